Context: an optimization exercise on an open-source flow, tuned for small area. The choices shown serve that exercise and are no tape-out recipe.
RTL that was checked went through simulation tests only; none was proved equivalent to the original.
The runs stand in the order in which they began. Some may have run side by side, so a run need not build on the results above it, and the first need not be the original design.
Some runs may be left out. An edit can pass the tests and still lose a function that they never use.
Function not checked in runs 1, 6 and 7: the RTL went through the layout flow alone.
The flow treats the clock pin as an ideal source, which a real chip does not have.
No activity file was given, so power comes from the tool's default toggle rates.

==> flow/design.v <==
`timescale 1ns / 1ps
module DECODER(
	input[2:0] ADDR,
	output[0:7] SELECT
    );
reg[0:7] DEC;
assign SELECT = ~DEC;
always@* begin
 case(ADDR)
	3'd0: DEC=8'b10000000;
   3'd1: DEC=8'b01000000;
   3'd2: DEC=8'b00100000;
   3'd3: DEC=8'b00010000;
   3'd4: DEC=8'b00001000;
   3'd5: DEC=8'b00000100;
   3'd6: DEC=8'b00000010;
   default: DEC=8'b00000001;
 endcase
end
endmodule
`timescale 1ns / 1ps
module COL_COUNTER(
	input CLK, CE, RST,
	output CEO, output[2:0] Q
    );
parameter [3:0] CNTR_WIDTH = 4;
parameter [3:0] MAX = 8;
reg [CNTR_WIDTH - 1:0] CNT;
reg DONE;
assign Q = CNT;
assign CEO = DONE;
always @ (posedge CLK, posedge RST) begin
	if(RST) CNT <= {CNTR_WIDTH{1'b0}};
	else if(CE) CNT <= CNT + 1; 
	else if(CNT == MAX)begin
		DONE <= 1;
		CNT <= 0;
	end
end
endmodule
`timescale 1ns / 1ps
module LR5_MATRIX_DISP(
	input CLK, CE, RST,
	input [63:0] SEQ,
	output ROW_0, ROW_1, ROW_2, ROW_3, ROW_4, ROW_5, ROW_6, ROW_7, 
	COL_0, COL_1, COL_2, COL_3, COL_4, COL_5, COL_6, COL_7
    );
wire[2:0]COL;
wire[7:0] CURR_COL;
assign ROW_0 = SEQ[(63-COL)];
assign ROW_1 = SEQ[(55-COL)];
assign ROW_2 = SEQ[(47-COL)];
assign ROW_3 = SEQ[(39-COL)];
assign ROW_4 = SEQ[(31-COL)];
assign ROW_5 = SEQ[(23-COL)];
assign ROW_6 = SEQ[(15-COL)];
assign ROW_7 = SEQ[(7-COL)];
COL_COUNTER COL_CNT(.CLK(CLK), .CE(CE), .Q(COL), .RST(RST));
DECODER COL_DEC(.ADDR(COL), .SELECT(CURR_COL));
assign {COL_0, COL_1, COL_2, COL_3, COL_4, COL_5, COL_6, COL_7} = 
 CURR_COL;
endmodule
`timescale 1ns / 1ps
module PWM_FSM #(
	parameter UDW = 4)
(
	input CLK,
	input RST,
	input RE,
	input CE,
	input [UDW-1:0] PWM_IN,
	output reg PWM_P,  
	output reg PWM_N,  
	output reg [UDW-1:0] PWM_REG, FSM_STATE
 );
 always@* PWM_N <= ~PWM_P;
 always@(posedge CLK, posedge RST)begin
	if(RST)PWM_REG <= 0;
	else if((FSM_STATE == 2**UDW-2) && CE) PWM_REG <= PWM_IN;
 end
 always @ (posedge CLK, posedge RST)begin
	if(RST)begin
		PWM_P <= 0;
		FSM_STATE <= 0;
	end	
	else if(RE)begin
		FSM_STATE <= 0;
		PWM_P <= 0;
	end
	else if(CE)begin
		case(FSM_STATE)
			0 : begin
				PWM_P <= 0;
				FSM_STATE <= 2**UDW-2;
			end
			{UDW{1'b1}} :begin
				if(PWM_REG != 0) PWM_P <= 1;
				else PWM_P <= 0;
				FSM_STATE <= 1;
			end 
			default : begin
				if(PWM_REG > FSM_STATE) PWM_P <= 1;
				else PWM_P <= 0;
				FSM_STATE <= FSM_STATE + 1;
			end
		endcase
	end
end
 endmodule
`timescale 1ns / 1ps
module SHIFT_REG(
	input clk, shift_l, shift_r, rst,
	output reg[63:0] shift
    );
always@(posedge clk, posedge rst)begin
	if(rst) shift<={{4'hD},{4'h4},{4'h7},{4'hA},{4'h8},{4'hB},{4'h8},{4'hD},{4'h3},{4'h5},{4'h2},
		{4'hF},{4'hB},{4'hC},{4'h7},{4'h0}};
	else if(shift_l) shift<=shift<<<4;
	else if(shift_r) shift<=shift>>>4;
end
endmodule
`timescale 1ns / 1ps
module LR5_TOP(
	input CLK_100,
	input BTN_0,BTN_1,BTN_2,BTN_3,
	output[0:7] ROW, 
	output[0:7] COL_B,
	output[0:15] LED
    );
wire CLK;
wire LEFT, RIGHT, RST, RE;
wire[63:0] SHIFT;
parameter PWM_WIDTH = 4;
assign RST = BTN_0;
assign RE = BTN_1;
assign LEFT = BTN_2;
assign RIGHT = BTN_3;
SHIFT_REG SH_REG(.clk(CLK_100), .shift_l(LEFT), .shift_r(RIGHT), .rst(RST), .shift(SHIFT));
genvar i;
generate
	for(i=0; i<64; i=i+4)begin : pwm_gen
		PWM_FSM#(.UDW(PWM_WIDTH)) PWM(.CLK(CLK_100), .RST(RST), .RE(RE), .CE(1'b1), 
			.PWM_IN(SHIFT[i+:4]), .PWM_P(LED[(i/4)]));
	end
endgenerate
LR5_MATRIX_DISP MATRIX(.CLK(CLK_100), .CE(1'b1), .SEQ(SHIFT), .RST(RST),
.ROW_0(ROW[0]),
.ROW_1(ROW[1]),
.ROW_2(ROW[2]),
.ROW_3(ROW[3]),
.ROW_4(ROW[4]),
.ROW_5(ROW[5]),
.ROW_6(ROW[6]),
.ROW_7(ROW[7]),
.COL_0(COL_B[0]),
.COL_1(COL_B[1]),
.COL_2(COL_B[2]),
.COL_3(COL_B[3]),
.COL_4(COL_B[4]),
.COL_5(COL_B[5]),
.COL_6(COL_B[6]),
.COL_7(COL_B[7]));
endmodule
==> flow/run.sh <==
#!/bin/bash
# synth_recipe.tcl (not shown) runs the flow's synth.tcl, then flattens the netlist and writes it again
# the make line also repeats each setting of config.mk as NAME=value (left out here)
make -C /OpenROAD-flow-scripts/flow DESIGN_CONFIG=/design/flow/config.mk WORK_HOME=/design/flow/orfs CLKGATE_MAP_FILE= SYNTH_SCRIPT=/design/flow/synth_recipe.tcl finish
==> flow/config.mk <==
export PLATFORM = sky130hd
export DESIGN_NAME = LR5_TOP
export DESIGN_NICKNAME = LR5_TOP
export VERILOG_FILES = /design/flow/design.v
export SDC_FILE = /design/flow/constraint.sdc
export NUM_CORES = 4
export LEC_CHECK = 0
export CAP_MARGIN = 20
export CORE_MARGIN = 2
export CORE_UTILIZATION = 40
export SLEW_MARGIN = 20
==> flow/constraint.sdc <==
create_clock -name core_clock -period 10.0 [get_ports {CLK_100}]
set_input_delay 2.0000 -clock core_clock [delete_from_list [all_inputs] [get_ports {CLK_100}]]
set_output_delay 2.0000 -clock core_clock [all_outputs]
set_load 0.01 [all_outputs]
==> impl_metrics.ini, run 1 <==
[outcome]
outcome = no timing/DRC/antenna violations

[sta]
fin_crit_sh_pct = 51.0
max_freq_mhz = 196
final-max-slew-violation-count = 0
rsz0062_at_grt = no
maxSlewHeadroom_pct = 28.2
max_slew.worst_pin.slew_ns = 1.08
finalSetupViolations = 0
final_hold_viol_count = 0
whs_ns = 0.512
fin_crit_ns = 5.10
finalSetupTns_ns = 0
finalClockSkew_ns = 0.00844

[final_layout]
final_common_cell = dfrtp_1
antenna_cells = 0
instances_no_fill = 1633
fin_area_sq_mm = 0.0136
fillCellCount = 2894
layout-drive-gt1-share_pct = 12.7
layout.nets = 1342
mostFrequentLayoutCells = dfrtp_1, nand2_1, ha_1, o21ai_0, inv_1
area_growth_pct = 10.8

[grt]
grt_max_degree = 125
antenna_found_initial = 0
grt_pass1_vias = 8688
grt_overflow = 0
grt_pass1_wl_microns = 43100
grt_usage_pct = 16.1

[synthesis]
syn_area_sq_mm = 0.0123
yosys_warnings = 4
yosysSeqAreaShare_pct = 43.3
ys_seq_elements = 211
synthDistinctLibCells = 36
syn_area_per_cell_sq_um = 10.1
syn_nets = 1343
synth_cells = 1221

[critical_path]
slowest_delay_ns = 0.97
worstSetupPathType = flip-flop to output port
worst_setup_path_start_kind = flip-flop
reg2reg_depth = 3
crit_slowest_cell = dfrtp_1
cp.required_ns = 8.00
crit_path_end_kind = output port
crit_arrival_ns = 3.10
path_cells = inv_1, ha_1, a2111o_1, nand2_1, clkdlybuf4s50_1
worst-path-max-fanout = 19

[drt]
wl_per_cell_microns = 15.3
wirelength_microns = 25000
drt-pass1-iter-count = 7
drt_iter0_drc = 354
ant_nets = 0
routed-via-count = 8683
drc_errors = 0
vias_per_cell = 5.32

[die]
die_area_sq_mm = 0.0322
die_y_microns = 179
boundaryPins = 37
initial_utilization_pct = 40.4
core_area_sq_mm = 0.0304
rows = 64
die_w_microns = 179

[clocking]
clk_pin_slew_ns = 0.06
post_cts_resized = 0
cts_tree = done
htree_levels = 1
root_buffer = clkbuf_16
cts_buffers = 25
cts.sinks = 211
holdBufCountCts = 0
insertion_delay_ns = 0.52
cts_setup_buffers = 0
cts_max_path_buffers = 3

[worst_hold_path]
min_path_cells = 2
hold_path.class = flip-flop to flip-flop

[place]
dp.cells = 1588
gp_congestion = 0.768
placed_area_sq_mm = 0.0128
dpl.hpwl_microns = 16800
io_buffers = 36

[run]
max-cap-violations = 0

[power]
ir_drop_uv = 117
power_density_mw_per_mm2 = 234
leakagePower_nw = 6.37
finalPower_w = 0.00319
==> registers in the layout, summed over array words and instances, names as in the netlist <==
signal                 count
pwm_gen.PWM.FSM_STATE     64
pwm_gen.PWM.PWM_P         16
pwm_gen.PWM.PWM_REG       64
MATRIX.COL_CNT.CNT         3
SH_REG.shift              64
==> cell usage after synthesis <==
master       n  area share [%]
a21oi_1     81             3.3
clkbuf_1    15            0.46
buf_2       16            0.65
o21ai_0    111             4.5
a41o_1      14             1.1
mux2_2      64             5.9
nand3_1     29             1.2
nand2_1    172             5.2
buf_12       1            0.16
nor3b_1     13            0.79
inv_1      102             3.1
dfstp_2     34             7.3
a32o_1       1           0.081
a2bb2oi_1    2            0.14
a41oi_1     23             1.6
a31oi_1      2            0.10
xnor2_1      1           0.071
nand4_1      5            0.25
buf_6        1           0.092
ha_1       117              12
mux4_2       8             1.5
or4_1        1           0.061
buf_4       33             2.0
mux2i_1     60             4.9
nor2_1      38             1.2
a2111o_1     1           0.092
mux4_1       8             1.7
a31o_2       1           0.071
nor3_1      20            0.81
nor4_1      18            0.92
nand2b_1     4            0.20
buf_1        4            0.12
and2_1       1           0.051
nor2b_1     17            0.86
dfrtp_1    177              36
a211oi_1    26             1.6
==> metrics by stage <==
step | setup WS [ns] | util (%)
2_1_floorplan | 2.29 | -
6_report | 4.90 | 44.8
3_5_place_dp | 5.36 | 41.9
5_1_grt | 4.66 | 44.8
4_1_cts | 4.79 | 44.7
3_3_place_gp | 5.43 | 41.9
==> kinds of logic (layout without fill, tap and decap cells) <==
kind of cell	count (synthesis)	in the layout	share of synthesized area, %
AND/OR/NAND/NOR	318	318	11.5
AO/OA/AOI/OAI	262	262	12.7
flip-flops	211	211	43.3
buffers and inverters	172	188	6.61
multiplexers	140	140	13.9
adder cells (fa/ha/maj)	117	117	11.9
XOR/XNOR	1	1	0.0712
==> critical path, delay by kind of cell, from the launching register on <==
family,cells,cell delay [ns]
simple gates,1,0.09
fa+ha+maj,1,0.32
flops,1,0.97
buf+inv,2,0.73
compound gates,1,0.47
==> final timing paths <==
check	from	end	slack [ns]
worst min register to register	SH_REG.shift[49]	SH_REG.shift[53]	0.51
max in group asynchronous	BTN_0	MATRIX.COL_CNT.CNT[2]	6.68
worst max register to register	MATRIX.COL_CNT.CNT[0]	MATRIX.COL_CNT.CNT[2]	8.36
worst min-delay path	SH_REG.shift[49]	SH_REG.shift[53]	0.51
min in group asynchronous	BTN_0	pwm_gen[44].PWM.FSM_STATE[0]	2.01
worst max-delay path	MATRIX.COL_CNT.CNT[0]	COL_B[3]	4.90
==> per-layer routing <==
layer | global-route usage [%] | part of all wire (%)
met2 | 27.3 | 47
met5 | 0 | 0
met4 | 4.03 | 2.2
met3 | 2.13 | 3.0
met1 | 21.8 | 48
==> power breakdown <==
group	switching, W	internal [W]	total (W)
logic	0.000574	0.000452	0.00103
clock network	0.000358	0.000585	0.000943
registers	0.000215	0.00100	0.00122
total	0.00115	0.00204	0.00319
==> layout make-up <==
type	count	area (sq um)	area share [%]
Tap cell	396	495	3.63
Timing Repair Buffer	42	405	2.97
Clock buffer	36	737	5.41
Clock inverter	8	119	0.872
Sequential cell	211	5320	39.0
Inverter	102	390	2.86
Multi-Input combinational cell	838	6160	45.2
==> run 2, diff against run 1 <==
==> flow/design.v (replaced) <==
`timescale 1ns / 1ps
module DECODER(
	input[2:0] ADDR,
	output[0:7] SELECT
    );
reg[0:7] DEC;
assign SELECT = ~DEC;
always@* begin
 case(ADDR)
	3'd0: DEC=8'b10000000;
   3'd1: DEC=8'b01000000;
   3'd2: DEC=8'b00100000;
   3'd3: DEC=8'b00010000;
   3'd4: DEC=8'b00001000;
   3'd5: DEC=8'b00000100;
   3'd6: DEC=8'b00000010;
   default: DEC=8'b00000001;
 endcase
end
endmodule
`timescale 1ns / 1ps
module COL_COUNTER(
	input CLK, RST,
	output reg [2:0] Q
    );
always @ (posedge CLK, posedge RST) begin
	if(RST) Q <= 3'd0;
	else Q <= Q + 3'd1;
end
endmodule
`timescale 1ns / 1ps
module LR5_MATRIX_DISP(
	input CLK, RST,
	input [63:0] SEQ,
	output [0:7] ROW,
	output [0:7] COL
    );
wire [2:0] C;
COL_COUNTER COL_CNT(.CLK(CLK), .RST(RST), .Q(C));
DECODER COL_DEC(.ADDR(C), .SELECT(COL));
genvar r;
generate
	for (r = 0; r < 8; r = r + 1) begin : row_gen
		wire [7:0] BYTE = SEQ[63-8*r -: 8];
		assign ROW[r] = BYTE[3'd7 - C];
	end
endgenerate
endmodule
`timescale 1ns / 1ps
module PWM_FSM (
	input CLK,
	input RST,
	input LD,
	input [3:0] NK,
	input [3:0] PWM_IN,
	output reg PWM_P
 );
 reg [3:0] PWM_REG;
 always @(posedge CLK) if (LD) PWM_REG <= PWM_IN;
 wire g0 = PWM_REG[0] & NK[0];
 wire g1 = (PWM_REG[1] & NK[1]) | (g0 & (PWM_REG[1] | NK[1]));
 wire g2 = (PWM_REG[2] & NK[2]) | (g1 & (PWM_REG[2] | NK[2]));
 wire g3 = (PWM_REG[3] & NK[3]) | (g2 & (PWM_REG[3] | NK[3]));
 always @(posedge CLK, posedge RST)
	if (RST) PWM_P <= 1'b0;
	else PWM_P <= g3;
endmodule
`timescale 1ns / 1ps
module SHIFT_REG(
	input clk, shift_l, shift_r, rst,
	output reg[63:0] shift
    );
always@(posedge clk, posedge rst)begin
	if(rst) shift<={{4'hD},{4'h4},{4'h7},{4'hA},{4'h8},{4'hB},{4'h8},{4'hD},{4'h3},{4'h5},{4'h2},
		{4'hF},{4'hB},{4'hC},{4'h7},{4'h0}};
	else if(shift_l) shift<=shift<<<4;
	else if(shift_r) shift<=shift>>>4;
end
endmodule
`timescale 1ns / 1ps
module LR5_TOP(
	input CLK_100,
	input BTN_0,BTN_1,BTN_2,BTN_3,
	output[0:7] ROW, 
	output[0:7] COL_B,
	output[0:15] LED
    );
wire RST = BTN_0;
wire RE = BTN_1;
wire LEFT = BTN_2;
wire RIGHT = BTN_3;
wire [63:0] SHIFT;
SHIFT_REG SH_REG(.clk(CLK_100), .shift_l(LEFT), .shift_r(RIGHT), .rst(RST), .shift(SHIFT));
reg [3:0] ST;
reg FRESH;
always @(posedge CLK_100, posedge RST) begin
	if (RST) begin
		ST <= 4'd0;
		FRESH <= 1'b1;
	end else begin
		if (ST == 4'd14) FRESH <= 1'b0;
		if (RE) ST <= 4'd0;
		else if (ST == 4'd0) ST <= 4'd14;
		else if (ST == 4'd15) ST <= 4'd1;
		else ST <= ST + 4'd1;
	end
end
wire LD = (ST == 4'd14);
wire BLOCK = RE | (ST == 4'd0) | (LD & FRESH);
wire [3:0] NK = BLOCK ? 4'd0 : (ST == 4'd15) ? 4'hF : ~ST;
genvar i;
generate
	for(i=0; i<16; i=i+1)begin : pwm_gen
		PWM_FSM PWM(.CLK(CLK_100), .RST(RST), .LD(LD), .NK(NK),
			.PWM_IN(SHIFT[4*i+:4]), .PWM_P(LED[i]));
	end
endgenerate
LR5_MATRIX_DISP MATRIX(.CLK(CLK_100), .RST(RST), .SEQ(SHIFT), .ROW(ROW), .COL(COL_B));
endmodule
==> run 2 against run 1 <==
  * Still clean
  * Synthesized cell count shrank 49%
  * First-iteration DRC count increased by 8.5%
  * Area after synthesis down 39%
  * Via count down 42%
  * Utilization grew 1.1 points
  * Cell count down 46%
==> impl_metrics.ini, run 2 <==
[outcome]
outcome = no timing/DRC/antenna violations

[sta]
final_hold_viol_count = 0
fin_crit_sh_pct = 48.9
max_slew.worst_pin.slew_ns = 1.11
maxSlewHeadroom_pct = 26.2
rsz0062_at_grt = no
finalSetupViolations = 0
max_freq_mhz = 204
final-max-slew-violation-count = 0
fin_crit_ns = 4.89
finalSetupTns_ns = 0
whs_ns = 0.498
setup_ws_ns = 5.11
finalClockSkew_ns = 0.00653

[synthesis]
synth_area_leaders = edfxtp_1, dfrtp_1, dfstp_2, mux2i_1, o21ai_0
ys_seq_elements = 152
yosys.area.top_type_share_pct = 25.6
synth.most_common_cell = nand2_1
syn_nets = 636
yosysSeqAreaShare_pct = 55.6
async_reset_ff_share_pct = 57.9
synth_edf_count = 64
synth_commonest_cells = nand2_1, o21ai_0, edfxtp_1
syn_area_per_cell_sq_um = 12.0
yosysTopAreaCell = edfxtp_1
syn_area_sq_mm = 0.00749
synthDistinctLibCells = 48
yosys_warnings = 5
synth_top_flop_cell = edfxtp_1
synth_cells = 623

[die]
rows = 50
die_y_microns = 141
die_area_sq_mm = 0.0198
die_w_microns = 141
initial_utilization_pct = 40.5
core_area_sq_mm = 0.0185
boundaryPins = 37

[power]
seqPwrFrac_pct = 41.8
power_density_mw_per_mm2 = 201
p_clk_share_pct = 41.1
switchingPower_w = 0.000489
p_int_w = 0.00121
swShare_pct = 28.7
leakagePower_nw = 3.37
ir_drop_uv = 126
combPwrFrac_pct = 17.2

[place]
dpl.hpwl_microns = 10500
gp_congestion = 0.779
placed_area_sq_mm = 0.00785
io_buffers = 36
place_worst_setup_slack_ns = 5.32

[grt]
grt_pass1_vias = 5187
antenna_found_initial = 0
grt_max_degree = 125
grt_pass1_wl_microns = 28100
grt_usage_pct = 18.3
grt_overflow = 0

[final_layout]
layout-drive-gt1-share_pct = 19.3
final_util_pct = 45.9
reg_top3 = SH_REG.shift: 64 flops, pwm_gen.PWM.PWM_REG: 64 flops, pwm_gen.PWM.PWM_P: 16 flops
antenna_cells = 0
fin_area_sq_mm = 0.00849
area_growth_pct = 13.3
mostFrequentLayoutCells = nand2_1, o21ai_0, edfxtp_1, mux2i_1, dfrtp_1
layout.nets = 641
final_common_cell = nand2_1

[worst_hold_path]
min_path_cells = 1
hold_path.class = flip-flop to flip-flop

[drt]
wl_per_cell_microns = 19.7
drc_errors = 0
routed-via-count = 5014
ant_nets = 0
vias_per_cell = 5.73
wirelength_microns = 17300
drt_iter0_drc = 384
drt-pass1-iter-count = 7

[clocking]
htree_levels = 4
cts_setup_buffers = 0
insertion_delay_ns = 0.43
holdBufCountCts = 0
cts_tree = done
cts_max_path_buffers = 2
root_buffer = clkbuf_16
cts_buffers = 17
post_cts_resized = 0
clk_pin_slew_ns = 0.06
cts.sinks = 152

[critical_path]
cp.required_ns = 8.00
crit_path_end_kind = output port
crit_arrival_ns = 2.89
worstSetupPathType = flip-flop to output port
worst-path-max-fanout = 19
slowest_delay_ns = 0.98
path_cells = inv_1, ha_1, a2111o_1, nand2_1, clkdlybuf4s50_1
crit_slowest_cell = dfrtp_1
worst_setup_path_start_kind = flip-flop
reg2reg_depth = 8
r2r_slack_ns = 6.42

[run]
max-cap-violations = 0
run 2: changes by cell type in the layout (fill, tap and decap cells not counted), sizes merged, moves of 25 or more:
cell,before,now
a211oi,26,1
a21oi,81,7
a32oi,0,32
dfrtp,177,53
edfxtp,0,64
ha,117,8
inv,103,25
mux2,64,0
nand2,172,91
nor2,38,12
o21ai,111,79
run 2: per-layer routing:
layer,vias up,wire length [microns],global-route usage (%)
met5,-,0,0
met4,0,400,8.63
met3,29,731,3.29
met2,140,8500,29.1
met1,2562,7630,24.6
li1,2283,-,-
run 2: cell type report:
type	count	area, sq um
multi-input combinational	391	2900
clock inverter	8	140
clock buffer	24	503
inverter	26	98.8
fill	1662	10000
timing repair buffer	40	385
tap	234	293
sequential	152	4170
run 2: power by group through the flow:
stage | clock network, W | registers [W] | logic, W
after floorplan | 0 | 0.000696 | 0.000250
after global routing | 0.000736 | 0.000716 | 0.000313
after global placement | 0 | 0.000723 | 0.000278
after detailed placement | 0 | 0.000724 | 0.000287
after CTS | 0.000707 | 0.000712 | 0.000289
final | 0.000699 | 0.000712 | 0.000292
run 2: through the flow:
stage / std cells / total power [W]
after floorplan: 623 / 0.000946
after global placement: 843 / 0.00100
after detailed placement: 843 / 0.00101
after CTS: 875 / 0.00171
after global routing: 875 / 0.00177
final: 875 / 0.00170
run 2: final timing paths:
| kind | from | endpoint |
|---|---|---|
| min in group asynchronous | BTN_0 | MATRIX.COL_CNT.Q[0] |
| max reg2reg | ST[1] | pwm_gen[13].PWM.PWM_P |
| min reg2reg | FRESH | FRESH |
| min | FRESH | FRESH |
| max in group asynchronous | BTN_0 | pwm_gen[12].PWM.PWM_P |
| max | MATRIX.COL_CNT.Q[1] | COL_B[3] |
run 2: logic make-up after synthesis:
logic type / synth area share, %
flip-flops: 55.6
AO/OA/AOI/OAI: 13.0
AND/OR/NAND/NOR: 9.10
multiplexers: 12.8
buffers and inverters: 5.81
adder cells (fa/ha/maj): 3.64
run 2: critical path, delay by kind of cell, from the launching register on:
kind,cells,cell delay (ns)
AOI/OAI and AO/OA,1,0.42
adders and majority gates,1,0.28
buffers and inverters,2,0.71
DFF,1,0.98
and+or+nand+nor,1,0.08
==> run 3, diff against run 2 <==
==> flow/flow/run.sh (new file) <==
#!/bin/bash
# Standard ORFS layout (standard.sh), with two changes:
#  - port buffers are the smallest buffer cell instead of the one buffer_ports picks;
#  - clock tree synthesis inserts no dummy loads and uses small clock buffers.
set -euo pipefail
bash standard.sh \
  "BUFFER_PORTS_ARGS=-buffer_cell sky130_fd_sc_hd__buf_1" \
  "CTS_ARGS=-sink_clustering_enable -repair_clock_nets -dont_use_dummy_load -buf_list {sky130_fd_sc_hd__clkbuf_1 sky130_fd_sc_hd__clkbuf_2 sky130_fd_sc_hd__clkbuf_4 sky130_fd_sc_hd__clkbuf_8}" \
  finish > standard_flow.log 2>&1
==> flow/standard.sh (new file) <==
#!/bin/bash
# synth_recipe.tcl (not shown) runs the flow's synth.tcl, then flattens the netlist and writes it again
# the make line also repeats each setting of config.mk as NAME=value (left out here)
make -C /OpenROAD-flow-scripts/flow DESIGN_CONFIG=/design/flow/config.mk WORK_HOME=/design/flow/orfs CLKGATE_MAP_FILE= SYNTH_SCRIPT=/design/flow/synth_recipe.tcl "${@:-finish}"
--- a/flow/config.mk
+++ b/flow/config.mk
@@ -5,6 +5,7 @@
 export SDC_FILE = /design/flow/constraint.sdc
 export NUM_CORES = 4
 export LEC_CHECK = 0
+export ABC_AREA = 1
 export CAP_MARGIN = 20
 export CORE_MARGIN = 2
 export CORE_UTILIZATION = 40
removed: flow/run.sh
==> run 3 against run 2 <==
  * Still clean on timing, DRC and antenna
  * Cell count rose by 11%
  * Worst setup slack improved by 0.014 ns
  * Design area fell by 11%
  * Sequential cell count did not move
  * Die area fell by 3.9%
  * Non-clock buffer count rose by 5
  * Hold slack got worse by 0.047 ns
  * Critical path type unchanged
  * Critical endpoint unchanged
==> impl_metrics.ini, run 3 <==
[synthesis]
synth_area_leaders = edfxtp_1, dfrtp_1, dfstp_2, inv_1, nand2_1
yosysSeqAreaShare_pct = 58.0
synth_cells = 749
syn_nets = 762
syn_area_per_cell_sq_um = 9.60
synth.most_common_cell = inv_1
syn_area_sq_mm = 0.00719
yosys_warnings = 5
synth_edf_count = 64
synthDistinctLibCells = 29
ys_seq_elements = 152
synth_commonest_cells = inv_1, nand2_1, o21ai_0
synth_top_flop_cell = edfxtp_1
yosysTopAreaCell = edfxtp_1
yosys.area.top_type_share_pct = 26.7
async_reset_ff_share_pct = 57.9

[grt]
grt_overflow = 0
grt_pass1_vias = 5251
grt_max_degree = 65
grt_pass1_wl_microns = 28700
antenna_found_initial = 0
grt_usage_pct = 18.9

[sta]
maxSlewHeadroom_pct = 47.0
final-max-slew-violation-count = 0
fin_crit_sh_pct = 48.8
finalSetupViolations = 0
max_slew.worst_pin.slew_ns = 0.796
final_hold_viol_count = 0
rsz0062_at_grt = no
finalSetupTns_ns = 0
max_freq_mhz = 205
finalClockSkew_ns = 0.0163
fin_crit_ns = 4.88

[clocking]
holdBufCountCts = 0
cts.sinks = 152
cts_setup_buffers = 0
cts_tree = done
insertion_delay_ns = 0.46
post_cts_resized = 0
clk_pin_slew_ns = 0.07
cts_buffers = 17
cts_max_path_buffers = 2
root_buffer = clkbuf_8
htree_levels = 4

[critical_path]
worstReg2RegEnd = pwm_gen[14].PWM.PWM_P
crit_slowest_cell = dfrtp_1
worstSetupPathType = flip-flop to output port
path_buf_inv = 2
worst-path-max-fanout = 19
worst_setup_path_start_kind = flip-flop
r2r_slack_ns = 7.30
crit_path_end_kind = output port
crit_family = buffers and inverters
path_cells = clkinv_1, ha_1, a2111o_1, nand2_1, buf_1
cp.required_ns = 8.00
reg2reg_depth = 8
slowest_delay_ns = 0.73
crit_arrival_ns = 2.88
worstReg2RegStart = ST[1]

[final_layout]
layout-drive-gt1-share_pct = 9.38
area_growth_pct = 5.59
instances_no_fill = 975
antenna_cells = 0
fin_area_sq_mm = 0.00759
mostFrequentLayoutCells = inv_1, nand2_1, o21ai_0, edfxtp_1
layout.nets = 761
final_common_cell = inv_1
reg_top3 = SH_REG.shift: 64 flops, pwm_gen.PWM.PWM_REG: 64 flops, pwm_gen.PWM.PWM_P: 16 flops

[power]
ir_drop_uv = 95.3
combPwrFrac_pct = 25.2
switchingPower_w = 0.000542
leakagePower_nw = 3.06
power_density_mw_per_mm2 = 207
swShare_pct = 34.6
p_clk_share_pct = 22.0
seqPwrFrac_pct = 52.8
p_int_w = 0.00103
finalPower_w = 0.00157

[die]
boundaryPins = 37
die_area_sq_mm = 0.0191
die_w_microns = 138
initial_utilization_pct = 40.4
die_y_microns = 138
core_area_sq_mm = 0.0178
rows = 49

[place]
io_buffers = 36
gp_congestion = 0.916
dp.cells = 958
dpl.hpwl_microns = 11800
placed_area_sq_mm = 0.00735

[drt]
wirelength_microns = 17700
drt_iter0_drc = 555
ant_nets = 0
vias_per_cell = 5.60
drc_errors = 0
drt-pass1-iter-count = 5
wl_per_cell_microns = 18.1
routed-via-count = 5458

[outcome]
outcome = no timing/DRC/antenna violations

[worst_hold_path]
hp-start = FRESH
min_path_cells = 2
hold_path.class = flip-flop to flip-flop
worstHoldEndpoint = FRESH

[run]
max-cap-violations = 0
-- run 3: cell types whose count changed after synthesis, sizes merged, moves of 15 or more --
cell,change
nand2,+20
a21oi,+47
nand4,+49
o221ai,+38
o211ai,-16
mux2i,-60
maj3,-16
a32oi,-32
inv,+88
nor2,+15
mux4,-16
and3,-16
-- run 3: worst register-to-register path: stages (launching register included) --
cell,delay (ns)
dfrtp_1,0.44
inv_1,0.10
ha_1,0.25
a21oi_4,0.16
buf_4,0.45
nand3_2,0.59
o21ai_0,0.39
inv_1,0.07
a21oi_1,0.17
-- run 3: power groups by stage --
stage | Sequential, W | Combinational [W] | Clock, W
2_1_floorplan | 0.000808 | 0.000338 | 0
3_3_place_gp | 0.000839 | 0.000382 | 0
3_5_place_dp | 0.000839 | 0.000396 | 0
4_1_cts | 0.000828 | 0.000398 | 0.000355
5_1_grt | 0.000841 | 0.000450 | 0.000379
6_report | 0.000829 | 0.000396 | 0.000345
-- run 3: area by class of cell --
cell class | count | area (sq um)
sequential | 152 | 4170
clock buffer | 17 | 234
multi-input combinational | 415 | 2260
tap | 229 | 287
timing repair buffer | 45 | 203
inverter | 117 | 440
fill | 1746 | 10200
-- run 3: how the worst max path moves through the flow --
| stage | from | endpoint | slack [ns] | depth (start not counted) |
|---|---|---|---|---|
| CTS | MATRIX.COL_CNT.Q[1] | COL_B[3] | 5.09 | 5 |
| global placement | BTN_1 | pwm_gen[0].PWM.PWM_P | 5.60 | 7 |
| floorplan | BTN_0 | MATRIX.COL_CNT.Q[0] | 5.78 | 1 |
| detailed placement | BTN_1 | pwm_gen[14].PWM.PWM_P | 5.53 | 7 |
| finish | MATRIX.COL_CNT.Q[1] | COL_B[3] | 5.12 | 5 |
| global route | MATRIX.COL_CNT.Q[1] | COL_B[3] | 4.87 | 5 |
-- run 3: cells by family after synthesis --
family	share of synthesized area, %
adder cells (fa/ha/maj)	1.39
AO/OA/AOI/OAI	16.5
flip-flops	58.0
buffers and inverters	10.7
AND/OR/NAND/NOR	13.4
-- run 3: metal layers --
layer | vias to the layer above | global-route usage, % | part of all wire, %
li1 | 2576 | - | -
met1 | 2638 | 27.9 | 48
met2 | 215 | 27.7 | 44
met3 | 29 | 3.74 | 5.8
met4 | 0 | 6.98 | 1.9
met5 | - | 0 | 0
-- run 3: metrics by stage --
| stage | worst slack (ns) | utilization, % | hold slack (ns) |
|---|---|---|---|
| floorplan | 5.78 | - | 0.425 |
| global placement | 5.60 | 41.4 | 0.443 |
| detailed placement | 5.53 | 41.4 | 0.442 |
| CTS | 5.09 | 42.7 | 0.452 |
| global route | 4.87 | 42.7 | 0.468 |
| finish | 5.12 | 42.7 | 0.451 |
==> run 4, diff against run 3 <==
==> flow/run.sh (new file) <==
#!/bin/bash
# synth_recipe.tcl (not shown) runs the flow's synth.tcl, then flattens the netlist and writes it again
# the make line also repeats each setting of config.mk as NAME=value (left out here)
make -C /OpenROAD-flow-scripts/flow DESIGN_CONFIG=/design/flow/config.mk WORK_HOME=/design/flow/orfs CLKGATE_MAP_FILE= SYNTH_SCRIPT=/design/flow/synth_recipe.tcl finish
--- a/flow/config.mk
+++ b/flow/config.mk
@@ -9,4 +9,5 @@
 export CAP_MARGIN = 20
 export CORE_MARGIN = 2
 export CORE_UTILIZATION = 40
+export CTS_BUF_LIST = sky130_fd_sc_hd__clkbuf_1 sky130_fd_sc_hd__clkbuf_2 sky130_fd_sc_hd__clkbuf_4 sky130_fd_sc_hd__clkbuf_8
 export SLEW_MARGIN = 20
removed: flow/flow/run.sh
removed: flow/standard.sh
==> run 4 against run 3 <==
  * Sequential share of layout area decreased by 2.7 points
  * Hold slack better by 0.0034 ns
  * Total power up 12%
  * Worst setup slack worse by 0.45 ns
  * First-iteration DRC count grew 12%
  * Non-clock buffer count stayed put
==> impl_metrics.ini, run 4 <==
[critical_path]
r2r_slack_ns = 7.22
crit_slowest_cell = dfrtp_1
cp.required_ns = 8.00
cp.depth = 5
worstReg2RegEnd = pwm_gen[0].PWM.PWM_P
crit_path_start = MATRIX.COL_CNT.Q[1]
crit_family = buffers and inverters
worst-path-max-fanout = 19
path_buf_inv = 2
crit_path_end_kind = output port
slowest_delay_ns = 0.75
worstSetupPathType = flip-flop to output port
crit_end = COL_B[3]
path_cells = clkinv_1, ha_1, a2111o_1, nand2_1, clkdlybuf4s50_1
worstReg2RegStart = ST[1]
worst_setup_path_start_kind = flip-flop
crit_arrival_ns = 3.33
reg2reg_depth = 8

[synthesis]
synth_top_flop_cell = edfxtp_1
synth_compound_area_share_pct = 16.5
synthDistinctLibCells = 29
synth_mux_area_share_pct = 0
synth_commonest_cells = inv_1, nand2_1, o21ai_0
syn_area_per_cell_sq_um = 9.60
syn_area_sq_mm = 0.00719
synth_cells = 749
synthSimpleGateAreaFrac_pct = 13.4
synth_edf_count = 64
yosys.area.top_type_share_pct = 26.7
yosysSeqAreaShare_pct = 58.0
yosysTopAreaCell = edfxtp_1
synth_area_leaders = edfxtp_1, dfrtp_1, dfstp_2, inv_1, nand2_1
synth_top_family_by_area = compound AO/OA/AOI/OAI gates
synth.most_common_cell = inv_1
yosys_warnings = 5
syn_nets = 762
synth-xor-area-share_pct = 0
async_reset_ff_share_pct = 57.9
ys_seq_elements = 152
synthAdderAreaFrac_pct = 1.39

[die]
die_y_microns = 138
die_area_sq_mm = 0.0191
core_area_sq_mm = 0.0178
boundaryPins = 37
initial_utilization_pct = 40.4
rows = 49
die_w_microns = 138

[place]
gp_congestion = 0.918
placed_area_sq_mm = 0.00758
dp.cells = 958
dpl.hpwl_microns = 12100
io_buffers = 36

[final_layout]
mostFrequentLayoutCells = inv_1, nand2_1, o21ai_0, edfxtp_1
final_common_cell = inv_1
reg_top3 = SH_REG.shift: 64 flops, pwm_gen.PWM.PWM_REG: 64 flops, pwm_gen.PWM.PWM_P: 16 flops
instances_no_fill = 990
fillCellCount = 1682
layout-drive-gt1-share_pct = 10.9
antenna_cells = 0
area_growth_pct = 11.1
layout.nets = 761
fin_area_sq_mm = 0.00799

[clocking]
cts.sinks = 152
holdBufCountCts = 0
htree_levels = 4
cts_setup_buffers = 0
clk_pin_slew_ns = 0.08
post_cts_resized = 0
root_buffer = clkbuf_8
cts_tree = done
insertion_delay_ns = 0.46
cts_buffers = 17
cts_max_path_buffers = 2

[sta]
rsz0062_at_grt = no
whs_ns = 0.455
max_freq_mhz = 188
fin_crit_sh_pct = 53.3
finalClockSkew_ns = 0.00898
maxSlewHeadroom_pct = 47.7
finalSetupTns_ns = 0
final-max-slew-violation-count = 0
fin_crit_ns = 5.33
final_hold_viol_count = 0
max_slew.worst_pin.slew_ns = 0.784
finalSetupViolations = 0

[drt]
drc_errors = 0
drt_iter0_drc = 619
drt-pass1-iter-count = 7
vias_per_cell = 5.62
wirelength_microns = 18300
routed-via-count = 5565
ant_nets = 0
wl_per_cell_microns = 18.5

[power]
p_int_w = 0.00117
switchingPower_w = 0.000587
p_clk_share_pct = 27.4
seqPwrFrac_pct = 47.2
power_density_mw_per_mm2 = 220
ir_drop_uv = 95.7
finalPower_w = 0.00176
leakagePower_nw = 3.23
combPwrFrac_pct = 25.3
swShare_pct = 33.4

[worst_hold_path]
hold_path.class = flip-flop to flip-flop

[grt]
grt_pass1_vias = 5170
grt_usage_pct = 19.4
grt_pass1_wl_microns = 29300
grt_overflow = 0
antenna_found_initial = 0
grt_max_degree = 65

[run]
max-cap-violations = 0

[outcome]
outcome = no timing/DRC/antenna violations
==> run 4: cell counts after synthesis <==
No cell type changed its count.
==> run 4: per-layer routing <==
layer	vias up	share of wire (%)	track usage, %
met4	0	1.6	7.41
li1	2589	-	-
met5	-	0	0
met1	2738	47	28.7
met3	29	5.9	3.64
met2	209	46	28.6
==> run 4: layout make-up <==
type	instances	area (sq um)	area share, %
inverter	117	440	5.51
clock buffer	19	251	3.15
multi-input combinational	415	2260	28.3
sequential	152	4170	52.2
tap	229	287	3.59
timing repair buffer	45	428	5.36
clock inverter	13	154	1.93
==> run 4: tightest hold or removal path, stage by stage (launching register included) <==
cell	delay (ns)
dfstp_2	0.38
nand2_1	0.05
inv_1	0.03
==> run 4: worst min path at each step <==
stage,start,to,slack (ns),depth (start not counted)
2_1_floorplan,SH_REG.shift[2],pwm_gen[0].PWM.PWM_REG[2],0.42,0
5_1_grt,FRESH,FRESH,0.47,2
3_3_place_gp,FRESH,FRESH,0.44,2
6_report,FRESH,FRESH,0.45,2
3_5_place_dp,SH_REG.shift[45],pwm_gen[11].PWM.PWM_REG[1],0.44,0
4_1_cts,FRESH,FRESH,0.46,2
==> run 4: cells by family after synthesis <==
kind of cell | count (synthesis)
compound gates | 194
fa+ha+maj | 8
flops | 152
simple gates | 213
buf+inv | 182
==> run 4: per-stage QoR <==
step           util (%)  setup slack (ns)
3_5_place_dp       42.6              5.07
3_3_place_gp       42.6              5.22
6_report           44.9              4.67
5_1_grt            44.9              4.49
2_1_floorplan         -              5.78
4_1_cts            44.9              4.66
==> run 4: power groups by stage <==
stage               Sequential [W]  Clock (W)  Combinational [W]
floorplan                 0.000808          0           0.000338
global placement          0.000838          0           0.000425
detailed placement        0.000843          0           0.000444
CTS                       0.000830   0.000491           0.000445
global route              0.000844   0.000513           0.000493
finish                    0.000830   0.000482           0.000445
==> run 5, diff against run 4 <==
==> flow/design.v (replaced) <==
`timescale 1ns / 1ps
module NAND3(input A, B, C, output Y);
	assign Y = ~(A & B & C);
endmodule
module INV(input A, output Y);
	assign Y = ~A;
endmodule
module DECODER(
	input[2:0] ADDR,
	output[0:7] SEL,
	output[0:7] SELECT
    );
wire [2:0] N;
INV I0(.A(ADDR[0]), .Y(N[0]));
INV I1(.A(ADDR[1]), .Y(N[1]));
INV I2(.A(ADDR[2]), .Y(N[2]));
genvar k;
generate
	for (k = 0; k < 8; k = k + 1) begin : dec_gen
		NAND3 D(.A(k[0] ? ADDR[0] : N[0]), .B(k[1] ? ADDR[1] : N[1]),
			.C(k[2] ? ADDR[2] : N[2]), .Y(SELECT[k]));
		INV I(.A(SELECT[k]), .Y(SEL[k]));
	end
endgenerate
endmodule
`timescale 1ns / 1ps
module COL_COUNTER(
	input CLK, RST,
	output reg [2:0] Q
    );
always @ (posedge CLK, posedge RST) begin
	if(RST) Q <= 3'd0;
	else Q <= Q + 3'd1;
end
endmodule
`timescale 1ns / 1ps
module SEL8(input [7:0] D, input [7:0] S, output Y);
	assign Y = |(D & S);
endmodule
module LR5_MATRIX_DISP(
	input CLK, RST,
	input [63:0] SEQ,
	output [0:7] ROW,
	output [0:7] COL
    );
wire [2:0] C;
wire [0:7] OH;
COL_COUNTER COL_CNT(.CLK(CLK), .RST(RST), .Q(C));
DECODER COL_DEC(.ADDR(C), .SEL(OH), .SELECT(COL));
genvar r, k;
generate
	for (r = 0; r < 8; r = r + 1) begin : row_gen
		wire [7:0] D;
		for (k = 0; k < 8; k = k + 1) begin : k_gen
			assign D[k] = SEQ[63 - 8*r - k];
		end
		SEL8 RSEL(.D(D), .S({OH[7], OH[6], OH[5], OH[4], OH[3], OH[2], OH[1], OH[0]}), .Y(ROW[r]));
	end
endgenerate
endmodule
`timescale 1ns / 1ps
module MAJ3(input A, B, C, output Y);
	assign Y = (A & B) | (C & (A | B));
endmodule
module PWM_CMP(input [3:0] R, input [3:0] NK, output Y);
	wire g0 = R[0] & NK[0];
	wire g1, g2;
	MAJ3 M1(.A(R[1]), .B(g0), .C(NK[1]), .Y(g1));
	MAJ3 M2(.A(R[2]), .B(g1), .C(NK[2]), .Y(g2));
	MAJ3 M3(.A(R[3]), .B(g2), .C(NK[3]), .Y(Y));
endmodule
module PWM_FSM (
	input CLK,
	input RST,
	input LD,
	input [3:0] NK,
	input [63:0] PWM_IN,
	output reg [0:15] PWM_P
 );
 reg [63:0] PWM_REG;
 always @(posedge CLK) if (LD) PWM_REG <= PWM_IN;
 wire [0:15] NEXT;
 genvar i;
 generate
	for (i = 0; i < 16; i = i + 1) begin : ch_gen
		PWM_CMP CMP(.R(PWM_REG[4*i+:4]), .NK(NK), .Y(NEXT[i]));
	end
 endgenerate
 always @(posedge CLK, posedge RST)
	if (RST) PWM_P <= 16'd0;
	else PWM_P <= NEXT;
endmodule
`timescale 1ns / 1ps
module SEL2(input A, SA, B, SB, output Y);
	assign Y = (A & SA) | (B & SB);
endmodule
module SEL3(input A, SA, B, SB, C, SC, output Y);
	assign Y = (A & SA) | (B & SB) | (C & SC);
endmodule
module SHIFT_REG(
	input clk, shift_l, shift_r, rst,
	output reg[63:0] shift
    );
wire SL = shift_l;
wire SR = ~shift_l & shift_r;
wire SH = ~shift_l & ~shift_r;
wire [63:0] NEXT;
genvar i;
generate
	for (i = 0; i < 64; i = i + 1) begin : bit_gen
		if (i < 4) begin : lo
			SEL2 SEL(.A(shift[i+4]), .SA(SR), .B(shift[i]), .SB(SH), .Y(NEXT[i]));
		end else if (i >= 60) begin : hi
			SEL2 SEL(.A(shift[i-4]), .SA(SL), .B(shift[i]), .SB(SH), .Y(NEXT[i]));
		end else begin : mid
			SEL3 SEL(.A(shift[i-4]), .SA(SL), .B(shift[i+4]), .SB(SR), .C(shift[i]), .SC(SH), .Y(NEXT[i]));
		end
	end
endgenerate
always@(posedge clk, posedge rst)begin
	if(rst) shift<={{4'hD},{4'h4},{4'h7},{4'hA},{4'h8},{4'hB},{4'h8},{4'hD},{4'h3},{4'h5},{4'h2},
		{4'hF},{4'hB},{4'hC},{4'h7},{4'h0}};
	else shift<=NEXT;
end
endmodule
`timescale 1ns / 1ps
module LR5_TOP(
	input CLK_100,
	input BTN_0,BTN_1,BTN_2,BTN_3,
	output[0:7] ROW, 
	output[0:7] COL_B,
	output[0:15] LED
    );
wire RST = BTN_0;
wire RE = BTN_1;
wire LEFT = BTN_2;
wire RIGHT = BTN_3;
wire [63:0] SHIFT;
SHIFT_REG SH_REG(.clk(CLK_100), .shift_l(LEFT), .shift_r(RIGHT), .rst(RST), .shift(SHIFT));
reg [3:0] K;
reg FRESH;
wire LD = (K == 4'd14);
always @(posedge CLK_100, posedge RST) begin
	if (RST) begin
		K <= 4'd15;
		FRESH <= 1'b1;
	end else begin
		if (LD) FRESH <= 1'b0;
		if (RE) K <= 4'd15;
		else if (K == 4'd15) K <= 4'd14;
		else if (LD) K <= 4'd0;
		else K <= K + 4'd1;
	end
end
wire BLOCK = RE | (LD & FRESH);
wire [3:0] NK = BLOCK ? 4'd0 : ~K;
PWM_FSM PWM(.CLK(CLK_100), .RST(RST), .LD(LD), .NK(NK), .PWM_IN(SHIFT), .PWM_P(LED));
LR5_MATRIX_DISP MATRIX(.CLK(CLK_100), .RST(RST), .SEQ(SHIFT), .ROW(ROW), .COL(COL_B));
endmodule
==> flow/flow/run.sh (new file) <==
#!/bin/bash
# Standard ORFS layout (standard.sh), with two changes:
#  - port buffers are the smallest buffer cell instead of the one buffer_ports picks;
#  - clock tree synthesis inserts no dummy loads and uses small clock buffers.
set -euo pipefail
bash standard.sh \
  "BUFFER_PORTS_ARGS=-buffer_cell sky130_fd_sc_hd__buf_1" \
  "CTS_ARGS=-sink_clustering_enable -repair_clock_nets -dont_use_dummy_load -buf_list {sky130_fd_sc_hd__clkbuf_1 sky130_fd_sc_hd__clkbuf_2 sky130_fd_sc_hd__clkbuf_4 sky130_fd_sc_hd__clkbuf_8}" \
  finish > standard_flow.log 2>&1
==> flow/standard.sh (new file) <==
#!/bin/bash
# synth_recipe.tcl (not shown) runs the flow's synth.tcl, then flattens the netlist and writes it again
# the make line also repeats each setting of config.mk as NAME=value (left out here)
make -C /OpenROAD-flow-scripts/flow DESIGN_CONFIG=/design/flow/config.mk WORK_HOME=/design/flow/orfs CLKGATE_MAP_FILE= SYNTH_SCRIPT=/design/flow/synth_recipe.tcl "${@:-finish}"
==> flow/config.mk (replaced) <==
export PLATFORM = sky130hd
export DESIGN_NAME = LR5_TOP
export DESIGN_NICKNAME = LR5_TOP
export VERILOG_FILES = /design/flow/design.v
export SDC_FILE = /design/flow/constraint.sdc
export NUM_CORES = 4
export LEC_CHECK = 0
export CAP_MARGIN = 20
export CORE_MARGIN = 2
export CORE_UTILIZATION = 40
export SLEW_MARGIN = 20
export SYNTH_HIERARCHICAL = 1
removed: flow/run.sh
==> run 5 against run 4 <==
  * Sequential power down 8.9%
  * Sequential share of layout area increased by 8.4 points
  * Still clean
  * Non-clock buffer count is 1 lower
  * Synthesized cell count fell by 43%
  * Total power decreased by 30%
  * Die area down 13%
  * Clock skew rose by 0.015 ns
  * Hold slack improved by 0.040 ns
  * Combinational power shrank 67%
  * Fmax grew 33%
  * Utilization rose by 0.38 points
  * Clock power is about 30% lower
==> impl_metrics.ini, run 5 <==
[synthesis]
ys_seq_elements = 152
syn_nets = 430
synth.most_common_cell = inv_1
yosys.area.top_type_share_pct = 31.0
synthDistinctLibCells = 26
syn_area_per_cell_sq_um = 14.6
yosys_warnings = 10
syn_area_sq_mm = 0.00621
synth_commonest_cells = inv_1, edfxtp_1, a222oi_1
yosysTopAreaCell = edfxtp_1
synth_area_leaders = edfxtp_1, dfrtp_1, dfstp_2, a222oi_1, maj3_2
synth_edf_count = 64
yosysSeqAreaShare_pct = 67.2
synth_cells = 424
synth_top_flop_cell = edfxtp_1
async_reset_ff_share_pct = 57.9

[drt]
drt_iter0_drc = 607
wl_per_cell_microns = 18.5
ant_nets = 0
routed-via-count = 3851
drt-pass1-iter-count = 7
drc_errors = 0
vias_per_cell = 5.72
wirelength_microns = 12400

[sta]
finalSetupTns_ns = 0
fin_crit_ns = 4.00
maxSlewHeadroom_pct = 40.2
final_hold_viol_count = 0
finalClockSkew_ns = 0.0244
fin_crit_sh_pct = 40.0
max_slew.worst_pin.slew_ns = 0.896
final-max-slew-violation-count = 0
rsz0062_at_grt = no
max_freq_mhz = 250
finalSetupViolations = 0

[clocking]
insertion_delay_ns = 0.44
cts_max_path_buffers = 2
clk_pin_slew_ns = 0.06
htree_levels = 4
cts.sinks = 152
cts_tree = done
cts_setup_buffers = 0
cts_buffers = 17
holdBufCountCts = 0
post_cts_resized = 0
root_buffer = clkbuf_8

[critical_path]
worstReg2RegEnd = PWM.PWM_P[6]
worst-path-max-fanout = 8
cp.required_ns = 8.00
reg2reg_depth = 6
worstReg2RegStart = K[2]
crit_path_end_kind = output port
slowest_delay_ns = 0.45
worst_setup_path_start_kind = flip-flop
path_buf_inv = 3
path_cells = inv_1, nand3_1, inv_1, a22oi_1, nand4_1, buf_1
crit_family = buffers and inverters
crit_arrival_ns = 2.00
worstSetupPathType = flip-flop to output port
r2r_slack_ns = 7.72
crit_slowest_cell = dfrtp_1
cp_common_cell = inv_1

[grt]
grt_pass1_vias = 3754
grt_pass1_wl_microns = 20100
grt_usage_pct = 15.8
antenna_found_initial = 0
grt_overflow = 0
grt_max_degree = 66

[final_layout]
fillCellCount = 1330
final_common_cell = inv_1
mostFrequentLayoutCells = inv_1, edfxtp_1, a222oi_1, dfrtp_1, maj3_2
area_growth_pct = 11.0
multi_input_area_sq_mm = 0.00178
fin_area_sq_mm = 0.00689
layout-drive-gt1-share_pct = 24.5
reg_top3 = PWM.PWM_REG: 64 flops, SH_REG.shift: 64 flops, PWM.PWM_P: 16 flops
instances_no_fill = 673
layout.nets = 493
seqCellArea_sq_mm = 0.00417
antenna_cells = 0

[power]
power_density_mw_per_mm2 = 179
ir_drop_uv = 82.2
finalPower_w = 0.00124
leakagePower_nw = 3.08

[die]
die_w_microns = 129
die_y_microns = 129
boundaryPins = 37
rows = 45
initial_utilization_pct = 40.8
core_area_sq_mm = 0.0152
die_area_sq_mm = 0.0165

[worst_hold_path]
hp-start = FRESH
hold_path.class = flip-flop to flip-flop
worstHoldEndpoint = FRESH
min_path_cells = 1

[outcome]
outcome = no timing/DRC/antenna violations

[run]
max-cap-violations = 0

[place]
gp_congestion = 0.780
dp.cells = 656
dpl.hpwl_microns = 7880
placed_area_sq_mm = 0.00665
io_buffers = 36
[run 5: per-layer routing]
layer / share of wire, % / GRT usage, %
met5: 0 / 0
met4: 1.8 / 5.69
met3: 4.7 / 4.12
met2: 48 / 24.8
met1: 46 / 21.4
[run 5: cell type report]
| class | count | share of cell area [%] |
|---|---|---|
| Multi-Input combinational cell | 200 | 25.8 |
| Timing Repair Buffer | 44 | 2.85 |
| Sequential cell | 152 | 60.6 |
| Clock buffer | 17 | 3.40 |
| Inverter | 72 | 3.92 |
| Tap cell | 188 | 3.42 |
[run 5: power breakdown]
part           switching, W  leakage, nW  internal [W]
Sequential        0.0000239         1.70      0.000732
Combinational     0.0000957         1.26     0.0000497
Clock              0.000185        0.122      0.000150
[run 5: cells by family after synthesis]
group / Yosys count / share of synthesized area (%)
buffers and inverters: 72 / 4.35
XOR/XNOR: 1 / 0.141
AO/OA/AOI/OAI: 104 / 15.0
adder cells (fa/ha/maj): 49 / 8.91
flip-flops: 152 / 67.2
AND/OR/NAND/NOR: 46 / 4.35
[run 5: metrics by stage]
step	setup WS, ns	hold slack, ns	util (%)
floorplan	5.68	0.470	-
global placement	6.12	0.486	43.8
detailed placement	6.10	0.487	43.8
CTS	5.98	0.500	45.3
global route	5.85	0.512	45.3
finish	6.00	0.495	45.3
[run 5: how the worst max path moves through the flow]
stage               cells after the start                 from                to
floorplan                               3                BTN_2  SH_REG.shift[10]
global placement                        6                BTN_1     PWM.PWM_P[14]
detailed placement                      6                BTN_1     PWM.PWM_P[14]
CTS                                     6  MATRIX.COL_CNT.Q[2]            ROW[4]
global route                            6  MATRIX.COL_CNT.Q[0]            ROW[4]
finish                                  6  MATRIX.COL_CNT.Q[0]            ROW[3]
[run 5: worst register-to-register path, stage by stage (launching register included)]
cell and delay [ns]:
dfstp_2 0.58, and3_2 0.21, a211oi_2 0.21, and2_1 0.22
maj3_2 0.32, maj3_2 0.33, maj3_2 0.30
[run 5: per-module statistics from Yosys, one instance, submodules excluded, a selection]
module | cell area, sq um | times used
SEL3 | 13.8 | 56
PWM_FSM | 2330 | 1
SEL8 | 36.3 | 8
SHIFT_REG | 1670 | 1
MAJ3 | 11.3 | 48
NAND3 | 5.00 | 8
PWM_CMP | 6.26 | 16
COL_COUNTER | 104 | 1
INV | 3.75 | 11
LR5_TOP | 259 | 1
SEL2 | 8.76 | 8
==> run 6, diff against run 5 <==
--- a/flow/design.v
+++ b/flow/design.v
@@ -34,8 +34,18 @@
 end
 endmodule
 `timescale 1ns / 1ps
+module AOI222(input A1, A2, B1, B2, C1, C2, output Y);
+	assign Y = ~((A1 & A2) | (B1 & B2) | (C1 & C2));
+endmodule
+module AOI22(input A1, A2, B1, B2, output Y);
+	assign Y = ~((A1 & A2) | (B1 & B2));
+endmodule
 module SEL8(input [7:0] D, input [7:0] S, output Y);
-	assign Y = |(D & S);
+	wire y0, y1, y2;
+	AOI222 G0(.A1(D[0]), .A2(S[0]), .B1(D[1]), .B2(S[1]), .C1(D[2]), .C2(S[2]), .Y(y0));
+	AOI222 G1(.A1(D[3]), .A2(S[3]), .B1(D[4]), .B2(S[4]), .C1(D[5]), .C2(S[5]), .Y(y1));
+	AOI22 G2(.A1(D[6]), .A2(S[6]), .B1(D[7]), .B2(S[7]), .Y(y2));
+	NAND3 G3(.A(y0), .B(y1), .C(y2), .Y(Y));
 endmodule
 module LR5_MATRIX_DISP(
 	input CLK, RST,
==> flow/flow/run.sh (replaced) <==
#!/bin/bash
# Standard ORFS layout (standard.sh), with these changes:
#  - port buffers are the smallest buffer cell instead of the one buffer_ports picks;
#  - clock tree synthesis inserts no dummy loads and uses small clock buffers;
#  - after floorplan, combinational cells get their smallest drive strength
#    (repair_design later upsizes or buffers where slew or load needs it);
#  - power recovery after global routing downsizes non-critical cells.
set -euo pipefail
bash standard.sh \
  "BUFFER_PORTS_ARGS=-buffer_cell sky130_fd_sc_hd__buf_1" \
  "CTS_ARGS=-sink_clustering_enable -repair_clock_nets -dont_use_dummy_load -buf_list {sky130_fd_sc_hd__clkbuf_1 sky130_fd_sc_hd__clkbuf_2 sky130_fd_sc_hd__clkbuf_4 sky130_fd_sc_hd__clkbuf_8}" \
  "POST_FLOORPLAN_TCL=$PWD/flow/downsize.tcl" \
  "RECOVER_POWER=100" \
  finish > standard_flow.log 2>&1
==> flow/flow/downsize.tcl (new file) <==
# Replace every combinational cell by the smallest-area cell of the same
# function family (same base name, other drive strength).
set n 0
set saved 0.0
foreach inst [get_cells *] {
  set master [get_property $inst ref_name]
  if {![regexp {^(sky130_fd_sc_hd__[a-z0-9]+)_([0-9]+)$} $master -> base drive]} { continue }
  if {[regexp {^sky130_fd_sc_hd__(df|edf|sdf|dl|sdl|clk|tap|fill|decap|conb|dly|lpflow|buf|inv|bufinv|probe|diode)} $base]} { continue }
  set best $master
  set best_area [get_property [get_lib_cells */$master] area]
  foreach d {0 1 2} {
    set cand ${base}_$d
    set lcs [get_lib_cells -quiet */$cand]
    if {[llength $lcs] == 0} { continue }
    if {[lsearch $::env(DONT_USE_CELLS) $cand] >= 0} { continue }
    set a [get_property $lcs area]
    if {$a < $best_area} { set best $cand; set best_area $a }
  }
  if {$best ne $master} {
    set saved [expr {$saved + [get_property [get_lib_cells */$master] area] - $best_area}]
    replace_cell $inst [get_lib_cells */$best]
    incr n
  }
}
puts "downsize: replaced $n cells, saved $saved um2"
==> run 6 against run 5 <==
  * Now fails the layout checks on capacitance limit, slew limit
  * Wire length is 4.2% higher
  * Cell count is 1.2% lower
  * Worst setup slack worse by 1.8 ns
  * Hold slack worse by 0.0038 ns
  * Total power is 0.63% lower
  * Die area is 0.16% higher
  * Via count is 1.1% higher
  * Global-route usage is 0.70 points higher
  * Fmax is 31% lower
  * Synthesized cell count is 1.9% lower
  * Count of clock-buffer cells in the layout stayed put
==> impl_metrics.ini, run 6 <==
[drt]
ant_nets = 0
routed-via-count = 3894
drt-pass1-iter-count = 11
dr_wl_met3_microns = 863
routedLengthMet1_microns = 5550
drc_errors = 0
wl_per_cell_microns = 19.5
route.top_layer_used = met4
wirelength_microns = 12900
drt_iter0_drc = 561
met2_length_microns = 6320
vias_per_cell = 5.86

[power]
power_density_mw_per_mm2 = 181
ir_drop_uv = 88.2
leakagePower_nw = 3.00

[final_layout]
instances_no_fill = 665
final_common_cell = a222oi_1
final_util_pct = 44.6
area_growth_pct = 9.00
layout-drive-gt1-share_pct = 6.08
layout.nets = 485
mostFrequentLayoutCells = a222oi_1, inv_1, edfxtp_1, dfrtp_1, maj3_1
reg_top3 = PWM.PWM_REG: 64 flops, SH_REG.shift: 64 flops, PWM.PWM_P: 16 flops
antenna_cells = 0

[synthesis]
synth-xor-area-share_pct = 0.141
yosysTopAreaCell = edfxtp_1
yosysSeqAreaShare_pct = 67.1
synthAdderAreaFrac_pct = 8.90
async_reset_ff_share_pct = 57.9
synth_commonest_cells = a222oi_1, inv_1, edfxtp_1
synthDistinctLibCells = 25
yosys.area.top_type_share_pct = 30.9
syn_area_sq_mm = 0.00622
synthSimpleGateAreaFrac_pct = 4.19
synth_edf_count = 64
yosys_warnings = 10
syn_nets = 422
syn_area_per_cell_sq_um = 14.9
ys_seq_elements = 152
synth_cells = 416
synth_top_family_by_area = compound AO/OA/AOI/OAI gates
synth_compound_area_share_pct = 15.3
synth_area_leaders = edfxtp_1, dfrtp_1, dfstp_2, a222oi_1, maj3_2
synth_mux_area_share_pct = 0
synth_top_flop_cell = edfxtp_1

[critical_path]
crit_path_end_kind = flip-flop
worstReg2RegStart = K[2]
worst_setup_path_start_kind = primary input
reg2reg_depth = 3
crit_path_start = BTN_2
cp.required_ns = 10.36
crit_arrival_ns = 6.16
worstReg2RegEnd = PWM.PWM_REG[15]
r2r_slack_ns = 6.14
worstSetupPathType = primary input to flip-flop
worst-path-max-fanout = 64

[place]
dp.cells = 648
gp_congestion = 0.894
io_buffers = 36
dpl.hpwl_microns = 8210

[clocking]
cts_tree = done
clk_pin_slew_ns = 0.07
cts_buffers = 17
holdBufCountCts = 0
post_cts_resized = 0
cts_max_path_buffers = 2
htree_levels = 4
root_buffer = clkbuf_8
insertion_delay_ns = 0.44
cts.sinks = 152
cts_setup_buffers = 0

[die]
core_area_sq_mm = 0.0152
die_y_microns = 129
rows = 45
die_area_sq_mm = 0.0166
initial_utilization_pct = 40.9
die_w_microns = 129
boundaryPins = 37

[sta]
max_slew.worst_pin.slew_ns = 3.53
fin_crit_sh_pct = 58.0
finalSetupTns_ns = 0
final_hold_viol_count = 0
finalClockSkew_ns = 0.0271
rsz0062_at_grt = no
fin_crit_ns = 5.80
final-max-slew-violation-count = 276
max_freq_mhz = 172
finalSetupViolations = 0
maxSlewHeadroom_pct = -135
whs_ns = 0.491

[outcome]
so_faults = capacitance limit, slew limit
outcome = finished with violations

[worst_hold_path]
min_path_cells = 1
hold_path.class = flip-flop to flip-flop
hp-start = PWM.PWM_REG[47]
worstHoldEndpoint = PWM.PWM_P[11]

[grt]
antenna_found_initial = 0
grt_usage_pct = 16.5
grt_max_degree = 66
grt_pass1_wl_microns = 20700
grt_overflow = 0
grt_pass1_vias = 3834

[run]
max-cap-violations = 5
## run 6: changes by cell type after synthesis
cell,previous run,this run
a222oi_1,56,72
nand3_1,8,16
a22oi_1,32,0
nand4_1,8,0
a22oi_2,0,8
## run 6: metal layers
metal | vias up | GRT usage, %
met4 | 0 | 6.39
li1 | 1781 | -
met5 | - | 0
met3 | 14 | 3.87
met2 | 148 | 26.1
met1 | 1951 | 22.3
## run 6: how the worst max path moves through the flow
stage	cells past startpoint	end
after global placement	6	PWM.PWM_P[12]
after detailed placement	6	PWM.PWM_P[12]
after floorplan	3	SH_REG.shift[10]
final	6	SH_REG.shift[39]
after global routing	6	SH_REG.shift[51]
after CTS	6	ROW[3]
## run 6: area by class of cell
class / instances / area (sq um)
fillers: 1366 / 8430
flip-flops and latches: 152 / 4170
multi-input cells: 192 / 1680
inverters: 72 / 270
well taps: 188 / 235
clock buffers: 17 / 234
repair buffers: 44 / 181
## run 6: kinds of logic after synthesis
logic type | Yosys count
adders and majority gates | 49
DFF | 152
buffers and inverters | 72
xor gates and xnor gates | 1
AOI/OAI and AO/OA | 96
and+or+nand+nor | 46
## run 6: worst max-delay path: stages
cell and delay, ns:
clkbuf_2 0.08, clkbuf_1 1.09, nor2_4 0.34, clkbuf_1 2.09, a222oi_1 0.32, inv_1 0.16
## run 6: modules after synthesis (local to each module, per instance), a selection
module / cell area (sq um) / cells
SEL2: 8.76 / 1
COL_COUNTER: 104 / 7
AOI222: 10.0 / 1
SEL3: 13.8 / 2
AOI22: 12.5 / 1
MAJ3: 11.3 / 1
SHIFT_REG: 1670 / 67
INV: 3.75 / 1
PWM_CMP: 6.26 / 1
NAND3: 5.00 / 1
## run 6: per-stage QoR
stage | power, W | instance area [sq um] | setup WS [ns]
global placement | 0.000900 | 6560 | 6.08
floorplan | 0.000864 | 6220 | 5.68
CTS | 0.00124 | 6800 | 5.94
detailed placement | 0.000905 | 6560 | 6.06
finish | 0.00123 | 6780 | 4.20
global route | 0.00129 | 6780 | 3.95
## run 6: power by group
part	internal [W]	leakage [nW]	total, W	switching [W]
registers	0.000737	1.70	0.000762	0.0000246
clock network	0.000150	0.122	0.000335	0.000186
logic	0.0000402	1.17	0.000131	0.0000911
total	0.000927	3.00	0.00123	0.000301
==> run 7, diff against run 6 <==
==> flow/flow/run.sh (replaced) <==
#!/bin/bash
# Standard ORFS layout (standard.sh), with these changes:
#  - port buffers are the smallest buffer cell instead of the one buffer_ports picks;
#  - clock tree synthesis inserts no dummy loads and uses small clock buffers;
#  - after floorplan, combinational cells get their smallest drive strength
#    (repair_design later upsizes or buffers where slew or load needs it);

set -euo pipefail
bash standard.sh \
  "BUFFER_PORTS_ARGS=-buffer_cell sky130_fd_sc_hd__buf_1" \
  "CTS_ARGS=-sink_clustering_enable -repair_clock_nets -dont_use_dummy_load -buf_list {sky130_fd_sc_hd__clkbuf_1 sky130_fd_sc_hd__clkbuf_2 sky130_fd_sc_hd__clkbuf_4 sky130_fd_sc_hd__clkbuf_8}" \
  "POST_FLOORPLAN_TCL=$PWD/flow/downsize.tcl" \
  finish > standard_flow.log 2>&1
==> run 7 against run 6 <==
  * Area after synthesis stayed put
  * The run now finishes clean
  * Worst setup slack better by 1.8 ns
  * Combinational power hardly changed
  * Non-clock buffer count stayed put
  * Largest cell class unchanged
  * Critical path depth stayed put
  * Die area stayed put
  * Hold slack hardly changed
  * Count of clock-buffer cells in the layout stayed put
  * Critical endpoint is now ROW[4]
  * Fmax is 44% higher
  * Utilization is 0.13 points higher
==> impl_metrics.ini, run 7 <==
[outcome]
outcome = no timing/DRC/antenna violations

[critical_path]
reg2reg_depth = 6
worstReg2RegEnd = PWM.PWM_P[12]
worst_setup_path_start_kind = flip-flop
cp.required_ns = 8.00
crit_path_end_kind = output port
worstSetupPathType = flip-flop to output port
worst-path-max-fanout = 8
crit_arrival_ns = 2.02
r2r_slack_ns = 7.55
worstReg2RegStart = K[2]

[synthesis]
yosysTopAreaCell = edfxtp_1
ys_seq_elements = 152
synth_area_leaders = edfxtp_1, dfrtp_1, dfstp_2, a222oi_1, maj3_2
syn_nets = 422
yosys.area.top_type_share_pct = 30.9
async_reset_ff_share_pct = 57.9
synthDistinctLibCells = 25
syn_area_sq_mm = 0.00622
synth_edf_count = 64
synth_cells = 416
synth_commonest_cells = a222oi_1, inv_1, edfxtp_1
syn_area_per_cell_sq_um = 14.9
yosys_warnings = 10
synth_top_flop_cell = edfxtp_1
yosysSeqAreaShare_pct = 67.1

[clocking]
cts_tree = done
holdBufCountCts = 0
insertion_delay_ns = 0.44
htree_levels = 4
cts_buffers = 17
cts.sinks = 152
cts_setup_buffers = 0
clk_pin_slew_ns = 0.07
root_buffer = clkbuf_8
cts_max_path_buffers = 2
post_cts_resized = 0

[sta]
fin_crit_sh_pct = 40.2
max_slew.worst_pin.slew_ns = 0.940
fin_crit_ns = 4.02
setup_ws_ns = 5.98
finalClockSkew_ns = 0.0270
final_hold_viol_count = 0
rsz0062_at_grt = no
maxSlewHeadroom_pct = 37.2
finalSetupViolations = 0
finalSetupTns_ns = 0
final-max-slew-violation-count = 0
max_freq_mhz = 249

[place]
dpl.hpwl_microns = 8210
io_buffers = 36
placed_area_sq_mm = 0.00656
place_worst_setup_slack_ns = 6.06
gp_congestion = 0.894

[drt]
drt-pass1-iter-count = 12
wirelength_microns = 12900
ant_nets = 0
wl_per_cell_microns = 19.5
routed-via-count = 3907
vias_per_cell = 5.88
drc_errors = 0
drt_iter0_drc = 602

[die]
initial_utilization_pct = 40.9
die_w_microns = 129
rows = 45
core_area_sq_mm = 0.0152
die_y_microns = 129
die_area_sq_mm = 0.0166
boundaryPins = 37

[final_layout]
final_common_cell = a222oi_1
layout-drive-gt1-share_pct = 14.7
mostFrequentLayoutCells = a222oi_1, inv_1, edfxtp_1, dfrtp_1, maj3_1
reg_top3 = PWM.PWM_REG: 64 flops, SH_REG.shift: 64 flops, PWM.PWM_P: 16 flops
antenna_cells = 0
area_growth_pct = 9.32
fin_area_sq_mm = 0.00680
layout.nets = 485

[grt]
grt_pass1_wl_microns = 20700
grt_pass1_vias = 3834
grt_max_degree = 66
top_usage_layer = met2
grt_overflow = 0
grt_usage_pct = 16.5
grtUsageMet1_pct = 22.3
antenna_found_initial = 0
use_met2_pct = 26.1
grt_util_met3_pct = 3.87

[power]
power_density_mw_per_mm2 = 180
leakagePower_nw = 3.02
ir_drop_uv = 88.4

[worst_hold_path]
min_path_cells = 1
worstHoldEndpoint = PWM.PWM_P[11]
hold_path.class = flip-flop to flip-flop
hp-start = PWM.PWM_REG[47]

[run]
max-cap-violations = 0
-- run 7: logic make-up (layout without fill, tap and decap cells) --
logic type / Yosys count / in the layout / synth area share [%]
fa+ha+maj: 49 / 49 / 8.90
simple gates: 46 / 46 / 4.19
compound gates: 96 / 96 / 15.3
flops: 152 / 152 / 67.1
xor+xnor: 1 / 1 / 0.141
buf+inv: 72 / 133 / 4.35
-- run 7: worst max-delay path by stage --
stage	to	from	slack (ns)
finish	ROW[4]	MATRIX.COL_CNT.Q[0]	5.98
detailed placement	PWM.PWM_P[12]	BTN_1	6.06
floorplan	SH_REG.shift[10]	BTN_2	5.68
CTS	ROW[3]	MATRIX.COL_CNT.Q[0]	5.94
global route	ROW[3]	MATRIX.COL_CNT.Q[0]	5.79
global placement	PWM.PWM_P[12]	BTN_1	6.08
-- run 7: where the power goes --
| part | total [W] | internal [W] | switching, W |
|---|---|---|---|
| Combinational | 0.000133 | 0.0000422 | 0.0000910 |
| Sequential | 0.000756 | 0.000732 | 0.0000243 |
| Clock | 0.000336 | 0.000150 | 0.000186 |
| Total | 0.00123 | 0.000924 | 0.000301 |
-- run 7: metal layers --
layer  vias up  part of all wire (%)
met5         -                     0
met4         0                   1.5
met3        13                   7.9
met2       179                    48
met1      1929                    42
li1       1786                     -
-- run 7: cell type report --
class | instances | area [sq um]
repair buffers | 44 | 196
flip-flops and latches | 152 | 4170
multi-input cells | 192 | 1690
inverters | 72 | 270
fillers | 1362 | 8410
clock buffers | 17 | 234
well taps | 188 | 235
-- run 7: modules after synthesis, one instance, submodules excluded, excerpt --
| module | times used | cells | cell area (sq um) | flops+latches |
|---|---|---|---|---|
| PWM_FSM | 1 | 81 | 2330 | 80 |
| SHIFT_REG | 1 | 67 | 1670 | 64 |
| LR5_TOP | 1 | 26 | 259 | 5 |
| SEL3 | 56 | 2 | 13.8 | 0 |
| AOI22 | 8 | 1 | 12.5 | 0 |
| MAJ3 | 48 | 1 | 11.3 | 0 |
| AOI222 | 16 | 1 | 10.0 | 0 |
| SEL2 | 8 | 1 | 8.76 | 0 |
| PWM_CMP | 16 | 1 | 6.26 | 0 |
| NAND3 | 16 | 1 | 5.00 | 0 |
-- run 7: per-stage QoR --
step	hold WS [ns]	util, %	cells	total power, W
final	0.491	44.7	665	0.00123
after global routing	0.508	44.7	665	0.00128
after CTS	0.495	44.7	665	0.00124
after detailed placement	0.480	43.2	648	0.000905
after global placement	0.475	43.2	648	0.000900
after floorplan	0.469	-	416	0.000864
-- run 7: critical path, stage by stage, from the launching register on --
cell and delay [ns]:
dfrtp_1 0.45, inv_1 0.12, nand3_1 0.12, inv_1 0.16
a222oi_1 0.38, nand3_1 0.19, buf_1 0.16
==> run 8, diff against run 7 <==
--- a/flow/design.v
+++ b/flow/design.v
@@ -1,36 +1,47 @@
 `timescale 1ns / 1ps
-module NAND3(input A, B, C, output Y);
-	assign Y = ~(A & B & C);
+module NAND2(input A, B, output Y);
+	assign Y = ~(A & B);
+endmodule
+module NOR2(input A, B, output Y);
+	assign Y = ~(A | B);
 endmodule
 module INV(input A, output Y);
 	assign Y = ~A;
 endmodule
+module NAND3(input A, B, C, output Y);
+	assign Y = ~(A & B & C);
+endmodule
 module DECODER(
-	input[2:0] ADDR,
+	input[3:0] ADDR,
 	output[0:7] SEL,
-	output[0:7] SELECT
+	output[0:7] SELECT,
+	output NADDR3
     );
-wire [2:0] N;
-INV I0(.A(ADDR[0]), .Y(N[0]));
-INV I1(.A(ADDR[1]), .Y(N[1]));
-INV I2(.A(ADDR[2]), .Y(N[2]));
-genvar k;
-generate
-	for (k = 0; k < 8; k = k + 1) begin : dec_gen
-		NAND3 D(.A(k[0] ? ADDR[0] : N[0]), .B(k[1] ? ADDR[1] : N[1]),
-			.C(k[2] ? ADDR[2] : N[2]), .Y(SELECT[k]));
-		INV I(.A(SELECT[k]), .Y(SEL[k]));
-	end
-endgenerate
+wire [3:0] J = ADDR;
+wire [3:0] N;
+INV I0(.A(J[0]), .Y(N[0]));
+INV I1(.A(J[1]), .Y(N[1]));
+INV I2(.A(J[2]), .Y(N[2]));
+INV I3(.A(J[3]), .Y(N[3]));
+assign NADDR3 = N[3];
+NOR2 S0(.A(J[0]), .B(J[3]), .Y(SEL[0])); NAND2 B0(.A(N[0]), .B(N[3]), .Y(SELECT[0]));
+NOR2 S1(.A(N[0]), .B(J[1]), .Y(SEL[1])); NAND2 B1(.A(J[0]), .B(N[1]), .Y(SELECT[1]));
+NOR2 S2(.A(N[1]), .B(J[2]), .Y(SEL[2])); NAND2 B2(.A(J[1]), .B(N[2]), .Y(SELECT[2]));
+NOR2 S3(.A(N[2]), .B(J[3]), .Y(SEL[3])); NAND2 B3(.A(J[2]), .B(N[3]), .Y(SELECT[3]));
+NOR2 S4(.A(N[3]), .B(N[0]), .Y(SEL[4])); NAND2 B4(.A(J[3]), .B(J[0]), .Y(SELECT[4]));
+NOR2 S5(.A(N[1]), .B(J[0]), .Y(SEL[5])); NAND2 B5(.A(J[1]), .B(N[0]), .Y(SELECT[5]));
+NOR2 S6(.A(N[2]), .B(J[1]), .Y(SEL[6])); NAND2 B6(.A(J[2]), .B(N[1]), .Y(SELECT[6]));
+NOR2 S7(.A(N[3]), .B(J[2]), .Y(SEL[7])); NAND2 B7(.A(J[3]), .B(N[2]), .Y(SELECT[7]));
 endmodule
 `timescale 1ns / 1ps
 module COL_COUNTER(
 	input CLK, RST,
-	output reg [2:0] Q
+	input QN3,		 
+	output reg [3:0] Q
     );
 always @ (posedge CLK, posedge RST) begin
-	if(RST) Q <= 3'd0;
-	else Q <= Q + 3'd1;
+	if(RST) Q <= 4'd0;
+	else Q <= {Q[2:0], QN3};
 end
 endmodule
 `timescale 1ns / 1ps
@@ -53,10 +64,11 @@
 	output [0:7] ROW,
 	output [0:7] COL
     );
-wire [2:0] C;
+wire [3:0] C;
 wire [0:7] OH;
-COL_COUNTER COL_CNT(.CLK(CLK), .RST(RST), .Q(C));
-DECODER COL_DEC(.ADDR(C), .SEL(OH), .SELECT(COL));
+wire QN3;
+COL_COUNTER COL_CNT(.CLK(CLK), .RST(RST), .QN3(QN3), .Q(C));
+DECODER COL_DEC(.ADDR(C), .SEL(OH), .SELECT(COL), .NADDR3(QN3));
 genvar r, k;
 generate
 	for (r = 0; r < 8; r = r + 1) begin : row_gen
==> flow/flow/run.sh (replaced) <==
#!/bin/bash
# Standard ORFS layout (standard.sh), with these changes:
#  - port buffers are the smallest buffer cell instead of the one buffer_ports picks;
#  - clock tree synthesis inserts no dummy loads and uses clkbuf_4 buffers;
#    after it, fix_clk_slew.tcl upsizes the clock buffers whose flip-flop
#    clock pins would see too high a slew;
#  - after floorplan, combinational cells get their smallest drive strength
#    (repair_design later upsizes or buffers where slew or load needs it).
set -euo pipefail
export CLK_SLEW_TARGET=0.100
bash standard.sh \
  "BUFFER_PORTS_ARGS=-buffer_cell sky130_fd_sc_hd__buf_1" \
  "CTS_ARGS=-sink_clustering_enable -repair_clock_nets -dont_use_dummy_load -buf_list {sky130_fd_sc_hd__clkbuf_4}" \
  "POST_FLOORPLAN_TCL=$PWD/flow/downsize.tcl" \
  "POST_CTS_TCL=$PWD/flow/fix_clk_slew.tcl" \
  finish > standard_flow.log 2>&1
==> flow/flow/fix_clk_slew.tcl (new file) <==
proc fix_clk_slew {} {
  set target $::env(CLK_SLEW_TARGET)
  set next_size [dict create \
    sky130_fd_sc_hd__clkbuf_1 sky130_fd_sc_hd__clkbuf_2 \
    sky130_fd_sc_hd__clkbuf_2 sky130_fd_sc_hd__clkbuf_4 \
    sky130_fd_sc_hd__clkbuf_4 sky130_fd_sc_hd__clkbuf_8 \
    sky130_fd_sc_hd__clkbuf_8 sky130_fd_sc_hd__clkbuf_16]
  for {set pass 0} {$pass < 4} {incr pass} {
    estimate_parasitics -placement
    set drivers {}
    foreach p [get_pins -hierarchical */CLK] {
      if {[get_property $p slew_max] <= $target} { continue }
      set net [get_nets -of_objects $p]
      foreach d [get_pins -of_objects $net -filter "direction == output"] {
        set inst [get_cells -of_objects $d]
        set name [get_full_name $inst]
        if {[lsearch $drivers $name] < 0} { lappend drivers $name }
      }
    }
    if {[llength $drivers] == 0} { break }
    set n 0
    foreach name $drivers {
      set inst [get_cells $name]
      set m [get_property $inst ref_name]
      if {![dict exists $next_size $m]} { continue }
      replace_cell $inst [get_lib_cells */[dict get $next_size $m]]
      incr n
    }
    puts "fix_clk_slew: pass $pass upsized $n clock buffers"
    if {$n == 0} { break }
  }
  detailed_placement
  check_placement -verbose
}
fix_clk_slew
==> flow/config.mk (replaced) <==
export PLATFORM = sky130hd
export DESIGN_NAME = LR5_TOP
export DESIGN_NICKNAME = LR5_TOP
export VERILOG_FILES = /design/flow/design.v
export SDC_FILE = /design/flow/constraint.sdc
export NUM_CORES = 4
export LEC_CHECK = 0
export CAP_MARGIN = 5
export CORE_MARGIN = 2
export CORE_UTILIZATION = 55
export SLEW_MARGIN = 5
export SYNTH_HIERARCHICAL = 1
==> run 8 against run 7 <==
  * Still clean
  * First-iteration DRC count grew 68%
  * Wire length is 2.9% higher
  * Count of clock-buffer cells in the layout is the same
  * Non-clock buffer count down 1
  * Hold slack worse by 0.045 ns
  * Utilization is 16 points higher
  * Die area decreased by 27%
  * Critical path depth is 1 lower
  * Clock skew is 0.0065 ns higher
  * Total power shrank 2.6%
  * Critical path type unchanged
  * Highest routed layer unchanged
==> impl_metrics.ini, run 8 <==
[die]
die_w_microns = 110
die_y_microns = 110
die_area_sq_mm = 0.0122
core_area_sq_mm = 0.0109
initial_utilization_pct = 56.8
rows = 38
boundaryPins = 37

[outcome]
outcome = no timing/DRC/antenna violations

[final_layout]
area_growth_pct = 7.43
layout-drive-gt1-share_pct = 14.7
layout.nets = 482
multi_input_area_sq_mm = 0.00169
seqCellArea_sq_mm = 0.00420
antenna_cells = 0
mostFrequentLayoutCells = a222oi_1, edfxtp_1, inv_1, dfrtp_1, maj3_1
final_common_cell = a222oi_1
reg_top3 = PWM.PWM_REG: 64 flops, SH_REG.shift: 64 flops, PWM.PWM_P: 16 flops
fin_area_sq_mm = 0.00667
fillCellCount = 859

[critical_path]
worst_setup_path_start_kind = flip-flop
crit_path_end_kind = output port
worst-path-max-fanout = 8
cp.required_ns = 8.00
worstSetupPathType = flip-flop to output port
crit_arrival_ns = 2.20

[synthesis]
yosysTopAreaCell = edfxtp_1
synth_cells = 415
syn_area_sq_mm = 0.00621
synth_edf_count = 64
ys_seq_elements = 153
yosys_warnings = 10
yosysSeqAreaShare_pct = 67.6
synth_top_flop_cell = edfxtp_1
synth.most_common_cell = a222oi_1
synthDistinctLibCells = 23
async_reset_ff_share_pct = 58.2
syn_nets = 420
syn_area_per_cell_sq_um = 15.0
synth_area_leaders = edfxtp_1, dfrtp_1, dfstp_2, a222oi_1, maj3_2
synth_commonest_cells = a222oi_1, edfxtp_1, inv_1
yosys.area.top_type_share_pct = 30.9

[clocking]
insertion_delay_ns = 0.56
cts_tree = done
clk_pin_slew_ns = 0.10
cts.sinks = 153

[grt]
grt_pass1_wl_microns = 21800
grt_overflow = 0
grt_pass1_vias = 3871
grt_usage_pct = 24.5
grt_max_degree = 66
antenna_found_initial = 0

[drt]
route.top_layer_used = met4
drc_errors = 0
routedLengthMet1_microns = 6070
wirelength_microns = 13300
met2_length_microns = 5960
vias_per_cell = 6.35
drt_iter0_drc = 1014
ant_nets = 0
routed-via-count = 3904
wl_per_cell_microns = 21.6
drt-pass1-iter-count = 8
dr_wl_met3_microns = 1150

[sta]
finalClockSkew_ns = 0.0335
maxSlewHeadroom_pct = 40.4
final-max-slew-violation-count = 0
fin_crit_sh_pct = 42.0
max_freq_mhz = 238
rsz0062_at_grt = no
max_slew.worst_pin.slew_ns = 0.893
finalSetupTns_ns = 0
finalSetupViolations = 0
final_hold_viol_count = 0
fin_crit_ns = 4.20

[power]
ir_drop_uv = 160
leakagePower_nw = 2.93
power_density_mw_per_mm2 = 179

[place]
io_buffers = 36
placed_area_sq_mm = 0.00649
dpl.hpwl_microns = 8540
gp_congestion = 0.799

[run]
max-cap-violations = 0

[worst_hold_path]
hold_path.class = flip-flop to flip-flop
run 8: routing by layer:
layer | track usage [%] | vias to the layer above
met5 | 0 | -
met1 | 39.2 | 1944
met3 | 6.00 | 13
met4 | 7.23 | 0
met2 | 32.8 | 177
li1 | - | 1770
run 8: metrics by stage:
| step | setup WS (ns) | instances | utilization, % | power, W | hold WS (ns) |
|---|---|---|---|---|---|
| 5_1_grt | 5.62 | 615 | 61.0 | 0.00125 | 0.496 |
| 6_report | 5.80 | 615 | 61.0 | 0.00119 | 0.446 |
| 2_1_floorplan | 5.68 | 415 | - | 0.000869 | 0.433 |
| 3_3_place_gp | 6.12 | 598 | 59.3 | 0.000908 | 0.459 |
| 3_5_place_dp | 6.07 | 598 | 59.3 | 0.000912 | 0.465 |
run 8: kinds of logic (layout without fill, tap and decap cells):
group	Yosys count	count (layout)	synth area share (%)
DFF	153	153	67.6
AOI/OAI and AO/OA	96	96	15.3
buffers and inverters	64	124	3.87
and+or+nand+nor	54	54	4.51
adders and majority gates	48	48	8.70
run 8: final timing paths:
kind,endpoint,cells after the start,startpoint,slack [ns]
worst max-delay path,ROW[5],5,MATRIX.COL_CNT.Q[1],5.80
worst min-delay path,MATRIX.COL_CNT.Q[1],0,MATRIX.COL_CNT.Q[0],0.45
worst max register to register,PWM.PWM_P[7],7,K[1],7.56
worst min register to register,MATRIX.COL_CNT.Q[1],0,MATRIX.COL_CNT.Q[0],0.45
max in group asynchronous,SH_REG.shift[1],3,BTN_0,7.68
min in group asynchronous,MATRIX.COL_CNT.Q[3],2,BTN_0,1.41
run 8: layout make-up:
type	instances	area share (%)
Tap cell	140	2.63
Sequential cell	153	62.9
Inverter	64	3.60
Clock buffer	17	2.76
Timing Repair Buffer	43	2.83
Multi-Input combinational cell	198	25.3
run 8: Yosys stat by module (local to each module, per instance), a selection:
module | copies in the design | flip-flops and latches | cells inside | cell area (sq um)
AOI22 | 8 | 0 | 1 | 12.5
AOI222 | 16 | 0 | 1 | 10.0
COL_COUNTER | 1 | 4 | 5 | 104
MAJ3 | 48 | 0 | 1 | 11.3
NAND2 | 8 | 0 | 1 | 3.75
NAND3 | 8 | 0 | 1 | 5.00
PWM_FSM | 1 | 80 | 81 | 2330
run 8: worst max-delay path, cell delays in order, from the launching register on:
cell	delay [ns]
dfrtp_1	0.46
inv_1	0.12
nor2_1	0.53
a222oi_1	0.19
nand3_1	0.17
buf_1	0.17
run 8: where the power goes:
group | internal (W) | switching, W | total (W)
combinational | 0.0000413 | 0.0000915 | 0.000133
clock | 0.000115 | 0.000182 | 0.000297
sequential | 0.000736 | 0.0000279 | 0.000764
total | 0.000892 | 0.000301 | 0.00119
==> run 9, diff against run 8 <==
--- a/flow/flow/run.sh
+++ b/flow/flow/run.sh
@@ -7,7 +7,7 @@
 #  - after floorplan, combinational cells get their smallest drive strength
 #    (repair_design later upsizes or buffers where slew or load needs it).
 set -euo pipefail
-export CLK_SLEW_TARGET=0.100
+export CLK_SLEW_TARGET=0.108
 bash standard.sh \
   "BUFFER_PORTS_ARGS=-buffer_cell sky130_fd_sc_hd__buf_1" \
   "CTS_ARGS=-sink_clustering_enable -repair_clock_nets -dont_use_dummy_load -buf_list {sky130_fd_sc_hd__clkbuf_4}" \
==> run 9 against run 8 <==
  * Hold slack improved by 0.043 ns
  * Wire length decreased by 0.31%
  * Count of clock-buffer cells in the layout did not move
  * Fmax grew 0.14%
  * Worst setup slack gained 0.0060 ns
  * Global-route usage barely moved
  * Combinational power is essentially flat
  * Sequential cell count did not move
  * Sequential power hardly changed
  * Critical path depth is the same
  * Register-to-register slack is essentially flat
  * Largest cell class unchanged
==> impl_metrics.ini, run 9 <==
[power]
leakagePower_nw = 2.92
finalPower_w = 0.00117
power_density_mw_per_mm2 = 176
ir_drop_uv = 159

[grt]
grt_overflow = 0
grt_max_degree = 66
grt_pass1_vias = 3860
antenna_found_initial = 0
grt_usage_pct = 24.4
grt_pass1_wl_microns = 21800

[critical_path]
crit_path_end_kind = output port
worst-path-max-fanout = 8
worstReg2RegEnd = PWM.PWM_P[10]
r2r_slack_ns = 7.57
cp.required_ns = 8.00
worstSetupPathType = flip-flop to output port
worstReg2RegStart = K[1]
crit_arrival_ns = 2.19
worst_setup_path_start_kind = flip-flop
reg2reg_depth = 7

[die]
boundaryPins = 37
die_area_sq_mm = 0.0122
core_area_sq_mm = 0.0109
die_w_microns = 110
rows = 38
die_y_microns = 110
initial_utilization_pct = 56.8

[run]
max-cap-violations = 0

[synthesis]
synth_commonest_cells = a222oi_1, edfxtp_1, inv_1
synth_mux_area_share_pct = 0
syn_area_per_cell_sq_um = 15.0
syn_area_sq_mm = 0.00621
synthSimpleGateAreaFrac_pct = 4.51
syn_nets = 420
async_reset_ff_share_pct = 58.2
ys_seq_elements = 153
synthAdderAreaFrac_pct = 8.70
synth-xor-area-share_pct = 0
yosys_warnings = 10
synth_top_family_by_area = compound AO/OA/AOI/OAI gates
yosys.area.top_type_share_pct = 30.9
synth_cells = 415
synth.most_common_cell = a222oi_1
yosysTopAreaCell = edfxtp_1
synthDistinctLibCells = 23
yosysSeqAreaShare_pct = 67.6
synth_compound_area_share_pct = 15.3
synth_edf_count = 64
synth_top_flop_cell = edfxtp_1
synth_area_leaders = edfxtp_1, dfrtp_1, dfstp_2, a222oi_1, maj3_2

[sta]
max_freq_mhz = 239
maxSlewHeadroom_pct = 40.6
fin_crit_sh_pct = 41.9
finalClockSkew_ns = 0.0380
finalSetupViolations = 0
finalSetupTns_ns = 0
final_hold_viol_count = 0
fin_crit_ns = 4.19
max_slew.worst_pin.slew_ns = 0.890
final-max-slew-violation-count = 0
rsz0062_at_grt = no

[drt]
drc_errors = 0
drt-pass1-iter-count = 10
drt_iter0_drc = 1078
vias_per_cell = 6.37
ant_nets = 0
wl_per_cell_microns = 21.6
wirelength_microns = 13300
routed-via-count = 3917

[place]
placed_area_sq_mm = 0.00649
io_buffers = 36
dpl.hpwl_microns = 8540
gp_congestion = 0.799

[clocking]
clk_pin_slew_ns = 0.10
insertion_delay_ns = 0.55
cts.sinks = 153
cts_tree = done

[worst_hold_path]
hold_path.class = flip-flop to flip-flop
worstHoldEndpoint = FRESH
hp-start = FRESH
min_path_cells = 1

[final_layout]
final_common_cell = a222oi_1
fin_area_sq_mm = 0.00664
fillCellCount = 866
layout.nets = 482
reg_top3 = PWM.PWM_REG: 64 flops, SH_REG.shift: 64 flops, PWM.PWM_P: 16 flops
antenna_cells = 0
area_growth_pct = 6.93
mostFrequentLayoutCells = a222oi_1, edfxtp_1, inv_1, dfrtp_1, maj3_1
layout-drive-gt1-share_pct = 14.7

[outcome]
outcome = no timing/DRC/antenna violations
## run 9: report_power, final
| group | internal, W | switching, W |
|---|---|---|
| combinational | 0.0000413 | 0.0000913 |
| sequential | 0.000736 | 0.0000279 |
| clock | 0.0000942 | 0.000179 |
## run 9: through the flow
step | setup WS [ns] | cells | utilization, % | hold slack (ns)
2_1_floorplan | 5.68 | 415 | - | 0.433
6_report | 5.81 | 615 | 60.7 | 0.489
3_3_place_gp | 6.12 | 598 | 59.3 | 0.459
3_5_place_dp | 6.07 | 598 | 59.3 | 0.465
5_1_grt | 5.65 | 615 | 60.7 | 0.508
## run 9: cell families (layout without fill, tap and decap cells)
| logic type | count (synthesis) | count (layout) |
|---|---|---|
| adder cells (fa/ha/maj) | 48 | 48 |
| AND/OR/NAND/NOR | 54 | 54 |
| buffers and inverters | 64 | 124 |
| flip-flops | 153 | 153 |
| AO/OA/AOI/OAI | 96 | 96 |
## run 9: final cells by class
class / instances / area (sq um) / share of cell area, %
inverters: 64 / 240 / 3.62
clock buffers: 17 / 153 / 2.30
repair buffers: 43 / 189 / 2.84
well taps: 140 / 175 / 2.64
flip-flops and latches: 153 / 4200 / 63.2
multi-input cells: 198 / 1690 / 25.4
## run 9: worst max path at each step
stage	cells past startpoint	end	from	slack, ns
finish	5	ROW[2]	MATRIX.COL_CNT.Q[1]	5.81
global route	5	ROW[2]	MATRIX.COL_CNT.Q[1]	5.65
detailed placement	7	PWM.PWM_P[9]	BTN_1	6.07
global placement	7	PWM.PWM_P[7]	BTN_1	6.12
floorplan	3	SH_REG.shift[10]	BTN_2	5.68
## run 9: routing by layer
layer | vias to the layer above | GRT usage [%] | wire length, microns
met3 | 15 | 6.00 | 1160
met2 | 188 | 32.8 | 5790
li1 | 1769 | - | -
met4 | 0 | 7.23 | 156
met1 | 1945 | 39.2 | 6160
met5 | - | 0 | 0
## run 9: critical path: stages, from the launching register on
cell and delay, ns:
dfrtp_1 0.46, inv_1 0.11, nor2_1 0.55, a222oi_1 0.18, nand3_1 0.17, buf_1 0.17
## run 9: per-module statistics from Yosys (local to each module, per instance), excerpt
module / cells inside / area (sq um) / copies in the design / flip-flops and latches
NAND3: 1 / 5.00 / 8 / 0
NAND2: 1 / 3.75 / 8 / 0
SHIFT_REG: 67 / 1670 / 1 / 64
PWM_FSM: 81 / 2330 / 1 / 80
PWM_CMP: 1 / 6.26 / 16 / 0
COL_COUNTER: 5 / 104 / 1 / 4
MAJ3: 1 / 11.3 / 48 / 0
==> run 10, diff against run 9 <==
--- a/flow/design.v
+++ b/flow/design.v
@@ -119,30 +119,41 @@
 module SEL3(input A, SA, B, SB, C, SC, output Y);
 	assign Y = (A & SA) | (B & SB) | (C & SC);
 endmodule
+module SEL3N(input A, SA, B, SB, C, SC, output Y);
+	assign Y = ~((A & SA) | (B & SB) | (C & SC));
+endmodule
 module SHIFT_REG(
 	input clk, shift_l, shift_r, rst,
-	output reg[63:0] shift
+	output [63:0] shift
     );
+localparam [63:0] INIT = {4'hD, 4'h4, 4'h7, 4'hA, 4'h8, 4'hB, 4'h8, 4'hD,
+	4'h3, 4'h5, 4'h2, 4'hF, 4'hB, 4'hC, 4'h7, 4'h0};
 wire SL = shift_l;
 wire SR = ~shift_l & shift_r;
 wire SH = ~shift_l & ~shift_r;
-wire [63:0] NEXT;
+reg [63:0] Q;
+wire [63:0] NEXT;	 
 genvar i;
 generate
 	for (i = 0; i < 64; i = i + 1) begin : bit_gen
 		if (i < 4) begin : lo
 			SEL2 SEL(.A(shift[i+4]), .SA(SR), .B(shift[i]), .SB(SH), .Y(NEXT[i]));
+			assign shift[i] = Q[i];
 		end else if (i >= 60) begin : hi
 			SEL2 SEL(.A(shift[i-4]), .SA(SL), .B(shift[i]), .SB(SH), .Y(NEXT[i]));
+			assign shift[i] = Q[i];
+		end else if (INIT[i]) begin : mid_inv
+			SEL3N SEL(.A(shift[i-4]), .SA(SL), .B(shift[i+4]), .SB(SR), .C(shift[i]), .SC(SH), .Y(NEXT[i]));
+			assign shift[i] = ~Q[i];
 		end else begin : mid
 			SEL3 SEL(.A(shift[i-4]), .SA(SL), .B(shift[i+4]), .SB(SR), .C(shift[i]), .SC(SH), .Y(NEXT[i]));
+			assign shift[i] = Q[i];
 		end
 	end
 endgenerate
 always@(posedge clk, posedge rst)begin
-	if(rst) shift<={{4'hD},{4'h4},{4'h7},{4'hA},{4'h8},{4'hB},{4'h8},{4'hD},{4'h3},{4'h5},{4'h2},
-		{4'hF},{4'hB},{4'hC},{4'h7},{4'h0}};
-	else shift<=NEXT;
+	if(rst) Q <= {INIT[63:60], 56'd0, INIT[3:0]};
+	else Q <= NEXT;
 end
 endmodule
 `timescale 1ns / 1ps
==> run 10 against run 9 <==
  * Still clean
  * Cell count rose by 0.49%
  * Die area up 3.2%
  * Design area decreased by 0.57%
==> impl_metrics.ini, run 10 <==
[critical_path]
crit_arrival_ns = 2.45
cp.required_ns = 8.00
reg2reg_depth = 7
worst_setup_path_start_kind = flip-flop
crit_path_end_kind = output port
worstSetupPathType = flip-flop to output port
worst-path-max-fanout = 8

[drt]
ant_nets = 0
drt-pass1-iter-count = 14
drc_errors = 0
wirelength_microns = 14000
wl_per_cell_microns = 22.7
route.top_layer_used = met4
routedLengthMet1_microns = 6220
vias_per_cell = 6.45
routed-via-count = 3984
drt_iter0_drc = 740
dr_wl_met3_microns = 1090
met2_length_microns = 6590

[sta]
rsz0062_at_grt = no
whs_ns = 0.490
max_slew.worst_pin.slew_ns = 1.08
finalClockSkew_ns = 0.0403
maxSlewHeadroom_pct = 27.5
fin_crit_sh_pct = 44.5
final_hold_viol_count = 0
finalSetupViolations = 0
finalSetupTns_ns = 0
max_freq_mhz = 225
final-max-slew-violation-count = 0
fin_crit_ns = 4.45

[die]
die_y_microns = 112
core_area_sq_mm = 0.0114
die_area_sq_mm = 0.0126
rows = 39
die_w_microns = 112
initial_utilization_pct = 56.2
boundaryPins = 37

[power]
leakagePower_nw = 2.87
power_density_mw_per_mm2 = 177
ir_drop_uv = 169

[run]
max-cap-violations = 0

[worst_hold_path]
hold_path.class = flip-flop to flip-flop
min_path_cells = 1

[synthesis]
synth_top_flop_cell = dfrtp_1
synthAdderAreaFrac_pct = 8.42
yosys_warnings = 10
synthSimpleGateAreaFrac_pct = 4.37
yosys.area.top_type_share_pct = 31.6
syn_area_per_cell_sq_um = 14.3
synth-xor-area-share_pct = 0
syn_area_sq_mm = 0.00642
synth_top_family_by_area = compound AO/OA/AOI/OAI gates
synth_compound_area_share_pct = 14.8
yosysSeqAreaShare_pct = 64.8
synth_mux_area_share_pct = 0
yosysTopAreaCell = dfrtp_1
synth_edf_count = 64
synth_commonest_cells = dfrtp_1, a222oi_1, edfxtp_1, inv_1, maj3_2
synth_cells = 448
async_reset_ff_share_pct = 58.2
ys_seq_elements = 153
synthDistinctLibCells = 24
synth_area_leaders = dfrtp_1, edfxtp_1, a222oi_1, maj3_2, buf_4
synth.most_common_cell = dfrtp_1
syn_nets = 453

[place]
gp_congestion = 0.772
dpl.hpwl_microns = 8260
io_buffers = 36
placed_area_sq_mm = 0.00645

[grt]
grt_max_degree = 66
grt_usage_pct = 23.6
antenna_found_initial = 1
grt_overflow = 0
grt_pass1_wl_microns = 22200
grt_pass1_vias = 3806

[final_layout]
area_growth_pct = 2.86
final_util_pct = 57.8
seqCellArea_sq_mm = 0.00416
fillCellCount = 945
multi_input_area_sq_mm = 0.00169
fin_area_sq_mm = 0.00660
final_common_cell = dfrtp_1
layout-drive-gt1-share_pct = 8.23
mostFrequentLayoutCells = dfrtp_1, a222oi_1, edfxtp_1, inv_1, maj3_1
reg_top3 = PWM.PWM_REG: 64 flops, SH_REG.Q: 64 flops, PWM.PWM_P: 16 flops
layout.nets = 481

[outcome]
outcome = no timing/DRC/antenna violations

[clocking]
insertion_delay_ns = 0.56
cts.sinks = 153
cts_tree = done
clk_pin_slew_ns = 0.10
## run 10: logic make-up after synthesis
| group | after synthesis |
|---|---|
| AO/OA/AOI/OAI | 96 |
| adder cells (fa/ha/maj) | 48 |
| buffers and inverters | 97 |
| AND/OR/NAND/NOR | 54 |
| flip-flops | 153 |
## run 10: area by class of cell
class                   count  share of cell area (%)
flip-flops and latches    153                    63.0
multi-input cells         198                    25.6
inverters                  64                    3.64
repair buffers             42                    2.75
well taps                 143                    2.71
clock buffers              17                    2.31
diodes                      1                  0.0379
## run 10: modules after synthesis, one instance, submodules excluded, a selection
module	copies in the design	cell area [sq um]	flops+latches	cells
PWM_FSM	1	2330	80	81
MAJ3	48	11.3	0	1
LR5_TOP	1	259	5	26
AOI22	8	12.5	0	1
SEL3N	31	10.0	0	1
NOR2	8	3.75	0	1
PWM_CMP	16	6.26	0	1
COL_COUNTER	1	104	4	5
INV	4	3.75	0	1
## run 10: worst max-delay path, cell delays in order, from the launching register on
cell and delay, ns:
dfrtp_1 0.43, inv_1 0.12, nor2_1 0.83, a22oi_1 0.18, nand3_1 0.16, buf_1 0.18
## run 10: through the flow
step           instances  total power (W)  worst slack (ns)
5_1_grt              618          0.00122              5.38
6_report             618          0.00117              5.55
3_3_place_gp         600         0.000903              6.08
2_1_floorplan        448         0.000869              5.62
3_5_place_dp         600         0.000907              6.00
## run 10: worst paths after layout
| path | from | to | slack, ns |
|---|---|---|---|
| max reg2reg | K[1] | PWM.PWM_P[1] | 7.50 |
| min in group asynchronous | BTN_0 | MATRIX.COL_CNT.Q[3] | 1.35 |
| min | PWM.PWM_REG[35] | PWM.PWM_P[8] | 0.49 |
| max in group asynchronous | BTN_0 | SH_REG.Q[58] | 7.71 |
| min reg2reg | PWM.PWM_REG[35] | PWM.PWM_P[8] | 0.49 |
| max | MATRIX.COL_CNT.Q[3] | ROW[0] | 5.55 |
## run 10: metal layers
| layer | track usage (%) | vias to the layer above |
|---|---|---|
| met1 | 35.7 | 2014 |
| met2 | 34.3 | 190 |
| met3 | 5.62 | 10 |
| met4 | 8.05 | 0 |
| li1 | - | 1770 |
| met5 | 0 | - |
## run 10: report_power, final
part / switching [W] / internal [W] / leakage [nW]
clock: 0.000181 / 0.0000942 / 0.0886
combinational: 0.0000939 / 0.0000405 / 1.12
sequential: 0.0000231 / 0.000734 / 1.66
==> run 11, diff against run 10 <==
--- a/flow/config.mk
+++ b/flow/config.mk
@@ -5,8 +5,8 @@
 export SDC_FILE = /design/flow/constraint.sdc
 export NUM_CORES = 4
 export LEC_CHECK = 0
-export CAP_MARGIN = 5
+export CAP_MARGIN = 0
 export CORE_MARGIN = 2
 export CORE_UTILIZATION = 55
-export SLEW_MARGIN = 5
+export SLEW_MARGIN = 0
 export SYNTH_HIERARCHICAL = 1
==> run 11 against run 10 <==
  * Still clean on timing, DRC and antenna
  * Wire length unchanged
  * Cell count did not move
  * Count of clock-buffer cells in the layout unchanged
  * Sequential cell count unchanged
  * Clock power is essentially flat
  * Total power unchanged
  * Worst setup slack unchanged
  * Utilization is the same
  * Critical path type unchanged
  * Critical endpoint unchanged
  * Largest power group unchanged
==> impl_metrics.ini, run 11 <==
[critical_path]
crit_arrival_ns = 2.45
worst-path-max-fanout = 8
crit_family = simple AND/OR/NAND/NOR gates
slowest_delay_ns = 0.83
worstSetupPathType = flip-flop to output port
worst_setup_path_start_kind = flip-flop
path_cells = inv_1, nor2_1, a22oi_1, nand3_1, buf_1
crit_path_end_kind = output port
path_buf_inv = 2
cp.required_ns = 8.00
crit_slowest_cell = nor2_1

[synthesis]
synth_area_leaders = dfrtp_1, edfxtp_1, a222oi_1, maj3_2, buf_4
synth_cells = 448
yosys.area.top_type_share_pct = 31.6
yosysTopAreaCell = dfrtp_1
synth_commonest_cells = dfrtp_1, a222oi_1, edfxtp_1, inv_1, maj3_2
syn_nets = 453
syn_area_per_cell_sq_um = 14.3
syn_area_sq_mm = 0.00642
yosys_warnings = 10
synth_top_flop_cell = dfrtp_1
synthDistinctLibCells = 24
yosysSeqAreaShare_pct = 64.8
synth_edf_count = 64
ys_seq_elements = 153
async_reset_ff_share_pct = 58.2
synth.most_common_cell = dfrtp_1

[drt]
wirelength_microns = 14000
drc_errors = 0
vias_per_cell = 6.45
drt-pass1-iter-count = 14
drt_iter0_drc = 740
ant_nets = 0
wl_per_cell_microns = 22.7
routed-via-count = 3984

[die]
rows = 39
die_y_microns = 112
die_w_microns = 112
core_area_sq_mm = 0.0114
initial_utilization_pct = 56.2
boundaryPins = 37
die_area_sq_mm = 0.0126

[power]
leakagePower_nw = 2.87
finalPower_w = 0.00117
swShare_pct = 25.5
combPwrFrac_pct = 11.5
seqPwrFrac_pct = 64.9
p_int_w = 0.000869
ir_drop_uv = 169
switchingPower_w = 0.000298
p_clk_share_pct = 23.6
power_density_mw_per_mm2 = 177

[final_layout]
layout.nets = 481
layout-drive-gt1-share_pct = 8.23
mostFrequentLayoutCells = dfrtp_1, a222oi_1, edfxtp_1, inv_1, maj3_1
fillCellCount = 945
final_util_pct = 57.8
instances_no_fill = 618
reg_top3 = PWM.PWM_REG: 64 flops, SH_REG.Q: 64 flops, PWM.PWM_P: 16 flops
area_growth_pct = 2.86
final_common_cell = dfrtp_1

[sta]
whs_ns = 0.490
fin_crit_ns = 4.45
rsz0062_at_grt = no
max_freq_mhz = 225
max_slew.worst_pin.slew_ns = 1.08
final-max-slew-violation-count = 0
fin_crit_sh_pct = 44.5
finalSetupViolations = 0
finalClockSkew_ns = 0.0403
final_hold_viol_count = 0
finalSetupTns_ns = 0
maxSlewHeadroom_pct = 27.5

[outcome]
outcome = no timing/DRC/antenna violations

[clocking]
clk_pin_slew_ns = 0.10
cts_tree = done
cts.sinks = 153
insertion_delay_ns = 0.56

[place]
dp.cells = 600
gp_congestion = 0.772
io_buffers = 36
dpl.hpwl_microns = 8260

[grt]
grt_pass1_wl_microns = 22200
grt_pass1_vias = 3806
grt_usage_pct = 23.6
grt_util_met3_pct = 5.62
top_usage_layer = met1
grt_max_degree = 66
grt_overflow = 0
antenna_found_initial = 1
grtUsageMet1_pct = 35.7
use_met2_pct = 34.3

[worst_hold_path]
hold_path.class = flip-flop to flip-flop

[run]
max-cap-violations = 0
-- run 11: cell counts after synthesis --
Identical to the previous run, type by type.
-- run 11: layer usage --
metal  routed length (microns)  vias up  part of all wire (%)
met5                         0        -                     0
met4                       128        0                  0.91
met3                      1090       10                   7.7
met2                      6590      190                    47
met1                      6220     2014                    44
li1                          -     1770                     -
-- run 11: worst paths after layout --
| check | start | to | slack, ns | cells after the start |
|---|---|---|---|---|
| setup / recovery | MATRIX.COL_CNT.Q[3] | ROW[0] | 5.55 | 5 |
| hold / removal | PWM.PWM_REG[35] | PWM.PWM_P[8] | 0.49 | 1 |
| setup reg to reg | K[1] | PWM.PWM_P[1] | 7.50 | 7 |
| hold reg to reg | PWM.PWM_REG[35] | PWM.PWM_P[8] | 0.49 | 1 |
| max in group asynchronous | BTN_0 | SH_REG.Q[58] | 7.71 | 3 |
| min in group asynchronous | BTN_0 | MATRIX.COL_CNT.Q[3] | 1.35 | 2 |
-- run 11: per-module statistics from Yosys, one instance, submodules excluded, excerpt --
| module | copies in the design | cells |
|---|---|---|
| AOI22 | 8 | 1 |
| SEL3 | 25 | 2 |
| NAND2 | 8 | 1 |
| COL_COUNTER | 1 | 5 |
| MAJ3 | 48 | 1 |
| SEL2 | 8 | 1 |
| PWM_FSM | 1 | 81 |
| INV | 4 | 1 |
| SHIFT_REG | 1 | 131 |
| SEL3N | 31 | 1 |
| PWM_CMP | 16 | 1 |
| AOI222 | 16 | 1 |
| LR5_TOP | 1 | 26 |
| NOR2 | 8 | 1 |
| NAND3 | 8 | 1 |
-- run 11: cells by family after synthesis --
family	count (synthesis)	synth area share, %
adder cells (fa/ha/maj)	48	8.42
AND/OR/NAND/NOR	54	4.37
AO/OA/AOI/OAI	96	14.8
flip-flops	153	64.8
buffers and inverters	97	7.60
-- run 11: power by group through the flow --
stage	registers, W	logic, W	clock network, W
after floorplan	0.000776	0.0000930	0
after global placement	0.000769	0.000134	0
after detailed placement	0.000771	0.000136	0
after global routing	0.000765	0.000149	0.000307
final	0.000757	0.000134	0.000275
-- run 11: final cells by class --
cell class                 instances  area (sq um)  share of cell area [%]
antenna                            1          2.50                  0.0379
timing repair buffer              42           181                    2.75
inverter                          64           240                    3.64
multi-input combinational        198          1690                    25.6
tap                              143           179                    2.71
clock buffer                      17           153                    2.31
sequential                       153          4160                    63.0
-- run 11: per-stage QoR --
| step | area (sq um) | setup slack, ns |
|---|---|---|
| 3_5_place_dp | 6450 | 6.00 |
| 6_report | 6600 | 5.55 |
| 5_1_grt | 6600 | 5.38 |
| 3_3_place_gp | 6450 | 6.08 |
| 2_1_floorplan | 6420 | 5.62 |
==> run 12, diff against run 11 <==
==> flow/config.mk (replaced) <==
export PLATFORM = sky130hd
export DESIGN_NAME = LR5_TOP
export DESIGN_NICKNAME = LR5_TOP
export VERILOG_FILES = /design/flow/design.v
export SDC_FILE = /design/flow/constraint.sdc
export NUM_CORES = 4
export LEC_CHECK = 0
export CAP_MARGIN = 5
export CORE_MARGIN = 2
export CORE_UTILIZATION = 50
export SLEW_MARGIN = 5
export SYNTH_HIERARCHICAL = 1
==> run 12 against run 11 <==
  * Clock skew is 0.0068 ns lower
  * Still clean
  * Hold slack worse by 0.014 ns
  * Fmax is 5.6% higher
  * Design area is 0.89% higher
==> impl_metrics.ini, run 12 <==
[power]
power_density_mw_per_mm2 = 176
leakagePower_nw = 2.88
finalPower_w = 0.00118
ir_drop_uv = 56.1

[place]
dp.cells = 631
gp_congestion = 0.813
dpl.hpwl_microns = 8360
io_buffers = 36

[sta]
fin_crit_ns = 4.21
max_freq_mhz = 237
final_hold_viol_count = 0
rsz0062_at_grt = no
final-max-slew-violation-count = 0
finalClockSkew_ns = 0.0336
maxSlewHeadroom_pct = 37.5
finalSetupTns_ns = 0
fin_crit_sh_pct = 42.1
max_slew.worst_pin.slew_ns = 0.936
finalSetupViolations = 0

[clocking]
cts.sinks = 153
clk_pin_slew_ns = 0.09
cts_tree = done
insertion_delay_ns = 0.55

[synthesis]
async_reset_ff_share_pct = 58.2
ys_seq_elements = 153
yosysSeqAreaShare_pct = 64.8
syn_nets = 453
syn_area_per_cell_sq_um = 14.3
yosys.area.top_type_share_pct = 31.6
synthDistinctLibCells = 24
yosysTopAreaCell = dfrtp_1
synth_area_leaders = dfrtp_1, edfxtp_1, a222oi_1, maj3_2, buf_4
synth_cells = 448
yosys_warnings = 10
synth_top_flop_cell = dfrtp_1
syn_area_sq_mm = 0.00642
synth_commonest_cells = dfrtp_1, a222oi_1, edfxtp_1, inv_1, maj3_2
synth_edf_count = 64
synth.most_common_cell = dfrtp_1

[final_layout]
final_common_cell = dfrtp_1
mostFrequentLayoutCells = dfrtp_1, a222oi_1, edfxtp_1, inv_1, maj3_1
reg_top3 = PWM.PWM_REG: 64 flops, SH_REG.Q: 64 flops, PWM.PWM_P: 16 flops
fillCellCount = 1075
antenna_cells = 0
area_growth_pct = 3.78
layout-drive-gt1-share_pct = 8.19
instances_no_fill = 648
layout.nets = 483

[die]
rows = 41
die_w_microns = 117
initial_utilization_pct = 51.1
boundaryPins = 37
core_area_sq_mm = 0.0126
die_area_sq_mm = 0.0138
die_y_microns = 117

[critical_path]
crit_arrival_ns = 2.21
cp.required_ns = 8.00
reg2reg_depth = 6
worst_setup_path_start_kind = flip-flop
worstSetupPathType = flip-flop to output port
worstReg2RegEnd = PWM.PWM_P[15]
r2r_slack_ns = 7.52
crit_end = ROW[3]
crit_path_start = MATRIX.COL_CNT.Q[1]
worstReg2RegStart = K[1]
crit_path_end_kind = output port
worst-path-max-fanout = 8

[grt]
antenna_found_initial = 0
grt_usage_pct = 19.9
grt_max_degree = 66
grt_pass1_wl_microns = 21200
grt_overflow = 0
grt_pass1_vias = 3923

[drt]
drt-pass1-iter-count = 12
vias_per_cell = 6.04
drc_errors = 0
ant_nets = 0
wl_per_cell_microns = 20.2
wirelength_microns = 13100
drt_iter0_drc = 562
routed-via-count = 3914

[outcome]
outcome = no timing/DRC/antenna violations

[run]
max-cap-violations = 0

[worst_hold_path]
hold_path.class = flip-flop to flip-flop
==> run 12: layout make-up <==
type	count	area, sq um	share of cell area [%]
Sequential cell	153	4160	62.4
Clock buffer	17	165	2.48
Inverter	64	240	3.61
Tap cell	172	215	3.23
Timing Repair Buffer	44	196	2.95
Multi-Input combinational cell	198	1690	25.3
==> run 12: how the worst min path moves through the flow <==
| stage | start | end | slack (ns) | cells past startpoint |
|---|---|---|---|---|
| after floorplan | MATRIX.COL_CNT.Q[0] | MATRIX.COL_CNT.Q[1] | 0.43 | 0 |
| after global placement | MATRIX.COL_CNT.Q[1] | MATRIX.COL_CNT.Q[2] | 0.47 | 0 |
| after detailed placement | MATRIX.COL_CNT.Q[0] | MATRIX.COL_CNT.Q[1] | 0.47 | 0 |
| after global routing | PWM.PWM_REG[35] | PWM.PWM_P[8] | 0.48 | 1 |
| final | PWM.PWM_REG[35] | PWM.PWM_P[8] | 0.48 | 1 |
==> run 12: logic make-up (layout without fill, tap and decap cells) <==
logic type                 after synthesis  in the layout  share of synthesized area (%)
AOI/OAI and AO/OA                       96             96                           14.8
buffers and inverters                   97            125                           7.60
and+or+nand+nor                         54             54                           4.37
DFF                                    153            153                           64.8
adders and majority gates               48             48                           8.42
==> run 12: critical path: stages (launching register included) <==
cell	delay (ns)
dfrtp_1	0.44
inv_1	0.11
nor2_1	0.55
a222oi_1	0.18
nand3_1	0.21
buf_1	0.17
==> run 12: stage by stage <==
step / worst slack [ns] / hold WS [ns] / cell area (sq um) / util [%]
final: 5.79 / 0.477 / 6660 / 53.0
after global routing: 5.63 / 0.481 / 6660 / 53.0
after detailed placement: 6.02 / 0.465 / 6500 / 51.7
after global placement: 6.10 / 0.465 / 6500 / 51.7
after floorplan: 5.62 / 0.433 / 6420 / -
==> run 12: power by group <==
group | switching, W | leakage (nW) | internal, W
clock network | 0.000178 | 0.0937 | 0.000103
registers | 0.0000253 | 1.66 | 0.000735
logic | 0.0000923 | 1.13 | 0.0000424
total | 0.000296 | 2.88 | 0.000879
==> run 12: Yosys stat by module, one instance, submodules excluded, a selection <==
module	cell area (sq um)	times used	cells inside	flip-flops and latches
NOR2	3.75	8	1	0
LR5_TOP	259	1	26	5
INV	3.75	4	1	0
AOI22	12.5	8	1	0
AOI222	10.0	16	1	0
SEL3N	10.0	31	1	0
PWM_FSM	2330	1	81	80
NAND2	3.75	8	1	0
PWM_CMP	6.26	16	1	0
MAJ3	11.3	48	1	0
SHIFT_REG	1990	1	131	64
COL_COUNTER	104	1	5	4
==> run 12: metal layers <==
layer  GRT usage (%)  up-vias  part of all wire, %
met5               0        -                    0
met4            6.40        0                 0.89
met3            4.72        8                  7.0
met2            30.2      173                   47
met1            28.4     1965                   45
li1                -     1768                    -
==> run 13, diff against run 12 <==
--- a/flow/config.mk
+++ b/flow/config.mk
@@ -7,6 +7,7 @@
 export LEC_CHECK = 0
 export CAP_MARGIN = 5
 export CORE_MARGIN = 2
-export CORE_UTILIZATION = 50
+export CORE_UTILIZATION = 55
+export PLACE_DENSITY = 0.75
 export SLEW_MARGIN = 5
 export SYNTH_HIERARCHICAL = 1
==> run 13 against run 12 <==
  * Critical endpoint is now ROW[4]
  * Hold slack lost 0.0033 ns
  * Clock skew grew 0.0076 ns
  * Combinational power is essentially flat
  * Die area shrank 8.8%
  * Utilization grew 5.0 points
  * Design area shrank 0.64%
  * Sequential power is essentially flat
  * Still clean on timing, DRC and antenna
  * Area after synthesis is the same
==> impl_metrics.ini, run 13 <==
[drt]
drt-pass1-iter-count = 11
wl_per_cell_microns = 20.7
wirelength_microns = 12800
routed-via-count = 4043
drt_iter0_drc = 954
ant_nets = 0
drc_errors = 0
vias_per_cell = 6.52

[place]
placed_area_sq_mm = 0.00646
io_buffers = 36
gp_congestion = 0.809
dpl.hpwl_microns = 8180

[critical_path]
slowest_delay_ns = 0.61
worst-path-max-fanout = 8
crit_arrival_ns = 2.26
path_cells = inv_1, nor2_1, a222oi_1, nand3_1, buf_1
worstSetupPathType = flip-flop to output port
crit_path_end_kind = output port
cp.required_ns = 8.00
worst_setup_path_start_kind = flip-flop
crit_slowest_cell = nor2_1
path_buf_inv = 2
crit_family = simple AND/OR/NAND/NOR gates

[synthesis]
synth_edf_count = 64
yosys.area.top_type_share_pct = 31.6
synth_area_leaders = dfrtp_1, edfxtp_1, a222oi_1, maj3_2, buf_4
syn_nets = 453
synth.most_common_cell = dfrtp_1
syn_area_sq_mm = 0.00642
synth_top_flop_cell = dfrtp_1
yosys_warnings = 10
async_reset_ff_share_pct = 58.2
synth_cells = 448
ys_seq_elements = 153
synthDistinctLibCells = 24
syn_area_per_cell_sq_um = 14.3
yosysSeqAreaShare_pct = 64.8
yosysTopAreaCell = dfrtp_1
synth_commonest_cells = dfrtp_1, a222oi_1, edfxtp_1, inv_1, maj3_2

[worst_hold_path]
hold_path.class = flip-flop to flip-flop

[sta]
rsz0062_at_grt = no
finalSetupTns_ns = 0
fin_crit_ns = 4.26
max_freq_mhz = 235
max_slew.worst_pin.slew_ns = 0.852
whs_ns = 0.473
finalClockSkew_ns = 0.0411
final_hold_viol_count = 0
finalSetupViolations = 0
fin_crit_sh_pct = 42.6
final-max-slew-violation-count = 0
maxSlewHeadroom_pct = 43.2

[die]
initial_utilization_pct = 56.2
rows = 39
die_area_sq_mm = 0.0126
die_y_microns = 112
die_w_microns = 112
core_area_sq_mm = 0.0114
boundaryPins = 37

[final_layout]
final_util_pct = 58.0
final_common_cell = dfrtp_1
area_growth_pct = 3.12
reg_top3 = PWM.PWM_REG: 64 flops, SH_REG.Q: 64 flops, PWM.PWM_P: 16 flops
fin_area_sq_mm = 0.00662
layout-drive-gt1-share_pct = 8.19
layout.nets = 483
mostFrequentLayoutCells = dfrtp_1, a222oi_1, edfxtp_1, inv_1, maj3_1

[power]
power_density_mw_per_mm2 = 177
ir_drop_uv = 144
leakagePower_nw = 2.88
finalPower_w = 0.00117

[grt]
antenna_found_initial = 1
grt_overflow = 0
grt_max_degree = 66
grt_usage_pct = 21.4
grt_pass1_vias = 3953
grt_pass1_wl_microns = 20700

[clocking]
clk_pin_slew_ns = 0.09
insertion_delay_ns = 0.55
cts.sinks = 153
cts_tree = done

[run]
max-cap-violations = 0

[outcome]
outcome = no timing/DRC/antenna violations
-- run 13: path summary, 6_finish.rpt --
check	start	end	slack, ns	depth (start not counted)
worst max-delay path	MATRIX.COL_CNT.Q[1]	ROW[4]	5.74	5
worst min-delay path	MATRIX.COL_CNT.Q[2]	MATRIX.COL_CNT.Q[3]	0.47	0
worst max register to register	K[3]	PWM.PWM_P[11]	7.58	7
worst min register to register	MATRIX.COL_CNT.Q[2]	MATRIX.COL_CNT.Q[3]	0.47	0
max in group asynchronous	BTN_0	SH_REG.Q[49]	7.64	3
min in group asynchronous	BTN_0	MATRIX.COL_CNT.Q[0]	1.44	2
-- run 13: layer usage --
layer	vias up	track usage [%]	share of wire, %
li1	1770	-	-
met1	2005	30.8	43
met2	245	30.8	46
met3	23	7.18	9.3
met4	0	7.56	1.9
met5	-	0	0
-- run 13: Yosys stat by module (local to each module, per instance), a selection --
module / copies in the design / flops+latches
SHIFT_REG: 1 / 64
NAND3: 8 / 0
AOI222: 16 / 0
MAJ3: 48 / 0
COL_COUNTER: 1 / 4
SEL3N: 31 / 0
INV: 4 / 0
SEL2: 8 / 0
PWM_FSM: 1 / 80
LR5_TOP: 1 / 5
PWM_CMP: 16 / 0
NAND2: 8 / 0
-- run 13: layout make-up --
cell class              count  area, sq um
fillers                   929         4800
flip-flops and latches    153         4160
multi-input cells         198         1680
inverters                  64          240
repair buffers             44          196
well taps                 143          179
clock buffers              17          159
diodes                      1         2.50
-- run 13: kinds of logic after synthesis --
| group | count (synthesis) | synth area share [%] |
|---|---|---|
| flip-flops | 153 | 64.8 |
| AND/OR/NAND/NOR | 54 | 4.37 |
| adder cells (fa/ha/maj) | 48 | 8.42 |
| AO/OA/AOI/OAI | 96 | 14.8 |
| buffers and inverters | 97 | 7.60 |
-- run 13: worst reg2reg max path, cell delays in order, from the launching register on --
cell	delay, ns
dfstp_2	0.59
and3_1	0.20
a211oi_1	0.09
buf_4	0.20
and2_1	0.15
maj3_1	0.34
maj3_1	0.36
maj3_1	0.35
-- run 13: through the flow --
stage | worst slack [ns] | instances
6_report | 5.74 | 620
5_1_grt | 5.63 | 620
3_5_place_dp | 6.10 | 602
3_3_place_gp | 6.17 | 602
2_1_floorplan | 5.62 | 448
-- run 13: where the power goes --
part           switching, W  internal (W)  total (W)
logic             0.0000903     0.0000419   0.000132
clock network      0.000178     0.0000984   0.000277
registers         0.0000269      0.000735   0.000762

==> static timing again, ports no longer ideal <==
In the flow no input, the clock included, has a driving cell. The finished layouts below were timed again as built, in two steps.
Step 1 (the two cells are an assumption about what drives the block):
set clk [get_ports {CLK_100}]
set_driving_cell -lib_cell sky130_fd_sc_hd__clkbuf_16 $clk
set_driving_cell -lib_cell sky130_fd_sc_hd__buf_2 [delete_from_list [all_inputs] $clk]
Step 2 adds t to the input delays and takes it off the output delays; t is the mean of the earliest and latest rising clock arrival at the registers after step 1. Input paths then give back, and output paths get back, about the clock's delay inside the block.
a / b / c = ideal ports / drivers / drivers and shift; a / b = the first two.
| run | t (ns) | slack for setup (ns) | slew at the worst register clock pin (ns) | worst data-port slew with drivers (ns) | cell pins on the clock port's net |
|---|---|---|---|---|---|
| run 1 | 0.564 | 4.903 / 4.856 / 5.420 | 0.06 / 0.06 | 0.05 | 1 |
| run 2 | 0.466 | 5.107 / 5.064 / 5.224 | 0.06 / 0.06 | 0.03 | 1 |
| run 3 | 0.485 | 5.121 / 5.086 / 5.571 | 0.08 / 0.08 | 0.03 | 1 |
| run 4 | 0.497 | 4.668 / 4.629 / 5.126 | 0.09 / 0.09 | 0.03 | 1 |
| run 5 | 0.459 | 5.999 / 5.967 / 6.165 | 0.08 / 0.08 | 0.03 | 1 |
| run 6 | 0.459 | 4.202 / 4.217 / 3.759 | 0.08 / 0.08 | 0.03 | 1 |
| run 7 | 0.459 | 5.984 / 5.950 / 6.070 | 0.08 / 0.08 | 0.03 | 1 |
| run 8 | 0.576 | 5.801 / 5.770 / 6.064 | 0.10 / 0.10 | 0.03 | 1 |
| run 9 | 0.559 | 5.807 / 5.776 / 6.065 | 0.11 / 0.11 | 0.03 | 1 |
| run 10 | 0.576 | 5.549 / 5.511 / 5.973 | 0.11 / 0.11 | 0.03 | 1 |
| run 11 | 0.576 | 5.549 / 5.511 / 5.973 | 0.11 / 0.11 | 0.03 | 1 |
| run 12 | 0.572 | 5.787 / 5.753 / 6.038 | 0.10 / 0.10 | 0.03 | 1 |
| run 13 | 0.569 | 5.738 / 5.703 / 6.072 | 0.11 / 0.11 | 0.03 | 1 |
The setup slack of run 6, which loses most, moves by +0.015 ns with the drivers and by -0.443 ns with both steps.
